Background: an optimization exercise with open tools, aiming at small area. Do not read the settings as production practice. Where RTL was checked, it was by simulation tests only, not by an equivalence proof against the original. Runs are listed by start time; runs that overlapped did not see each other's results, and the first one shown may already differ from the original design. Some runs may be left out. An edit can pass the tests and still lose a function that they never use. For runs 1 and 3 to 6, only the layout was checked, not whether the RTL still works. In runs 7 to 15 the design's own scripts or RTL, not TritonCTS, make the clock network. The flow treats the clock pin as an ideal source. Dropping or thinning the clock tree relies on that and would not hold on a real chip. Power figures rest on the tool's default switching activity, not on a simulated workload.

### design.v
module Square_wave
(
 output wire [13:0]DA_Data,
 output wire DA_Clock,
 input wire Sys_Clock,
 input wire nReset
);
reg ja, jb, jc;
always @(posedge Sys_Clock or negedge nReset)
  if (!nReset) begin
    ja <= 1'b0; jb <= 1'b0; jc <= 1'b1;
  end else begin
    ja <= jc; jb <= ja; jc <= ~jb;
  end
assign DA_Clock = jc;
reg [5:0]  p;
reg [10:0] u;
reg        ce;       
reg        cd;       
reg [6:0]  lv;       
reg rise, fall;
always @* begin
  case (u[8:0])
    9'd0: rise = 1'b1;
    9'd2: rise = 1'b1;
    9'd6: rise = 1'b1;
    9'd12: rise = 1'b1;
    9'd20: rise = 1'b1;
    9'd30: rise = 1'b1;
    9'd42: rise = 1'b1;
    9'd56: rise = 1'b1;
    9'd72: rise = 1'b1;
    9'd90: rise = 1'b1;
    9'd110: rise = 1'b1;
    9'd132: rise = 1'b1;
    9'd156: rise = 1'b1;
    9'd182: rise = 1'b1;
    9'd210: rise = 1'b1;
    9'd240: rise = 1'b1;
    9'd272: rise = 1'b1;
    9'd306: rise = 1'b1;
    9'd342: rise = 1'b1;
    default: rise = 1'b0;
  endcase
end
always @* begin
  case (u[8:0])
    9'd1: fall = 1'b1;
    9'd4: fall = 1'b1;
    9'd9: fall = 1'b1;
    9'd16: fall = 1'b1;
    9'd25: fall = 1'b1;
    9'd36: fall = 1'b1;
    9'd49: fall = 1'b1;
    9'd64: fall = 1'b1;
    9'd81: fall = 1'b1;
    9'd100: fall = 1'b1;
    9'd121: fall = 1'b1;
    9'd144: fall = 1'b1;
    9'd169: fall = 1'b1;
    9'd196: fall = 1'b1;
    9'd225: fall = 1'b1;
    9'd256: fall = 1'b1;
    9'd289: fall = 1'b1;
    9'd324: fall = 1'b1;
    9'd361: fall = 1'b1;
    default: fall = 1'b0;
  endcase
end
wire [16:0] cnt = {u, p};
wire [17:0] inc = {1'b0, cnt} + 18'd1;
wire carry6 = &p;
wire ovf = inc[17];
wire unit0 = ~p[5] & ~p[4] & ~p[2] & ~p[0];              
wire ev = ce & unit0;
wire bend = ce & u[8] & u[6] & u[5] & u[4] & u[1] & p[4] & p[3] & p[2] & p[1] & p[0];   
always @(posedge Sys_Clock or negedge nReset)
  if (!nReset) begin
    p <= 6'd10; u <= 11'd0; ce <= 1'b1; cd <= 1'b1; lv <= 7'd0;
  end else begin
    if (bend) begin
      p <= 6'd2; u <= 11'd0;
    end else begin
      u <= inc[16:6];
      p <= inc[5:0] | ((ce | ovf) & carry6 ? 6'd10 : 6'd0);
    end
    if (bend) ce <= 1'b0;
    else if (ovf) ce <= 1'b1;
    if (bend) cd <= 1'b0;
    else if (ev & rise) cd <= 1'b1;
    else if (ev & fall) cd <= 1'b0;
    if (ev & rise & (u[8:0] != 9'd0)) lv <= lv + 7'd1;
  end
assign DA_Data = {6'd0, cd ? lv : 7'd0, 1'b0};
endmodule
### run.sh
#!/bin/bash
# synth_recipe.tcl (not shown) runs the flow's synth.tcl, then flattens the netlist and writes it again
# the make line also repeats each setting of config.mk as NAME=value (left out here)
make -C /OpenROAD-flow-scripts/flow DESIGN_CONFIG=/design/flow/config.mk WORK_HOME=/design/flow/orfs CLKGATE_MAP_FILE= SYNTH_SCRIPT=/design/flow/synth_recipe.tcl finish
### config.mk
export PLATFORM = sky130hd
export DESIGN_NAME = Square_wave
export DESIGN_NICKNAME = Square_wave
export VERILOG_FILES = /design/flow/design.v
export SDC_FILE = /design/flow/constraint.sdc
export NUM_CORES = 4
export LEC_CHECK = 0
export CAP_MARGIN = 20
export CORE_MARGIN = 2
export CORE_UTILIZATION = 40
export SLEW_MARGIN = 20
### constraint.sdc
create_clock -name core_clock -period 9.25 [get_ports {Sys_Clock}]
set_input_delay 1.8500 -clock core_clock [delete_from_list [all_inputs] [get_ports {Sys_Clock}]]
set_output_delay 1.8500 -clock core_clock [all_outputs]
set_load 0.01 [all_outputs]
==> flow_metrics.py, run 1 <==
metrics = {
    "drt": {
        "drcViolationCount": 0,
        "dr.pass1.iters": 4,
        "vias": 1626,
        "ant_nets": 0,
        "drt_iter0_drc": 126,
        "routed_via_density": 5.35,
        "wl_per_cell_um": 14.0,
        "wl_mm": 4.25,
    },
    "synthesis": {
        "yosysTopAreaCellShare": 0.293,
        "synth_top_area_cell": "dfrtp_1",
        "synth.avg_cell_area_um2": 8.75,
        "netlist_top_cells_area": "dfrtp_1 (29%), xor2_1 (6.8%), dfstp_2 (6.4%), nor2_1 (4.2%), xnor2_1 (3.4%)",
        "synth.distinct_cells": 56,
        "synth-seq-area-share": 0.358,
        "synth_flop_cell": "dfrtp_1",
        "synthArstFlopShare": 1.00,
        "yosysWarnings": 1,
        "synth-seq-cells": 29,
        "synthCells": 234,
        "synth-edff-count": 0,
        "mappedNetlistArea_um2": 2050,
    },
    "worst_setup_path": {
        "worstSetupPathType": "flip-flop to primary output",
        "worstPathRequired_ps": 7400,
        "crit_slowest_cell": "dfstp_2",
        "cp.arrival_ps": 1530,
        "max_stage_delay_ps": 580,
        "endpoint_kind": "primary output",
        "path_max_fanout": 8,
        "crit_family": "flip-flops",
        "critPathLaunchType": "flip-flop",
        "worstPathBufferInverterCount": 1,
        "crit_chain": "and2_1 > clkdlybuf4s50_1",
    },
    "worst_hold_path": {
        "hp-class": "flip-flop to flip-flop",
    },
    "placement": {
        "port_buffers": 9,
        "gp_congestion": 0.824,
        "hpwl_mm": 2.74,
    },
    "sta": {
        "setup_violations": 0,
        "fmax_mhz": 296,
        "slew_headroom": 0.493,
        "tightestPinTransition_ps": 760,
        "fin_crit_ps": 3380,
        "drv_slew": 0,
        "tns_ps": 0,
        "skew_ps": 5.18,
        "hold_viol": 0,
        "period_share": 0.365,
        "rsz0062_at_grt": "false",
    },
    "layout": {
        "syn_to_final_growth_pct": 8.44,
        "final_common_cell": "dfrtp_1",
        "antennaDiodeCount": 0,
        "nets": 237,
        "layout-drive-gt1-share": 0.0897,
        "utilization": 0.443,
        "final_cell_mix": "dfrtp_1 (24), nor2_1 (23), xor2_1 (16)",
    },
    "floorplan": {
        "fp.dieW_um": 75.5,
        "die_y_um": 75.5,
        "num_rows": 26,
        "dieArea_um2": 5710,
        "core_area_um2": 5010,
        "io-pin-count": 17,
        "start_util": 0.409,
    },
    "global_routing": {
        "grt-busiest-layer": "met2",
        "grt_max_degree": 30,
        "antenna_found_initial": 0,
        "globalRoute.totalOverflow": 0,
        "grt_util_met3": 0.0384,
        "grt_pass1_wl_mm": 7.14,
        "grt_pass1_vias": 1460,
        "use_met2": 0.248,
        "grt_use_total": 0.165,
        "use_met1": 0.230,
    },
    "clocking": {
        "cts_root_buf": "clkbuf_8",
        "htreeDepth": 2,
        "clk_path_buf_depth": 2,
        "cts_setup_buffers": 0,
        "numCtsBuffers": 5,
        "tritoncts": "built",
        "cts.sinks": 29,
        "cts.clk_slew.worst_paths_ps": 60,
        "cts-resized-gates": 0,
        "hold_buffers": 0,
        "clock_latency_ps": 280,
    },
    "outcome": {
        "status": "timing/DRC/antenna clean",
    },
    "run": {
        "cap_violations": 0,
    },
}
stage by stage:
stage	setup slack, ps	hold WS [ps]	instance area [um2]	cells
after global routing	5800	357	2220	304
after CTS	5840	351	2220	304
after detailed placement	6140	336	2130	296
after global placement	6160	335	2130	296
after floorplan	6700	331	2070	240
final	5870	349	2220	304
flip-flops by register name (all words and copies together) (netlist names):
| register | cells |
|---|---|
| cd | 1 |
| p | 6 |
| ja | 1 |
| lv | 7 |
| jb | 1 |
| jc | 1 |
| u | 11 |
| ce | 1 |
synthesized netlist by cell type, types with 2 or more instances:
master	n
a21oi_1	5
a31oi_1	2
a41oi_1	2
and2_1	8
and3_1	10
and3b_1	2
buf_1	3
buf_2	7
buf_4	7
clkbuf_1	7
dfrtp_1	24
dfstp_2	5
ha_1	2
inv_1	8
nand2_1	12
nand2b_1	2
nand3_1	11
nand4_1	6
nor2_1	23
nor2b_1	8
nor3_1	7
nor3b_1	2
nor4_1	2
nor4b_1	2
o211ai_1	3
o21ai_0	5
o32ai_1	5
or3_1	4
xnor2_1	8
xor2_1	16
layer usage:
metal	up-vias	part of all wire
met4	0	0.0092
met2	33	0.45
li1	819	-
met3	5	0.038
met1	769	0.50
met5	-	0
cell families after synthesis:
logic type,after synthesis,share of synthesized area
compound gates,38,0.155
xor+xnor,24,0.103
fa+ha+maj,2,0.0122
buf+inv,33,0.0776
flops,29,0.358
mux,1,0.00550
other cells,1,0.00183
simple gates,106,0.288
path summary, 6_finish.rpt:
kind,from,to,slack [ps],cells past startpoint
max,cd,DA_Data[6],5870,2
min,ja,jb,350,0
max reg2reg,u[7],lv[1],6530,6
min reg2reg,ja,jb,350,0
max in group asynchronous,nReset,p[3],6980,2
min in group asynchronous,nReset,ja,1950,2
worst reg2reg max path, cell delays in order, from the launching register on:
cell and delay, ps:
dfrtp_1 730, nor2b_1 380, a32oi_1 150, nor4b_1 500, a21oi_2 220, o32ai_4 290
mux2_1 350
cell type report:
class	count	area, um2
Multi-Input combinational cell	178	1180
Inverter	9	33.8
Tap cell	70	87.6
Sequential cell	29	732
Clock buffer	8	90.1
Fill cell	504	2790
Timing Repair Buffer	10	97.6
Power of run 1 is not shown: the default activity estimate is doubtful for this run.
==> run 2: changes to the inputs <==
==> design.v (replaced) <==
module Square_wave
(
 output wire [13:0]DA_Data,
 output wire DA_Clock,
 input wire Sys_Clock,
 input wire nReset
);
reg ja, jb, jc;
always @(posedge Sys_Clock or negedge nReset)
  if (!nReset) begin
    ja <= 1'b0; jb <= 1'b0; jc <= 1'b1;
  end else begin
    ja <= jc; jb <= ja; jc <= ~jb;
  end
assign DA_Clock = jc;
reg [5:0] n;
reg [4:0] h;
reg [5:0] p;
reg       ce;       
reg [6:0] lv;       
wire c6  = &p;                    
wire c11 = c6 & (&h);              
wire ovf = c11 & (&n);             
wire tog = ce & c6 & (h == n[5:1]);
wire cn  = tog | c11;
wire bend = ce & n[5] & n[2] & n[0] & h[3] & h[0] & p[4] & p[3] & p[2] & p[1];
always @(posedge Sys_Clock or negedge nReset)
  if (!nReset) begin
    n <= 6'd0; h <= 5'd0; p <= 6'd9; ce <= 1'b1; lv <= 7'd0;
  end else begin
    if (bend) begin
      n <= 6'd0; h <= 5'd0; p <= 6'd1;
    end else begin
      p <= (c6 & (ce | ovf)) ? 6'd10 : p + 6'd1;
      h <= tog ? 5'd0 : h + {4'd0, c6};
      n <= n + {5'd0, cn};
    end
    if (bend) ce <= 1'b0;
    else if (ovf) ce <= 1'b1;
    if (tog & n[0]) lv <= lv + 7'd1;
  end
assign DA_Data = {6'd0, (ce & ~n[0]) ? lv : 7'd0, 1'b0};
endmodule
==> flow_metrics.py, run 2 <==
metrics = {
    "outcome": {
        "status": "timing/DRC/antenna clean",
    },
    "floorplan": {
        "core_area_um2": 3720,
        "io-pin-count": 17,
        "die_y_um": 66.6,
        "start_util": 0.421,
        "num_rows": 22,
        "dieArea_um2": 4430,
        "fp.dieW_um": 66.6,
    },
    "power": {
        "p_leak_nw": 0.816,
        "p_per_area_nw_per_um2": 126,
        "peakVddDrop_mv": 0.0581,
        "power_mw": 0.223,
    },
    "sta": {
        "period_share": 0.403,
        "rsz0062_at_grt": "false",
        "skew_ps": 8.99,
        "hold_slack_ps": 357,
        "fmax_mhz": 268,
        "setup_violations": 0,
        "tns_ps": 0,
        "worst_slack_ps": 5520,
        "tightestPinTransition_ps": 518,
        "drv_slew": 0,
        "slew_headroom": 0.653,
        "fin_crit_ps": 3730,
        "hold_viol": 0,
    },
    "clocking": {
        "tritoncts": "built",
        "htreeDepth": 1,
        "cts.sinks": 28,
        "cts.clk_slew.worst_paths_ps": 100,
        "clock_latency_ps": 280,
        "clk_path_buf_depth": 2,
        "cts_root_buf": "clkbuf_8",
        "cts-resized-gates": 0,
        "cts_setup_buffers": 0,
        "numCtsBuffers": 3,
        "hold_buffers": 0,
    },
    "drt": {
        "wl_mm": 2.52,
        "vias": 967,
        "wl_per_cell_um": 12.3,
        "routed_via_density": 4.74,
        "drcViolationCount": 0,
        "dr.pass1.iters": 3,
        "drt_iter0_drc": 56,
        "ant_nets": 0,
    },
    "placement": {
        "dpl_worst_slack_ps": 5790,
        "port_buffers": 9,
        "gp_congestion": 0.803,
        "dpl_cell_area_um2": 1690,
        "hpwl_mm": 1.92,
        "dp.cells": 200,
    },
    "synthesis": {
        "yosys.area_share.adder": 0.0480,
        "synthArstFlopShare": 1.00,
        "synth_top_area_cell": "dfrtp_1",
        "synth.top_cells.by_count": "dfrtp_1 (24), nor2_1 (14), nand2_1 (11), xor2_1 (11), and2_1 (10)",
        "yosysMostFrequentCell": "dfrtp_1",
        "yosysTopAreaCellShare": 0.384,
        "synth_flop_cell": "dfrtp_1",
        "synthCells": 143,
        "synthMuxAreaShare": 0.00719,
        "netlist_top_cells_area": "dfrtp_1 (38%), dfstp_2 (6.7%), xor2_1 (6.2%), ha_1 (4.8%), xnor2_2 (4.2%)",
        "synth-seq-area-share": 0.451,
        "yosysWarnings": 1,
        "synth_top_family_by_area": "simple AND/OR/NAND/NOR gates",
        "synth-edff-count": 0,
        "synth.distinct_cells": 33,
        "synth.avg_cell_area_um2": 10.9,
        "synth_compound_area_frac": 0.0512,
        "yosys.area_share.simple": 0.258,
        "synth-seq-cells": 28,
        "synth_xor_area_frac": 0.137,
        "mappedNetlistArea_um2": 1570,
    },
    "worst_setup_path": {
        "cp.arrival_ps": 1880,
        "endpoint_kind": "primary output",
        "path_max_fanout": 7,
        "worstPathRequired_ps": 7400,
        "crit_slowest_cell": "dfstp_2",
        "max_stage_delay_ps": 580,
        "critPathLaunchType": "flip-flop",
        "worstPathBufferInverterCount": 1,
        "crit_family": "flip-flops",
        "worstSetupPathType": "flip-flop to primary output",
        "crit_chain": "nor2b_1 > and2_1 > clkdlybuf4s50_1",
    },
    "layout": {
        "fin_area_um2": 1760,
        "n_fill_cell": 338,
        "largest_reg_flops": 7,
        "antennaDiodeCount": 0,
        "final_common_cell": "dfrtp_1",
        "utilization": 0.475,
        "syn_to_final_growth_pct": 12.7,
        "fin_cells": 204,
        "final_cell_mix": "dfrtp_1 (24), nor2_1 (14), nand2_1 (11), xor2_1 (11), and2_1 (10)",
        "top_regs": "lv (7), n (6), p (6)",
        "top_register": "lv",
        "nets": 165,
        "layout-drive-gt1-share": 0.173,
    },
    "global_routing": {
        "grt_pass1_vias": 982,
        "antenna_found_initial": 0,
        "grt_use_total": 0.134,
        "grt_max_degree": 29,
        "globalRoute.totalOverflow": 0,
        "grt_pass1_wl_mm": 4.51,
    },
    "worst_hold_path": {
        "hp-class": "flip-flop to flip-flop",
    },
    "run": {
        "cap_violations": 0,
    },
}
run 2: cell families after synthesis:
| logic type | count (synthesis) |
|---|---|
| compound gates | 10 |
| flops | 28 |
| other cells | 1 |
| mux | 1 |
| buf+inv | 12 |
| xor+xnor | 21 |
| fa+ha+maj | 6 |
| simple gates | 64 |
run 2: worst register-to-register path, stage by stage (launching register included):
cell,delay (ps)
dfrtp_1,420
xnor2_1,350
nand2_1,170
or3_1,330
a21oi_1,140
ha_1,200
ha_1,190
nand3_1,100
xor2_1,160
nor2_1,60
run 2: layer usage:
layer  GRT usage  wire length, um
met1       0.177             1230
met2       0.216             1180
met3      0.0253               68
met4      0.0510               32
met5           0                0
run 2: area by class of cell:
class                           count  area [um2]  share of cell area
Tap cell                           48        60.1              0.0340
Clock inverter                      1        30.0              0.0170
Inverter                            5        18.8              0.0106
Timing Repair Buffer               10        97.6              0.0553
Multi-Input combinational cell    109         811               0.460
Clock buffer                        3        41.3              0.0234
Sequential cell                    28         706               0.400
run 2: final timing paths:
kind	from	endpoint	slack, ps	cells after the start
max	ce	DA_Data[2]	5520	3
max reg2reg	n[5]	n[4]	7000	9
min in group asynchronous	nReset	p[5]	1950	2
max in group asynchronous	nReset	ce	6990	2
min	jb	jc	360	1
min reg2reg	jb	jc	360	1
run 2: where the power goes:
group / switching (mW) / total [mW] / internal, mW / leakage, nW
clock: 0.0383 / 0.0962 / 0.0580 / 0.0357
combinational: 0.00358 / 0.00423 / 0.000648 / 0.413
sequential: 0 / 0.122 / 0.122 / 0.368
total: 0.0418 / 0.223 / 0.181 / 0.816
==> run 3: changes to the inputs <==
--- a/design.v
+++ b/design.v
@@ -20,8 +20,8 @@
 reg [6:0] lv;       
-wire c6  = &p;                    
-wire c11 = c6 & (&h);              
-wire ovf = c11 & (&n);             
-wire tog = ce & c6 & (h == n[5:1]);
-wire cn  = tog | c11;
-wire bend = ce & n[5] & n[2] & n[0] & h[3] & h[0] & p[4] & p[3] & p[2] & p[1];
+wire c6  = &p;                     
+wire b   = c6 & ~(|h);             
+wire ovf = b & (&n);               
+wire [5:0] nn = n + {5'd0, b};
+wire ld  = b & (ce | (&n));        
+wire bend = ce & n[5] & n[2] & n[0] & ~h[2] & ~h[1] & h[3] & h[0] & p[4] & p[3] & p[2] & p[1];
 always @(posedge Sys_Clock or negedge nReset)
@@ -31,7 +31,7 @@
     if (bend) begin
-      n <= 6'd0; h <= 5'd0; p <= 6'd1;
+      n <= 6'd0; h <= 5'd31; p <= 6'd1;
     end else begin
       p <= (c6 & (ce | ovf)) ? 6'd10 : p + 6'd1;
-      h <= tog ? 5'd0 : h + {4'd0, c6};
-      n <= n + {5'd0, cn};
+      h <= ld ? nn[5:1] : h - {4'd0, c6};
+      n <= nn;
     end
@@ -39,3 +39,3 @@
     else if (ovf) ce <= 1'b1;
-    if (tog & n[0]) lv <= lv + 7'd1;
+    if (ce & b & n[0]) lv <= lv + 7'd1;
   end
--- a/config.mk
+++ b/config.mk
@@ -10,2 +10,3 @@
 export CORE_UTILIZATION = 40
+export CTS_BUF_LIST = sky130_fd_sc_hd__clkbuf_8
 export SLEW_MARGIN = 20
==> flow_metrics.py, run 3 <==
metrics = {
    "outcome": {
        "status": "timing/DRC/antenna clean",
    },
    "floorplan": {
        "start_util": 0.425,
        "dieArea_um2": 4130,
        "num_rows": 21,
        "core_area_um2": 3420,
        "fp.dieW_um": 64.2,
        "die_y_um": 64.2,
        "io-pin-count": 17,
    },
    "synthesis": {
        "synth_flop_cell": "dfrtp_1",
        "netlist_top_cells_area": "dfrtp_1 (41%), dfstp_2 (7.2%), xor2_1 (5.4%), and2_1 (5.2%), ha_1 (5.2%)",
        "yosysMostFrequentCell": "dfrtp_1",
        "yosysWarnings": 1,
        "synth.avg_cell_area_um2": 10.5,
        "synthCells": 138,
        "synth.distinct_cells": 31,
        "synth_top_area_cell": "dfrtp_1",
        "synth-edff-count": 0,
        "synth.top_cells.by_count": "dfrtp_1 (24), and2_1 (12), nor2_1 (9), xor2_1 (9), xnor2_1 (8)",
        "synthArstFlopShare": 1.00,
        "yosysTopAreaCellShare": 0.414,
        "synth-seq-area-share": 0.486,
        "mappedNetlistArea_um2": 1450,
        "synth-seq-cells": 28,
    },
    "layout": {
        "final_cell_mix": "dfrtp_1 (24), and2_1 (12), nor2_1 (9), xor2_1 (9), clkdlybuf4s50_1 (9)",
        "n_fill_cell": 331,
        "syn_to_final_growth_pct": 10.7,
        "multi_input_comb_area_um2": 669,
        "final_common_cell": "dfrtp_1",
        "layout-drive-gt1-share": 0.0940,
        "antennaDiodeCount": 0,
        "top_register": "lv",
        "ff_latch_area_um2": 706,
        "nets": 159,
        "largest_reg_flops": 7,
        "fin_cells": 195,
        "top_regs": "lv (7), n (6), p (6)",
    },
    "global_routing": {
        "globalRoute.totalOverflow": 0,
        "grt_max_degree": 29,
        "grt_use_total": 0.136,
        "grt_pass1_vias": 996,
        "antenna_found_initial": 0,
        "grt_pass1_wl_mm": 4.45,
    },
    "clocking": {
        "cts_setup_buffers": 0,
        "cts_root_buf": "clkbuf_8",
        "htreeDepth": 1,
        "cts.clk_slew.worst_paths_ps": 80,
        "cts.sinks": 28,
        "cts-resized-gates": 0,
        "numCtsBuffers": 3,
        "clock_latency_ps": 260,
        "clk_path_buf_depth": 2,
        "hold_buffers": 0,
        "tritoncts": "built",
    },
    "sta": {
        "fin_crit_ps": 3730,
        "tns_ps": 0,
        "skew_ps": 2.52,
        "hold_slack_ps": 356,
        "tightestPinTransition_ps": 525,
        "period_share": 0.403,
        "setup_violations": 0,
        "rsz0062_at_grt": "false",
        "hold_viol": 0,
        "slew_headroom": 0.647,
        "drv_slew": 0,
        "fmax_mhz": 268,
    },
    "worst_setup_path": {
        "cp.arrival_ps": 1880,
        "crit_slowest_cell": "dfstp_2",
        "endpoint_kind": "primary output",
        "r2r_slack_ps": 6540,
        "worstPathBufferInverterCount": 1,
        "worstPathRequired_ps": 7400,
        "crit_chain": "nor2b_1 > and2_1 > clkdlybuf4s50_1",
        "critPathLaunchType": "flip-flop",
        "worstSetupPathType": "flip-flop to primary output",
        "max_stage_delay_ps": 580,
        "path_max_fanout": 7,
        "crit_family": "flip-flops",
    },
    "drt": {
        "ant_nets": 0,
        "wl_per_cell_um": 12.5,
        "routed_via_density": 4.98,
        "drt_iter0_drc": 57,
        "dr.pass1.iters": 4,
        "drcViolationCount": 0,
        "vias": 971,
        "wl_mm": 2.44,
    },
    "power": {
        "peakVddDrop_mv": 0.0975,
        "p_leak_nw": 0.773,
        "p_per_area_nw_per_um2": 118,
    },
    "placement": {
        "dp.cells": 192,
        "gp_congestion": 0.777,
        "port_buffers": 9,
        "hpwl_mm": 1.80,
    },
    "run": {
        "cap_violations": 0,
    },
    "worst_hold_path": {
        "hp-class": "flip-flop to flip-flop",
    },
}
==> run 3: changes by cell type after synthesis, moves of 3 or more <==
cell | before | now
xnor2_2 | 4 | 0
nand2_1 | 11 | 4
nor3_1 | 0 | 5
nor3_2 | 3 | 0
nand4_1 | 2 | 6
nor2_1 | 14 | 9
==> run 3: cell type report <==
cell class,instances,share of cell area
repair buffers,11,0.0654
multi-input cells,101,0.417
inverters,6,0.0171
flip-flops and latches,28,0.439
well taps,46,0.0358
clock buffers,3,0.0257
==> run 3: per-layer routing <==
layer,global-route usage,part of all wire,vias up
li1,-,-,481
met1,0.177,0.49,468
met2,0.227,0.47,20
met3,0.0387,0.039,2
met4,0.0239,0.0070,0
met5,0,0,-
==> run 3: path summary, 6_finish.rpt <==
check,from,to,cells after the start
max in group asynchronous,nReset,p[3],2
min in group asynchronous,nReset,lv[0],2
worst min register to register,ja,jb,0
worst max register to register,p[0],h[3],10
worst min-delay path,ja,jb,0
worst max-delay path,ce,DA_Data[1],3
==> run 3: where the power goes <==
part           switching (mW)  internal (mW)  total [mW]
sequential                  0          0.122       0.122
clock                  0.0337         0.0291      0.0628
combinational         0.00360       0.000647     0.00425
total                  0.0373          0.152       0.189
==> run 3: per-stage QoR <==
stage	power, mW	instance area, um2	worst slack, ps	utilization
3_3_place_gp	0.129	1570	5870	0.458
2_1_floorplan	0.128	1470	6420	-
3_5_place_dp	0.129	1570	5810	0.458
4_1_cts	0.193	1610	5500	0.470
6_report	0.189	1610	5520	0.470
5_1_grt	0.199	1610	5380	0.470
==> run 3: cell families (layout without fill, tap and decap cells) <==
| logic type | Yosys count | count (layout) | share of synthesized area |
|---|---|---|---|
| other | 1 | 7 | 0.00258 |
| flip-flops | 28 | 28 | 0.486 |
| AND/OR/NAND/NOR | 54 | 54 | 0.208 |
| buffers and inverters | 15 | 20 | 0.0681 |
| XOR/XNOR | 17 | 17 | 0.103 |
| adder cells (fa/ha/maj) | 6 | 6 | 0.0517 |
| AO/OA/AOI/OAI | 16 | 16 | 0.0733 |
| multiplexers | 1 | 1 | 0.00776 |
==> run 4: changes to the inputs <==
==> flow/run.sh (new file) <==
#!/bin/bash
# Standard ORFS layout, with two changes to how it is made:
#  - synthesis maps the logic with an area-oriented ABC script (flow/abc_area.script)
#    in place of ORFS's delay-oriented one; the flip-flops are mapped as before;
#  - the port buffers are sky130_fd_sc_hd__buf_1.
set -euo pipefail
W=$(pwd)
rm -rf "$W/scripts"
cp -r "$FLOW_HOME/scripts" "$W/scripts"
cp "$W/flow/abc_area.script" "$W/scripts/abc_speed.script"
cp "$W/flow/abc_area.script" "$W/scripts/abc_area.script"
export SCRIPTS_DIR="$W/scripts"
export BUFFER_PORTS_ARGS="-buffer_cell sky130_fd_sc_hd__buf_1"
bash standard.sh > "$W/standard.log" 2>&1
==> flow/abc_area.script (new file) <==
strash
balance -l
resub -K 6 -l
rewrite -l
resub -K 6 -N 2 -l
refactor -l
resub -K 8 -l
balance -l
resub -K 8 -N 2 -l
rewrite -l
resub -K 10 -l
rewrite -z -l
resub -K 10 -N 2 -l
balance -l
resub -K 12 -l
refactor -z -l
resub -K 12 -N 2 -l
rewrite -z -l
balance -l
balance -l
resub -K 6 -l
rewrite -l
resub -K 6 -N 2 -l
refactor -l
resub -K 8 -l
balance -l
resub -K 8 -N 2 -l
rewrite -l
resub -K 10 -l
rewrite -z -l
resub -K 10 -N 2 -l
balance -l
resub -K 12 -l
refactor -z -l
resub -K 12 -N 2 -l
rewrite -z -l
balance -l
dch -f
amap
==> standard.sh (new file) <==
#!/bin/bash
# synth_recipe.tcl (not shown) runs the flow's synth.tcl, then flattens the netlist and writes it again
# the make line also repeats each setting of config.mk as NAME=value (left out here)
make -C /OpenROAD-flow-scripts/flow DESIGN_CONFIG=/design/flow/config.mk WORK_HOME=/design/flow/orfs CLKGATE_MAP_FILE= SYNTH_SCRIPT=/design/flow/synth_recipe.tcl "${@:-finish}"
removed: run.sh
==> flow_metrics.py, run 4 <==
metrics = {
    "worst_setup_path": {
        "critPathLaunch": "ce",
        "r2r-start": "p[0]",
        "worstSetupPathType": "flip-flop to primary output",
        "endpoint_kind": "primary output",
        "crit_slowest_cell": "dfstp_2",
        "cp.arrival_ps": 1310,
        "worstPathRequired_ps": 7400,
        "crit_end": "DA_Data[1]",
        "crit_chain": "nand2b_1 > nor2b_1 > buf_1",
        "critPathLaunchType": "flip-flop",
        "r2r_end": "lv[5]",
        "r2r_cells": 12,
        "r2r_slack_ps": 6790,
        "path_max_fanout": 7,
        "max_stage_delay_ps": 550,
    },
    "sta": {
        "hold_viol": 0,
        "skew_ps": 5.63,
        "drv_slew": 0,
        "tns_ps": 0,
        "fmax_mhz": 317,
        "tightestPinTransition_ps": 736,
        "rsz0062_at_grt": "false",
        "slew_headroom": 0.505,
        "setup_violations": 0,
        "fin_crit_ps": 3160,
        "period_share": 0.341,
        "hold_slack_ps": 356,
    },
    "floorplan": {
        "start_util": 0.409,
        "io-pin-count": 17,
        "num_rows": 21,
        "fp.dieW_um": 61.9,
        "die_y_um": 61.9,
        "core_area_um2": 3280,
        "dieArea_um2": 3840,
    },
    "drt": {
        "routed_via_density": 4.63,
        "drt_iter0_drc": 58,
        "detailroute.wirelength.met3_um": 66,
        "dr.pass1.iters": 4,
        "m1WireLength_mm": 1.06,
        "ant_nets": 0,
        "vias": 963,
        "wl_mm": 2.21,
        "wl_met2_mm": 1.08,
        "drcViolationCount": 0,
        "wl_per_cell_um": 10.6,
        "routed.top_layer": "met4",
    },
    "power": {
        "internal_power_mw": 0.181,
        "combPwrFrac": 0.018,
        "p_per_area_nw_per_um2": 148,
        "switching_share": 0.180,
        "p_seq_frac": 0.556,
        "p_leak_nw": 0.648,
        "clkPwrFrac": 0.426,
        "peakVddDrop_mv": 0.134,
        "p_switching_mw": 0.0395,
    },
    "synthesis": {
        "synth.top_cells.by_count": "nor2_1 (29), dfrtp_1 (24), clkinv_1 (19)",
        "synth.distinct_cells": 26,
        "mappedNetlistArea_um2": 1340,
        "synth-edff-count": 0,
        "yosysWarnings": 1,
        "synthArstFlopShare": 1.00,
        "yosysTopAreaCellShare": 0.447,
        "synth_top_area_cell": "dfrtp_1",
        "synth_flop_cell": "dfrtp_1",
        "synth-seq-cells": 28,
        "netlist_top_cells_area": "dfrtp_1 (45%), nor2_1 (8.1%), dfstp_2 (7.8%), ha_1 (5.6%), clkinv_1 (5.3%)",
        "synth-seq-area-share": 0.526,
        "yosysMostFrequentCell": "nor2_1",
        "synth.avg_cell_area_um2": 9.07,
        "synthCells": 148,
    },
    "global_routing": {
        "grt_use_total": 0.135,
        "grt_pass1_wl_mm": 3.75,
        "globalRoute.totalOverflow": 0,
        "antenna_found_initial": 0,
        "grt_max_degree": 29,
        "grt_pass1_vias": 876,
    },
    "placement": {
        "hpwl_mm": 1.76,
        "gp_congestion": 0.767,
        "dpl_cell_area_um2": 1420,
        "port_buffers": 9,
    },
    "clocking": {
        "clock_latency_ps": 270,
        "cts-resized-gates": 0,
        "numCtsBuffers": 3,
        "cts.clk_slew.worst_paths_ps": 90,
        "cts_root_buf": "clkbuf_8",
        "hold_buffers": 0,
        "clk_path_buf_depth": 2,
        "cts.sinks": 28,
        "htreeDepth": 1,
        "tritoncts": "built",
        "cts_setup_buffers": 0,
    },
    "layout": {
        "top_register": "lv",
        "final_common_cell": "nor2_1",
        "nets": 171,
        "layout-drive-gt1-share": 0.0617,
        "largest_reg_flops": 7,
        "syn_to_final_growth_pct": 11.0,
        "antennaDiodeCount": 0,
        "final_cell_mix": "nor2_1 (29), dfrtp_1 (24), clkinv_1 (19)",
        "fin_area_um2": 1490,
        "n_fill_cell": 329,
        "top_regs": "lv (7), n (6), p (6)",
    },
    "run": {
        "cap_violations": 0,
    },
    "worst_hold_path": {
        "hp-class": "flip-flop to flip-flop",
        "whs_path_depth": 0,
    },
    "outcome": {
        "status": "timing/DRC/antenna clean",
    },
}
run 4: cell count changes after synthesis, sizes merged, moves of 3 or more:
cell    previous run  this run
nand3              6         3
clkinv             1        19
nor2               9        29
nand2              4        16
and2              12         0
nand4              6         1
inv                5         0
xor2               9         1
o221ai             0         5
xnor2              8         0
and3               3         0
run 4: worst min path at each step:
stage	startpoint	end	slack, ps
after global placement	ja	jb	340
final	ja	jb	360
after CTS	ja	jb	360
after floorplan	ja	jb	330
after global routing	ja	jb	370
after detailed placement	ja	jb	340
run 4: critical path: cells and delay by family, from the launching register on:
family	cells	cell delay, ps
buffers and inverters	1	160
DFF	1	550
and+or+nand+nor	2	330
run 4: cell families (layout without fill, tap and decap cells):
group | after synthesis | after routing | share of synthesized area
and+or+nand+nor | 63 | 63 | 0.204
DFF | 28 | 28 | 0.526
buffers and inverters | 26 | 34 | 0.0923
AOI/OAI and AO/OA | 23 | 23 | 0.113
adders and majority gates | 6 | 6 | 0.0559
other | 1 | 7 | 0.00279
xor gates and xnor gates | 1 | 1 | 0.00652
run 4: final cells by class:
| type | instances | area, um2 | area share |
|---|---|---|---|
| timing repair buffer | 11 | 48.8 | 0.0327 |
| inverter | 19 | 71.3 | 0.0479 |
| sequential | 28 | 706 | 0.474 |
| clock buffer | 3 | 41.3 | 0.0277 |
| clock inverter | 1 | 30.0 | 0.0202 |
| multi-input combinational | 100 | 536 | 0.359 |
| tap | 46 | 57.6 | 0.0386 |
run 4: per-layer routing:
metal  up-vias  GRT usage
met1       437      0.182
met4         0     0.0274
met3         2     0.0435
met2        14      0.215
li1        510          -
met5         -          0
run 4: through the flow:
stage / power [mW] / setup WS, ps / std cells / util
6_report: 0.220 / 6090 / 208 / 0.454
4_1_cts: 0.224 / 6060 / 208 / 0.454
2_1_floorplan: 0.128 / 6540 / 154 / -
5_1_grt: 0.229 / 5990 / 208 / 0.454
3_5_place_dp: 0.129 / 6370 / 204 / 0.432
3_3_place_gp: 0.129 / 6430 / 204 / 0.432
run 4: power by group through the flow:
| stage | logic (mW) | registers, mW | clock network [mW] |
|---|---|---|---|
| CTS | 0.00414 | 0.122 | 0.0979 |
| floorplan | 0.00343 | 0.125 | 0 |
| detailed placement | 0.00412 | 0.125 | 0 |
| global route | 0.00482 | 0.122 | 0.101 |
| finish | 0.00392 | 0.122 | 0.0939 |
| global placement | 0.00406 | 0.125 | 0 |
==> run 5: changes to the inputs <==
==> flow/run.sh (replaced) <==
#!/bin/bash
# ORFS's standard layout (standard.sh), with these changes to how it is made:
#  - synthesis maps the logic with an area-oriented ABC script (flow/abc_area.script)
#    and without Yosys's full-adder extraction; flip-flops are mapped as before;
#  - port buffers: sky130_fd_sc_hd__buf_1 on the outputs, buf_4 on the input;
#  - clock tree: clkbuf_8 only, one sink cluster, no dummy loads;
#  - one tie cell for all the constant outputs.
set -euo pipefail
W=$(pwd)
rm -rf "$W/scripts"
cp -r "$FLOW_HOME/scripts" "$W/scripts"
cp "$W/flow/abc_area.script" "$W/scripts/abc_speed.script"
cp "$W/flow/abc_area.script" "$W/scripts/abc_area.script"
python3 - "$W/scripts/global_place.tcl" <<'PY'
import sys
f = sys.argv[1]
s = open(f).read()
old = "buffer_ports {*}[env_var_or_empty BUFFER_PORTS_ARGS]"
assert old in s
s = s.replace(old, "buffer_ports -inputs -buffer_cell sky130_fd_sc_hd__buf_4\n    buffer_ports -outputs -buffer_cell sky130_fd_sc_hd__buf_1")
open(f, "w").write(s)
PY
export SCRIPTS_DIR="$W/scripts"
export ADDER_MAP_FILE=
export SKIP_REPAIR_TIE_FANOUT=1
export CTS_ARGS="-sink_clustering_enable -repair_clock_nets -dont_use_dummy_load -buf_list sky130_fd_sc_hd__clkbuf_8 -root_buf sky130_fd_sc_hd__clkbuf_8 -sink_clustering_size 40 -sink_clustering_max_diameter 300"
bash standard.sh > "$W/standard.log" 2>&1
--- a/flow/abc_area.script
+++ b/flow/abc_area.script
@@ -37,3 +37,10 @@
 balance -l
-dch -f
-amap
+&get -n
+&dch -f
+&nf -R 1000
+&put
+strash
+&get -n
+&dch -f
+&nf -R 1000
+&put
--- a/config.mk
+++ b/config.mk
@@ -10,3 +10,2 @@
 export CORE_UTILIZATION = 40
-export CTS_BUF_LIST = sky130_fd_sc_hd__clkbuf_8
 export SLEW_MARGIN = 20
==> flow_metrics.py, run 5 <==
metrics = {
    "outcome": {
        "status": "timing/DRC/antenna clean",
    },
    "layout": {
        "n_fill_cell": 298,
        "utilization": 0.440,
        "antennaDiodeCount": 0,
        "largest_reg_flops": 7,
        "multi_input_comb_area_um2": 482,
        "syn_to_final_growth_pct": 6.02,
        "final_cell_mix": "dfrtp_1 (24), nor2_1 (15), and2_0 (8), buf_1 (8)",
        "nets": 129,
        "ff_latch_area_um2": 706,
        "final_common_cell": "dfrtp_1",
        "layout-drive-gt1-share": 0.0720,
        "top_register": "lv",
        "top_regs": "lv (7), n (6), p (6)",
    },
    "drt": {
        "routed_via_density": 5.08,
        "drcViolationCount": 0,
        "dr.pass1.iters": 2,
        "vias": 802,
        "ant_nets": 0,
        "wl_per_cell_um": 12.6,
        "drt_iter0_drc": 24,
        "wl_mm": 1.99,
    },
    "worst_setup_path": {
        "r2r_slack_ps": 5440,
        "endpoint_kind": "flip-flop",
        "r2r_cells": 12,
        "worstSetupPathType": "flip-flop to flip-flop",
        "path_max_fanout": 7,
        "r2r_end": "h[2]",
        "cp.arrival_ps": 3960,
        "critPathLaunchType": "flip-flop",
        "worstPathBufferInverterCount": 0,
        "crit_chain": "and3_1 > and3_1 > nand2_1 > or3_1 > or2_0 > nor3_1 > and2_0 > and3_1 > a41oi_1 > nor2b_1 > a22oi_1 > or2_0",
        "max_stage_delay_ps": 560,
        "worstPathRequired_ps": 9400,
        "cpMostUsedCell": "and3_1",
        "crit_slowest_cell": "dfstp_2",
        "r2r-start": "p[0]",
        "crit_family": "simple AND/OR/NAND/NOR gates",
    },
    "global_routing": {
        "grt_pass1_wl_mm": 3.46,
        "globalRoute.totalOverflow": 0,
        "antenna_found_initial": 0,
        "grt_use_total": 0.133,
        "grt_max_degree": 29,
        "grt_pass1_vias": 767,
    },
    "sta": {
        "tightestPinTransition_ps": 829,
        "skew_ps": 12.6,
        "period_share": 0.411,
        "fmax_mhz": 263,
        "hold_viol": 0,
        "worst_slack_ps": 5440,
        "fin_crit_ps": 3810,
        "slew_headroom": 0.443,
        "hold_slack_ps": 356,
        "rsz0062_at_grt": "false",
        "drv_slew": 0,
        "tns_ps": 0,
        "setup_violations": 0,
    },
    "power": {
        "p_leak_nw": 0.633,
        "p_per_area_nw_per_um2": 144,
        "peakVddDrop_mv": 0.0735,
        "power_mw": 0.190,
    },
    "clocking": {
        "cts.clk_slew.worst_paths_ps": 90,
        "cts-resized-gates": 0,
        "numCtsBuffers": 3,
        "htreeDepth": 1,
        "tritoncts": "built",
        "cts.sinks": 28,
        "cts_root_buf": "clkbuf_8",
        "hold_buffers": 0,
        "clock_latency_ps": 280,
        "clk_path_buf_depth": 2,
        "cts_setup_buffers": 0,
    },
    "floorplan": {
        "die_y_um": 59.8,
        "dieArea_um2": 3580,
        "core_area_um2": 3000,
        "start_util": 0.415,
        "io-pin-count": 17,
        "fp.dieW_um": 59.8,
        "num_rows": 20,
    },
    "synthesis": {
        "synthCells": 119,
        "synth_flop_cell": "dfrtp_1",
        "yosysWarnings": 1,
        "synth_top_area_cell": "dfrtp_1",
        "synth-seq-area-share": 0.566,
        "synth-edff-count": 0,
        "synth.top_cells.by_count": "dfrtp_1 (24), nor2_1 (15), and2_0 (8)",
        "mappedNetlistArea_um2": 1250,
        "yosys.area_share.adder": 0,
        "yosysMostFrequentCell": "dfrtp_1",
        "synth-seq-cells": 28,
        "synth.distinct_cells": 26,
        "synthMuxAreaShare": 0,
        "synthArstFlopShare": 1.00,
        "yosys.area_share.simple": 0.220,
        "yosysTopAreaCellShare": 0.481,
        "synth_compound_area_frac": 0.0722,
        "netlist_top_cells_area": "dfrtp_1 (48%), dfstp_2 (8.4%), xnor2_1 (4.9%), nor2_1 (4.5%), buf_4 (4.2%)",
        "synth_top_family_by_area": "simple AND/OR/NAND/NOR gates",
        "synth.avg_cell_area_um2": 10.5,
        "synth_xor_area_frac": 0.0913,
    },
    "run": {
        "cap_violations": 0,
    },
    "worst_hold_path": {
        "hp-class": "flip-flop to flip-flop",
        "whs_path_depth": 0,
        "hold_end": "jb",
        "worstHoldStart": "ja",
    },
    "placement": {
        "hpwl_mm": 1.39,
        "dpl_worst_slack_ps": 5490,
        "gp_congestion": 0.763,
        "port_buffers": 9,
    },
}
run 5: logic make-up after synthesis:
group | count (synthesis)
buf+inv | 9
xor+xnor | 13
simple gates | 53
compound gates | 15
other cells | 1
flops | 28
run 5: area by class of cell:
| type | instances | area share |
|---|---|---|
| sequential | 28 | 0.534 |
| inverter | 2 | 0.00568 |
| multi-input combinational | 82 | 0.364 |
| timing repair buffer | 10 | 0.0341 |
| tap | 33 | 0.0312 |
| clock buffer | 3 | 0.0312 |
run 5: worst register-to-register path, delay by kind of cell, from the launching register on:
| kind | cells | cell delay (ps) |
|---|---|---|
| AND/OR/NAND/NOR | 10 | 2790 |
| flip-flops | 1 | 560 |
| AO/OA/AOI/OAI | 2 | 350 |
run 5: worst max-delay path by stage:
stage	from	to	slack (ps)	depth (start not counted)
3_5_place_dp	p[0]	h[2]	5490	12
4_1_cts	p[0]	h[2]	5440	12
2_1_floorplan	p[0]	h[2]	5930	12
5_1_grt	p[0]	h[2]	5070	12
3_3_place_gp	p[0]	h[2]	5590	12
6_report	p[0]	h[2]	5440	12
run 5: layer usage:
layer | track usage | vias to the layer above | part of all wire
li1 | - | 402 | -
met1 | 0.176 | 381 | 0.49
met2 | 0.189 | 14 | 0.44
met3 | 0.0455 | 5 | 0.044
met4 | 0.0762 | 0 | 0.023
met5 | 0 | - | 0
run 5: where the power goes:
group / leakage [nW] / internal (mW) / switching, mW
sequential: 0.368 / 0.122 / 0
clock: 0.0216 / 0.0292 / 0.0350
combinational: 0.244 / 0.000287 / 0.00353
total: 0.633 / 0.152 / 0.0385
run 5: metrics by stage:
stage | cells | instance area, um2
2_1_floorplan | 119 | 1250
3_3_place_gp | 155 | 1280
3_5_place_dp | 155 | 1280
4_1_cts | 158 | 1320
5_1_grt | 158 | 1320
6_report | 158 | 1320
==> run 6: changes to the inputs <==
==> flow/run.sh (replaced) <==
#!/bin/bash
# ORFS's standard layout (standard.sh), with these changes to how it is made:
#  - synthesis maps the logic with an area-oriented ABC script (flow/abc_area.script)
#    and without Yosys's full-adder extraction; flip-flops are mapped as before;
#  - port buffers: sky130_fd_sc_hd__buf_1 on the outputs, buf_4 on the input;
#  - clock tree: a single clkbuf_16 drives all the registers (flow/cts_single.tcl);
#  - one tie cell for all the constant outputs.
# Each tool's output is in orfs/logs/ (ORFS's own per-step logs) and standard.log.
set -euo pipefail
W=$(pwd)
rm -rf "$W/scripts"
cp -r "$FLOW_HOME/scripts" "$W/scripts"
cp "$W/flow/abc_area.script" "$W/scripts/abc_speed.script"
cp "$W/flow/abc_area.script" "$W/scripts/abc_area.script"
python3 - "$W/scripts" "$W/flow/cts_single.tcl" <<'PY'
import sys
d, cts = sys.argv[1], sys.argv[2]
def patch(name, old, new):
    f = d + "/" + name
    s = open(f).read()
    assert old in s, (name, old)
    open(f, "w").write(s.replace(old, new))
patch("global_place.tcl", "buffer_ports {*}[env_var_or_empty BUFFER_PORTS_ARGS]",
      "buffer_ports -inputs -buffer_cell sky130_fd_sc_hd__buf_4\n    buffer_ports -outputs -buffer_cell sky130_fd_sc_hd__buf_1")
patch("cts.tcl", "log_cmd clock_tree_synthesis {*}$cts_args", "source " + cts)
PY
export SCRIPTS_DIR="$W/scripts"
export ADDER_MAP_FILE=
export SKIP_REPAIR_TIE_FANOUT=1
export FLOW_CLK_PORT=Sys_Clock
bash standard.sh > "$W/standard.log" 2>&1
==> flow/cts_single.tcl (new file) <==
# Clock tree for a small design: one clkbuf_16 at the centroid of the clock sinks drives
# every register's clock pin, so all registers get the same clock arrival.
set clk_net [get_nets $::env(FLOW_CLK_PORT)]
set xs 0
set ys 0
set k 0
foreach pin [get_pins -of_objects $clk_net] {
  set inst [[sta::sta_to_db_pin $pin] getInst]
  set bb [$inst getBBox]
  set xs [expr {$xs + ([$bb xMin] + [$bb xMax]) / 2}]
  set ys [expr {$ys + ([$bb yMin] + [$bb yMax]) / 2}]
  incr k
}
set dbu [[ord::get_db_block] getDbUnitsPerMicron]
set x [expr {double($xs) / $k / $dbu}]
set y [expr {double($ys) / $k / $dbu}]
puts "clock sinks: $k, root buffer at ($x, $y)"
insert_buffer -buffer_cell sky130_fd_sc_hd__clkbuf_16 -net $::env(FLOW_CLK_PORT) \
  -location [list $x $y] -buffer_name clkbuf_0_root -net_name clknet_0_root
[[ord::get_db_block] findNet $::env(FLOW_CLK_PORT)] setSigType CLOCK
[[ord::get_db_block] findNet clknet_0_root] setSigType CLOCK
set_propagated_clock [all_clocks]
==> flow_metrics.py, run 6 <==
metrics = {
    "synthesis": {
        "synth_flop_cell": "dfrtp_1",
        "synth.avg_cell_area_um2": 10.5,
        "synthCells": 119,
        "yosysMostFrequentCell": "dfrtp_1",
        "netlist_top_cells_area": "dfrtp_1 (48%), dfstp_2 (8.4%), xnor2_1 (4.9%), nor2_1 (4.5%), buf_4 (4.2%)",
        "synthArstFlopShare": 1.00,
        "synth_top_area_cell": "dfrtp_1",
        "synth.distinct_cells": 26,
        "mappedNetlistArea_um2": 1250,
        "synth-seq-area-share": 0.566,
        "yosysTopAreaCellShare": 0.481,
        "synth-seq-cells": 28,
        "yosysWarnings": 1,
        "synth-edff-count": 0,
        "synth.top_cells.by_count": "dfrtp_1 (24), nor2_1 (15), and2_0 (8)",
    },
    "floorplan": {
        "die_y_um": 59.8,
        "start_util": 0.415,
        "io-pin-count": 17,
        "fp.dieW_um": 59.8,
        "num_rows": 20,
    },
    "outcome": {
        "firstError": "Error: cts.tcl, 36 invalid command name \"NULL\"",
        "status": "stopped before the end",
        "lastStage": "clock tree synthesis (4_1_cts)",
    },
    "placement": {
        "hpwl_mm": 1.39,
        "gp_congestion": 0.763,
        "dp.cells": 155,
        "port_buffers": 9,
    },
}
## run 6: cell counts after synthesis
Identical to the previous run, type by type.
## run 6: power groups by stage
stage,registers (mW),logic (mW),clock network (mW)
3_5_place_dp,0.125,0.00406,0
2_1_floorplan,0.125,0.00343,0
3_3_place_gp,0.125,0.00392,0
## run 6: per-stage QoR
stage           util  area, um2  setup WS, ps  hold slack (ps)
2_1_floorplan      -       1250          5930              331
3_3_place_gp   0.427       1280          5590              337
3_5_place_dp   0.427       1280          5490              337
## run 6: cells by family after synthesis
| group | count (synthesis) | share of synthesized area |
|---|---|---|
| compound gates | 15 | 0.0722 |
| simple gates | 53 | 0.220 |
| other cells | 1 | 0.00301 |
| buf+inv | 9 | 0.0481 |
| xor+xnor | 13 | 0.0913 |
| flops | 28 | 0.566 |
## run 6: how the worst min path moves through the flow
stage | from | end | slack [ps] | cells after the start
floorplan | ja | jb | 330 | 0
global placement | ja | jb | 340 | 0
detailed placement | ja | jb | 340 | 0
==> run 7: changes to the inputs <==
--- a/design.v
+++ b/design.v
@@ -19,3 +19,3 @@
 reg       ce;       
-reg [6:0] lv;       
+reg [6:0] lvb;      
 wire c6  = &p;                     
@@ -28,3 +28,3 @@
   if (!nReset) begin
-    n <= 6'd0; h <= 5'd0; p <= 6'd9; ce <= 1'b1; lv <= 7'd0;
+    n <= 6'd0; h <= 5'd0; p <= 6'd9; ce <= 1'b1; lvb <= 7'h7f;
   end else begin
@@ -39,5 +39,6 @@
     else if (ovf) ce <= 1'b1;
-    if (ce & b & n[0]) lv <= lv + 7'd1;
+    if (ce & b & n[0]) lvb <= lvb - 7'd1;
   end
-assign DA_Data = {6'd0, (ce & ~n[0]) ? lv : 7'd0, 1'b0};
+wire off = ~ce | n[0];             
+assign DA_Data = {6'd0, ~(lvb | {7{off}}), 1'b0};
 endmodule
==> flow/cts_single.tcl (replaced) <==
# Clock tree for a small design: one clkbuf_16 at the centroid of the clock sinks drives
# every register's clock pin, so all registers get the same clock arrival.
set block [ord::get_db_block]
set clk_net [get_nets $::env(FLOW_CLK_PORT)]
set xs 0
set ys 0
set k 0
foreach pin [get_pins -of_objects $clk_net] {
  set inst [[sta::sta_to_db_pin $pin] getInst]
  set bb [$inst getBBox]
  set xs [expr {$xs + ([$bb xMin] + [$bb xMax]) / 2}]
  set ys [expr {$ys + ([$bb yMin] + [$bb yMax]) / 2}]
  incr k
}
set dbu [$block getDbUnitsPerMicron]
set x [expr {double($xs) / $k / $dbu}]
set y [expr {double($ys) / $k / $dbu}]
puts "clock sinks: $k, root buffer at ($x, $y)"
set newbuf [insert_buffer -buffer_cell sky130_fd_sc_hd__clkbuf_16 -net $::env(FLOW_CLK_PORT) \
  -location [list $x $y] -buffer_name clkbuf_0_root -net_name clknet_0_root]
puts "inserted $newbuf"
set root [sta::sta_to_db_inst $newbuf]
puts "root buffer [$root getName]"
foreach it [$root getITerms] {
  set net [$it getNet]
  if { $net != "NULL" } {
    puts "clock net [$net getName]"
    $net setSigType CLOCK
  }
}
set_propagated_clock [all_clocks]
==> flow_metrics.py, run 7 <==
metrics = {
    "synthesis": {
        "synth-seq-area-share": 0.578,
        "synthCells": 118,
        "synth_top_area_cell": "dfrtp_1",
        "synth.avg_cell_area_um2": 10.5,
        "synth_flop_cell": "dfrtp_1",
        "synth-edff-count": 0,
        "netlist_top_cells_area": "dfrtp_1 (34%), dfstp_2 (23%), nor2_1 (6.7%), xor2_1 (6.4%), buf_4 (4.3%)",
        "synth.top_cells.by_count": "nor2_1 (22), dfrtp_1 (17), dfstp_2 (11)",
        "yosysMostFrequentCell": "nor2_1",
        "synthArstFlopShare": 1.00,
        "yosysTopAreaCellShare": 0.344,
        "mappedNetlistArea_um2": 1240,
        "yosysWarnings": 1,
        "synth.distinct_cells": 26,
        "synth-seq-cells": 28,
    },
    "power": {
        "power_mw": 0.174,
        "p_per_area_nw_per_um2": 134,
        "p_leak_nw": 0.626,
        "peakVddDrop_mv": 0.0806,
    },
    "sta": {
        "hold_viol": 0,
        "slew_headroom": 0.549,
        "drv_slew": 0,
        "fin_crit_ps": 3400,
        "setup_violations": 0,
        "skew_ps": 4.88,
        "fmax_mhz": 294,
        "worst_slack_ps": 5850,
        "tightestPinTransition_ps": 672,
        "tns_ps": 0,
        "rsz0062_at_grt": "false",
        "period_share": 0.368,
    },
    "layout": {
        "nets": 126,
        "fin_area_um2": 1290,
        "n_fill_cell": 298,
        "largest_reg_flops": 7,
        "antennaDiodeCount": 0,
        "multi_input_comb_area_um2": 465,
        "ff_latch_area_um2": 714,
        "final_cell_mix": "nor2_1 (22), dfrtp_1 (17), dfstp_2 (11)",
        "syn_to_final_growth_pct": 4.76,
        "fin_cells": 155,
        "top_regs": "lvb (7), n (6), p (6)",
        "top_register": "lvb",
        "layout-drive-gt1-share": 0.115,
        "final_common_cell": "nor2_1",
    },
    "floorplan": {
        "fp.dieW_um": 59.6,
        "num_rows": 20,
        "dieArea_um2": 3550,
        "core_area_um2": 3000,
        "start_util": 0.412,
        "io-pin-count": 17,
        "die_y_um": 59.6,
    },
    "worst_setup_path": {
        "critPathLaunchType": "flip-flop",
        "worstPathRequired_ps": 9300,
        "worstSetupPathType": "flip-flop to flip-flop",
        "path_max_fanout": 5,
        "endpoint_kind": "flip-flop",
        "cp.arrival_ps": 3460,
    },
    "global_routing": {
        "grt_pass1_vias": 756,
        "antenna_found_initial": 0,
        "grt_max_degree": 29,
        "grt_use_total": 0.118,
        "grt_pass1_wl_mm": 3.36,
        "globalRoute.totalOverflow": 0,
    },
    "drt": {
        "routed_via_density": 5.08,
        "drcViolationCount": 0,
        "wl_per_cell_um": 12.4,
        "wl_mm": 1.92,
        "wl_met2_um": 899,
        "detailroute.wirelength.met3_um": 68,
        "routed.top_layer": "met3",
        "dr.pass1.iters": 5,
        "drt_iter0_drc": 22,
        "vias": 788,
        "m1WireLength_um": 955,
        "ant_nets": 0,
    },
    "placement": {
        "hpwl_mm": 1.42,
        "dp.cells": 154,
        "gp_congestion": 0.789,
        "dpl_cell_area_um2": 1270,
        "port_buffers": 9,
        "dpl_worst_slack_ps": 5880,
    },
    "clocking": {
        "cts-resized-gates": 0,
        "clock_latency_ps": 160,
        "hold_buffers": 0,
        "cts_setup_buffers": 0,
        "cts.clk_slew.worst_paths_ps": 100,
    },
    "worst_hold_path": {
        "hp-class": "flip-flop to flip-flop",
    },
    "outcome": {
        "status": "timing/DRC/antenna clean",
    },
    "run": {
        "cap_violations": 0,
    },
}
==> run 7: changes by cell type after synthesis, moves of 2 or more <==
cell,previous run,this run
xor2_1,6,9
nor3_1,6,8
nand4b_1,2,0
xnor2_1,7,5
nor2b_1,2,0
dfrtp_1,24,17
nand2_1,6,4
nand2b_1,1,4
o21ai_0,2,4
a21oi_1,7,5
and2_0,8,2
dfstp_2,4,11
nor2_1,15,22
==> run 7: path summary, 6_finish.rpt <==
check | from | slack, ps | endpoint | depth (start not counted)
min in group asynchronous | nReset | 1590 | n[3] | 1
max in group asynchronous | nReset | 7360 | lvb[5] | 1
max reg2reg | p[0] | 5850 | h[2] | 13
max | p[0] | 5850 | h[2] | 13
min | ja | 360 | jb | 0
min reg2reg | ja | 360 | jb | 0
==> run 7: where the power goes <==
group / internal [mW] / leakage, nW / switching [mW]
clock network: 0.0199 / 0.0123 / 0.0277
registers: 0.123 / 0.342 / 0
logic: 0.000288 / 0.272 / 0.00342
total: 0.143 / 0.626 / 0.0311
==> run 7: worst max-delay path: stages (launching register included) <==
cell	delay, ps
dfstp_2	570
and3_1	230
and3_1	240
nand2_1	140
nor2_1	170
nand2_1	150
nor3_1	210
and2_0	300
and3_1	290
and2_0	240
a31oi_1	160
nor2_1	270
a22oi_1	140
or2_0	210
==> run 7: per-layer routing <==
layer	vias to the layer above	global-route usage
met5	-	0
met2	16	0.206
met1	377	0.170
li1	395	-
met3	0	0.0109
met4	0	0.00317
==> run 7: cell families (layout without fill, tap and decap cells) <==
kind of cell / after synthesis / count (layout) / share of synthesized area
simple gates: 52 / 52 / 0.202
buf+inv: 8 / 12 / 0.0455
flops: 28 / 28 / 0.578
other cells: 1 / 1 / 0.00303
xor+xnor: 14 / 14 / 0.0992
compound gates: 15 / 15 / 0.0719
==> run 7: final cells by class, without the clock buffers <==
cell class / count / share of cell area
sequential: 28 / 0.552
tap: 33 / 0.0319
inverter: 1 / 0.00290
multi-input combinational: 82 / 0.359
timing repair buffer: 10 / 0.0348
==> run 7: through the flow <==
step | hold slack, ps | utilization
5_1_grt | 367 | 0.431
2_1_floorplan | 331 | -
4_1_cts | 363 | 0.431
3_3_place_gp | 333 | 0.423
6_report | 359 | 0.431
3_5_place_dp | 343 | 0.423
==> run 8: changes to the inputs <==
--- a/flow/run.sh
+++ b/flow/run.sh
@@ -23,3 +23,3 @@
 patch("global_place.tcl", "buffer_ports {*}[env_var_or_empty BUFFER_PORTS_ARGS]",
-      "buffer_ports -inputs -buffer_cell sky130_fd_sc_hd__buf_4\n    buffer_ports -outputs -buffer_cell sky130_fd_sc_hd__buf_1")
+      "buffer_ports -inputs -buffer_cell sky130_fd_sc_hd__buf_2\n    buffer_ports -outputs -buffer_cell sky130_fd_sc_hd__buf_1")
 patch("cts.tcl", "log_cmd clock_tree_synthesis {*}$cts_args", "source " + cts)
--- a/config.mk
+++ b/config.mk
@@ -7,5 +7,5 @@
 export LEC_CHECK = 0
-export CAP_MARGIN = 20
+export CAP_MARGIN = 0
 export CORE_MARGIN = 2
 export CORE_UTILIZATION = 40
-export SLEW_MARGIN = 20
+export SLEW_MARGIN = 0
==> flow_metrics.py, run 8 <==
metrics = {
    "floorplan": {
        "dieArea_um2": 3550,
        "core_area_um2": 3000,
        "start_util": 0.412,
        "fp.dieW_um": 59.6,
        "io-pin-count": 17,
        "num_rows": 20,
        "die_y_um": 59.6,
    },
    "worst_setup_path": {
        "worstPathBufferInverterCount": 0,
        "r2r_cells": 13,
        "worstSetupPathType": "flip-flop to flip-flop",
        "cpMostUsedCell": "and3_1",
        "crit_family": "simple AND/OR/NAND/NOR gates",
        "endpoint_kind": "flip-flop",
        "cp.arrival_ps": 3420,
        "critPathLaunchType": "flip-flop",
        "crit_slowest_cell": "dfstp_2",
        "r2r_slack_ps": 5880,
        "r2r-start": "p[0]",
        "max_stage_delay_ps": 570,
        "crit_chain": "and3_1 > and3_1 > nand2_1 > nor2_1 > nand2_1 > nor3_1 > and2_0 > and3_1 > and2_0 > a31oi_1 > nor2_1 > a22oi_1 > or2_0",
        "worstPathRequired_ps": 9300,
        "path_max_fanout": 5,
        "r2r_end": "h[4]",
    },
    "drt": {
        "vias": 778,
        "wl_per_cell_um": 12.0,
        "m1WireLength_um": 966,
        "routed_via_density": 5.02,
        "wl_met2_um": 822,
        "drcViolationCount": 0,
        "routed.top_layer": "met3",
        "drt_iter0_drc": 32,
        "detailroute.wirelength.met3_um": 72,
        "dr.pass1.iters": 4,
        "wl_mm": 1.86,
        "ant_nets": 0,
    },
    "synthesis": {
        "yosys.area_share.simple": 0.202,
        "mappedNetlistArea_um2": 1240,
        "synth-seq-area-share": 0.578,
        "synth_top_family_by_area": "simple AND/OR/NAND/NOR gates",
        "synthArstFlopShare": 1.00,
        "synth_flop_cell": "dfrtp_1",
        "synthCells": 118,
        "yosysMostFrequentCell": "nor2_1",
        "yosys.area_share.adder": 0,
        "synthMuxAreaShare": 0,
        "synth.distinct_cells": 26,
        "synth-seq-cells": 28,
        "synth_compound_area_frac": 0.0719,
        "synth_xor_area_frac": 0.0992,
        "synth.avg_cell_area_um2": 10.5,
        "synth.top_cells.by_count": "nor2_1 (22), dfrtp_1 (17), dfstp_2 (11)",
        "yosysWarnings": 1,
        "yosysTopAreaCellShare": 0.344,
        "synth-edff-count": 0,
        "synth_top_area_cell": "dfrtp_1",
        "netlist_top_cells_area": "dfrtp_1 (34%), dfstp_2 (23%), nor2_1 (6.7%), xor2_1 (6.4%), buf_4 (4.3%)",
    },
    "global_routing": {
        "grt_max_degree": 29,
        "globalRoute.totalOverflow": 0,
        "antenna_found_initial": 0,
        "grt_pass1_wl_mm": 3.24,
        "grt_use_total": 0.115,
        "grt_pass1_vias": 741,
    },
    "placement": {
        "hpwl_mm": 1.42,
        "dpl_worst_slack_ps": 5880,
        "port_buffers": 9,
        "gp_congestion": 0.736,
    },
    "layout": {
        "top_register": "lvb",
        "layout-drive-gt1-share": 0.115,
        "largest_reg_flops": 7,
        "final_cell_mix": "nor2_1 (22), dfrtp_1 (17), dfstp_2 (11)",
        "final_common_cell": "nor2_1",
        "antennaDiodeCount": 0,
        "top_regs": "lvb (7), n (6), p (6)",
        "syn_to_final_growth_pct": 4.55,
        "nets": 126,
    },
    "clocking": {
        "cts.clk_slew.worst_paths_ps": 100,
        "cts-resized-gates": 0,
        "hold_buffers": 0,
        "clock_latency_ps": 160,
        "cts_setup_buffers": 0,
    },
    "power": {
        "p_leak_nw": 0.625,
        "p_per_area_nw_per_um2": 135,
        "peakVddDrop_mv": 0.0731,
    },
    "sta": {
        "fin_crit_ps": 3370,
        "drv_slew": 0,
        "slew_headroom": 0.532,
        "tightestPinTransition_ps": 696,
        "hold_slack_ps": 365,
        "worst_slack_ps": 5880,
        "period_share": 0.364,
        "rsz0062_at_grt": "false",
        "fmax_mhz": 297,
        "setup_violations": 0,
        "tns_ps": 0,
        "skew_ps": 1.68,
        "hold_viol": 0,
    },
    "run": {
        "cap_violations": 0,
    },
    "outcome": {
        "status": "timing/DRC/antenna clean",
    },
    "worst_hold_path": {
        "hp-class": "flip-flop to flip-flop",
        "hold_end": "jb",
        "whs_path_depth": 0,
        "worstHoldStart": "ja",
    },
}
-- run 8: kinds of logic (layout without fill, tap and decap cells) --
kind of cell | Yosys count | count (layout)
simple gates | 52 | 52
flops | 28 | 28
compound gates | 15 | 15
xor+xnor | 14 | 14
buf+inv | 8 | 12
other cells | 1 | 1
-- run 8: how the worst max path moves through the flow --
| stage | startpoint | cells after the start | to |
|---|---|---|---|
| floorplan | p[0] | 13 | h[4] |
| global placement | p[0] | 13 | h[2] |
| detailed placement | p[0] | 13 | h[2] |
| CTS | p[0] | 13 | h[4] |
| global route | p[0] | 13 | h[4] |
| finish | p[0] | 13 | h[4] |
-- run 8: stage by stage --
| stage | power (mW) | cell area, um2 | util | cells |
|---|---|---|---|---|
| 2_1_floorplan | 0.128 | 1240 | - | 118 |
| 3_3_place_gp | 0.129 | 1270 | 0.422 | 154 |
| 3_5_place_dp | 0.129 | 1270 | 0.422 | 154 |
| 4_1_cts | 0.178 | 1290 | 0.430 | 155 |
| 5_1_grt | 0.181 | 1290 | 0.430 | 155 |
| 6_report | 0.175 | 1290 | 0.430 | 155 |
-- run 8: final cells by class, without the clock buffers --
cell class,count,area (um2)
fill,296,1710
inverter,1,3.75
multi-input combinational,82,465
sequential,28,714
tap,33,41.3
timing repair buffer,10,42.5
-- run 8: layer usage --
layer  vias up  global-route usage
met5         -                   0
met4         0             0.00317
met3         0              0.0109
met2        11               0.188
met1       368               0.175
li1        399                   -
-- run 8: power breakdown --
group / leakage, nW / internal [mW] / switching (mW)
registers: 0.342 / 0.123 / 0
clock network: 0.0123 / 0.0200 / 0.0286
logic: 0.271 / 0.000151 / 0.00339
==> run 9: changes to the inputs <==
--- a/flow/run.sh
+++ b/flow/run.sh
@@ -23,3 +23,3 @@
 patch("global_place.tcl", "buffer_ports {*}[env_var_or_empty BUFFER_PORTS_ARGS]",
-      "buffer_ports -inputs -buffer_cell sky130_fd_sc_hd__buf_2\n    buffer_ports -outputs -buffer_cell sky130_fd_sc_hd__buf_1")
+      "buffer_ports -inputs -buffer_cell sky130_fd_sc_hd__buf_1\n    buffer_ports -outputs -buffer_cell sky130_fd_sc_hd__buf_1")
 patch("cts.tcl", "log_cmd clock_tree_synthesis {*}$cts_args", "source " + cts)
--- a/config.mk
+++ b/config.mk
@@ -7,5 +7,5 @@
 export LEC_CHECK = 0
-export CAP_MARGIN = 0
+export CAP_MARGIN = 20
 export CORE_MARGIN = 2
 export CORE_UTILIZATION = 40
-export SLEW_MARGIN = 0
+export SLEW_MARGIN = 20
==> flow_metrics.py, run 9 <==
metrics = {
    "sta": {
        "drv_slew": 0,
        "tns_ps": 0,
        "rsz0062_at_grt": "false",
        "tightestPinTransition_ps": 645,
        "fmax_mhz": 298,
        "hold_slack_ps": 361,
        "fin_crit_ps": 3360,
        "slew_headroom": 0.567,
        "period_share": 0.363,
        "skew_ps": 5.36,
        "setup_violations": 0,
        "hold_viol": 0,
    },
    "synthesis": {
        "yosysMostFrequentCell": "nor2_1",
        "synth-seq-area-share": 0.578,
        "synth-edff-count": 0,
        "mappedNetlistArea_um2": 1240,
        "synth.avg_cell_area_um2": 10.5,
        "synth_flop_cell": "dfrtp_1",
        "yosysWarnings": 1,
        "synth_top_area_cell": "dfrtp_1",
        "netlist_top_cells_area": "dfrtp_1 (34%), dfstp_2 (23%), nor2_1 (6.7%), xor2_1 (6.4%), buf_4 (4.3%)",
        "synthArstFlopShare": 1.00,
        "synth.top_cells.by_count": "nor2_1 (22), dfrtp_1 (17), dfstp_2 (11)",
        "synthCells": 118,
        "synth.distinct_cells": 26,
        "synth-seq-cells": 28,
        "yosysTopAreaCellShare": 0.344,
    },
    "clocking": {
        "cts_setup_buffers": 0,
        "hold_buffers": 0,
        "cts-resized-gates": 0,
        "clock_latency_ps": 160,
        "cts.clk_slew.worst_paths_ps": 100,
    },
    "floorplan": {
        "fp.dieW_um": 59.6,
        "dieArea_um2": 3550,
        "die_y_um": 59.6,
        "start_util": 0.412,
        "core_area_um2": 3000,
        "num_rows": 20,
        "io-pin-count": 17,
    },
    "global_routing": {
        "grt_use_total": 0.120,
        "antenna_found_initial": 0,
        "grt_max_degree": 29,
        "grt_pass1_wl_mm": 3.48,
        "globalRoute.totalOverflow": 0,
        "grt_pass1_vias": 775,
    },
    "worst_hold_path": {
        "hp-class": "flip-flop to flip-flop",
    },
    "worst_setup_path": {
        "cp.arrival_ps": 3410,
        "endpoint_kind": "flip-flop",
        "path_max_fanout": 5,
        "worstPathRequired_ps": 9300,
        "worstSetupPathType": "flip-flop to flip-flop",
        "critPathLaunchType": "flip-flop",
    },
    "drt": {
        "drt_iter0_drc": 25,
        "ant_nets": 0,
        "wl_mm": 1.88,
        "dr.pass1.iters": 4,
        "vias": 785,
        "wl_per_cell_um": 12.0,
        "drcViolationCount": 0,
        "routed_via_density": 5.03,
    },
    "placement": {
        "gp_congestion": 0.798,
        "hpwl_mm": 1.41,
        "port_buffers": 9,
    },
    "layout": {
        "top_regs": "lvb (7), n (6), p (6)",
        "layout-drive-gt1-share": 0.114,
        "syn_to_final_growth_pct": 5.06,
        "top_register": "lvb",
        "utilization": 0.433,
        "largest_reg_flops": 7,
        "nets": 127,
        "antennaDiodeCount": 0,
        "final_common_cell": "nor2_1",
        "final_cell_mix": "nor2_1 (22), dfrtp_1 (17), dfstp_2 (11)",
    },
    "outcome": {
        "status": "timing/DRC/antenna clean",
    },
    "power": {
        "peakVddDrop_mv": 0.0815,
        "p_leak_nw": 0.627,
        "p_per_area_nw_per_um2": 134,
    },
    "run": {
        "cap_violations": 0,
    },
}
-- run 9: changes by cell type in the layout (fill, tap and decap cells not counted) --
| cell | delta |
|---|---|
| buf_1 | +1 |
| buf_4 | +1 |
| buf_2 | -1 |
-- run 9: kinds of logic (layout without fill, tap and decap cells) --
logic type	after synthesis	after routing	share of synthesized area
flops	28	28	0.578
xor+xnor	14	14	0.0992
buf+inv	8	13	0.0455
other cells	1	1	0.00303
simple gates	52	52	0.202
compound gates	15	15	0.0719
-- run 9: metrics by stage --
step / cells / worst slack [ps] / power (mW) / instance area [um2]
3_5_place_dp: 155 / 5850 / 0.129 / 1270
3_3_place_gp: 155 / 5990 / 0.129 / 1270
5_1_grt: 156 / 5390 / 0.183 / 1300
2_1_floorplan: 118 / 6280 / 0.128 / 1240
4_1_cts: 156 / 5850 / 0.178 / 1300
6_report: 156 / 5890 / 0.174 / 1300
-- run 9: routing by layer --
layer / up-vias / wire, um / track usage
li1: 401 / - / -
met1: 373 / 913 / 0.171
met2: 11 / 906 / 0.212
met3: 0 / 55 / 0.0109
met4: 0 / 0 / 0.00317
met5: - / 0 / 0
-- run 9: worst paths after layout --
path                       endpoint  slack (ps)  startpoint  cells after the start
max                            h[2]        5890        p[0]                     13
min                              jb         360          ja                      0
max reg2reg                    h[2]        5890        p[0]                     13
min reg2reg                      jb         360          ja                      0
max in group asynchronous    lvb[6]        7280      nReset                      2
min in group asynchronous      n[0]        1670      nReset                      2
-- run 9: final cells by class, without the clock buffers --
type,instances,area (um2)
Sequential cell,28,714
Inverter,1,3.75
Timing Repair Buffer,11,48.8
Fill cell,311,1700
Tap cell,33,41.3
Multi-Input combinational cell,82,465
-- run 9: power by group --
part | internal (mW) | total [mW] | switching (mW)
combinational | 0.000378 | 0.00385 | 0.00347
sequential | 0.123 | 0.123 | 0
clock | 0.0199 | 0.0479 | 0.0279
total | 0.143 | 0.174 | 0.0314
-- run 9: critical path: stages, from the launching register on --
cell and delay [ps]:
dfstp_2 570, and3_1 240, and3_1 240, nand2_1 130
nor2_1 160, nand2_1 140, nor3_1 210, and2_0 320
and3_1 260, and2_0 220, a31oi_1 150, nor2_1 270
a22oi_1 130, or2_0 210
==> run 10: changes to the inputs <==
--- a/design.v
+++ b/design.v
@@ -20,3 +20,5 @@
 reg [6:0] lvb;      
-wire c6  = &p;                     
+wire pz  = ~(p[4] | p[2] | p[1] | p[0]);
+wire fb  = p[5] ^ p[0] ^ (pz & (~p[3] | ce));
+wire c6  = (p == 6'd22);           
 wire b   = c6 & ~(|h);             
@@ -25,11 +27,11 @@
 wire ld  = b & (ce | (&n));        
-wire bend = ce & n[5] & n[2] & n[0] & ~h[2] & ~h[1] & h[3] & h[0] & p[4] & p[3] & p[2] & p[1];
+wire bend = ce & n[5] & n[2] & n[0] & ~h[2] & ~h[1] & h[3] & h[0] & ~p[5] & p[2] & p[1];
 always @(posedge Sys_Clock or negedge nReset)
   if (!nReset) begin
-    n <= 6'd0; h <= 5'd0; p <= 6'd9; ce <= 1'b1; lvb <= 7'h7f;
+    n <= 6'd0; h <= 5'd1; p <= 6'd22; ce <= 1'b1; lvb <= 7'h7f;
   end else begin
     if (bend) begin
-      n <= 6'd0; h <= 5'd31; p <= 6'd1;
+      n <= 6'd0; h <= 5'd31; p <= 6'd25;
     end else begin
-      p <= (c6 & (ce | ovf)) ? 6'd10 : p + 6'd1;
+      p <= {p[4:0], fb};
       h <= ld ? nn[5:1] : h - {4'd0, c6};
--- a/flow/run.sh
+++ b/flow/run.sh
@@ -23,3 +23,3 @@
 patch("global_place.tcl", "buffer_ports {*}[env_var_or_empty BUFFER_PORTS_ARGS]",
-      "buffer_ports -inputs -buffer_cell sky130_fd_sc_hd__buf_1\n    buffer_ports -outputs -buffer_cell sky130_fd_sc_hd__buf_1")
+      "buffer_ports -inputs -buffer_cell sky130_fd_sc_hd__buf_4\n    buffer_ports -outputs -buffer_cell sky130_fd_sc_hd__buf_1")
 patch("cts.tcl", "log_cmd clock_tree_synthesis {*}$cts_args", "source " + cts)
==> flow_metrics.py, run 10 <==
metrics = {
    "synthesis": {
        "synth_flop_cell": "dfrtp_1",
        "synth-seq-cells": 28,
        "yosysWarnings": 1,
        "synthCells": 114,
        "synth-edff-count": 0,
        "synth-seq-area-share": 0.590,
        "synth.avg_cell_area_um2": 10.7,
        "synth.distinct_cells": 27,
        "mappedNetlistArea_um2": 1220,
        "yosysMostFrequentCell": "dfrtp_1",
        "synth_top_area_cell": "dfrtp_1",
        "yosysTopAreaCellShare": 0.309,
        "netlist_top_cells_area": "dfrtp_1 (31%), dfstp_2 (28%), buf_4 (4.3%), xnor2_1 (4.3%), nor2_1 (4.0%)",
        "synthArstFlopShare": 1.00,
        "synth.top_cells.by_count": "dfrtp_1 (15), dfstp_2 (13), nor2_1 (13)",
    },
    "clocking": {
        "clock_latency_ps": 160,
        "cts-resized-gates": 0,
        "cts.clk_slew.worst_paths_ps": 100,
        "cts_setup_buffers": 0,
        "hold_buffers": 0,
    },
    "drt": {
        "wl_per_cell_um": 13.0,
        "ant_nets": 0,
        "drcViolationCount": 0,
        "dr.pass1.iters": 4,
        "drt_iter0_drc": 24,
        "vias": 762,
        "wl_mm": 1.93,
        "routed_via_density": 5.11,
    },
    "floorplan": {
        "dieArea_um2": 3500,
        "fp.dieW_um": 59.1,
        "core_area_um2": 2980,
        "num_rows": 20,
        "die_y_um": 59.1,
        "io-pin-count": 17,
        "start_util": 0.408,
    },
    "worst_setup_path": {
        "r2r_cells": 11,
        "r2r_end": "lvb[6]",
        "path_max_fanout": 5,
        "cp.arrival_ps": 3740,
        "r2r_slack_ps": 5600,
        "r2r-start": "p[1]",
        "critPathLaunchType": "flip-flop",
        "worstPathRequired_ps": 9340,
        "worstSetupPathType": "flip-flop to flip-flop",
        "endpoint_kind": "flip-flop",
    },
    "power": {
        "peakVddDrop_mv": 0.0690,
        "p_switching_mw": 0.0322,
        "switching_share": 0.184,
        "power_mw": 0.175,
        "p_seq_frac": 0.701,
        "p_per_area_nw_per_um2": 139,
        "combPwrFrac": 0.021,
        "clkPwrFrac": 0.279,
        "p_leak_nw": 0.544,
        "internal_power_mw": 0.143,
    },
    "global_routing": {
        "grt_max_degree": 29,
        "grt_use_total": 0.115,
        "grt_pass1_wl_mm": 3.24,
        "grt_pass1_vias": 723,
        "antenna_found_initial": 0,
        "globalRoute.totalOverflow": 0,
    },
    "layout": {
        "top_regs": "lvb (7), n (6), p (6)",
        "final_common_cell": "dfrtp_1",
        "nets": 120,
        "final_cell_mix": "dfrtp_1 (15), nor2_1 (13), dfstp_2 (13)",
        "syn_to_final_growth_pct": 3.91,
        "multi_input_comb_area_um2": 439,
        "layout-drive-gt1-share": 0.129,
        "antennaDiodeCount": 0,
        "largest_reg_flops": 7,
        "fin_area_um2": 1260,
        "top_register": "lvb",
        "n_fill_cell": 291,
        "ff_latch_area_um2": 717,
    },
    "run": {
        "cap_violations": 0,
    },
    "sta": {
        "hold_viol": 0,
        "drv_slew": 0,
        "skew_ps": 3.06,
        "tns_ps": 0,
        "setup_violations": 0,
        "fmax_mhz": 274,
        "rsz0062_at_grt": "false",
        "period_share": 0.394,
        "fin_crit_ps": 3650,
    },
    "placement": {
        "gp_congestion": 0.815,
        "dpl_cell_area_um2": 1240,
        "hpwl_mm": 1.44,
        "port_buffers": 9,
    },
    "worst_hold_path": {
        "hp-class": "flip-flop to flip-flop",
        "worstHoldStart": "ja",
        "hold_end": "jb",
        "whs_path_depth": 0,
    },
    "outcome": {
        "status": "timing/DRC/antenna clean",
    },
}
run 10: worst max path at each step:
stage,slack [ps],to,from
5_1_grt,5320,lvb[6],p[1]
2_1_floorplan,5980,lvb[6],p[1]
3_3_place_gp,5720,lvb[6],p[1]
3_5_place_dp,5620,lvb[6],p[1]
6_report,5600,lvb[6],p[1]
4_1_cts,5590,lvb[6],p[1]
run 10: cell type report, without the clock buffers:
type,instances,area share
repair buffers,9,0.0297
multi-input cells,77,0.348
flip-flops and latches,28,0.567
inverters,1,0.00297
well taps,33,0.0327
run 10: kinds of logic after synthesis:
group | Yosys count | synth area share
AND/OR/NAND/NOR | 51 | 0.213
flip-flops | 28 | 0.590
AO/OA/AOI/OAI | 15 | 0.0730
XOR/XNOR | 10 | 0.0720
buffers and inverters | 9 | 0.0494
other | 1 | 0.00308
run 10: critical path: stages (launching register included):
cell      delay, ps
dfstp_2         580
nand4b_1         90
or3_1           340
or2_0           280
or3_1           400
nor3_1          340
and2_0          320
nand2_1         100
or2_0           280
or4_1           480
nor3_1          200
xor2_1          170
run 10: through the flow:
stage / setup slack (ps) / util / cells / hold WS [ps]
final: 5600 / 0.424 / 149 / 367
after global routing: 5320 / 0.424 / 149 / 373
after CTS: 5590 / 0.424 / 149 / 374
after detailed placement: 5620 / 0.416 / 148 / 350
after global placement: 5720 / 0.416 / 148 / 337
after floorplan: 5980 / - / 114 / 331
run 10: power by group through the flow:
| stage | clock, mW | combinational, mW | sequential [mW] |
|---|---|---|---|
| after detailed placement | 0 | 0.00388 | 0.125 |
| after floorplan | 0 | 0.00343 | 0.125 |
| final | 0.0488 | 0.00366 | 0.123 |
| after CTS | 0.0510 | 0.00386 | 0.123 |
| after global routing | 0.0549 | 0.00436 | 0.123 |
| after global placement | 0 | 0.00385 | 0.125 |
run 10: metal layers:
| layer | track usage | routed length (um) |
|---|---|---|
| met1 | 0.169 | 943 |
| met2 | 0.192 | 912 |
| met3 | 0.00873 | 60 |
| met4 | 0.00974 | 16 |
| met5 | 0 | 0 |
==> run 11: changes to the inputs <==
--- a/flow/run.sh
+++ b/flow/run.sh
@@ -23,3 +23,3 @@
 patch("global_place.tcl", "buffer_ports {*}[env_var_or_empty BUFFER_PORTS_ARGS]",
-      "buffer_ports -inputs -buffer_cell sky130_fd_sc_hd__buf_4\n    buffer_ports -outputs -buffer_cell sky130_fd_sc_hd__buf_1")
+      "buffer_ports -inputs -buffer_cell sky130_fd_sc_hd__buf_2\n    buffer_ports -outputs -buffer_cell sky130_fd_sc_hd__buf_1")
 patch("cts.tcl", "log_cmd clock_tree_synthesis {*}$cts_args", "source " + cts)
--- a/config.mk
+++ b/config.mk
@@ -7,5 +7,5 @@
 export LEC_CHECK = 0
-export CAP_MARGIN = 20
+export CAP_MARGIN = 0
 export CORE_MARGIN = 2
 export CORE_UTILIZATION = 40
-export SLEW_MARGIN = 20
+export SLEW_MARGIN = 0
==> flow_metrics.py, run 11 <==
metrics = {
    "clocking": {
        "clock_latency_ps": 160,
        "cts_setup_buffers": 0,
        "cts.clk_slew.worst_paths_ps": 100,
        "cts-resized-gates": 0,
        "hold_buffers": 0,
    },
    "sta": {
        "worst_slack_ps": 5570,
        "tns_ps": 0,
        "drv_slew": 0,
        "tightestPinTransition_ps": 606,
        "hold_viol": 0,
        "skew_ps": 2.38,
        "fmax_mhz": 272,
        "period_share": 0.397,
        "rsz0062_at_grt": "false",
        "fin_crit_ps": 3680,
        "slew_headroom": 0.596,
        "setup_violations": 0,
    },
    "drt": {
        "vias": 769,
        "drt_iter0_drc": 31,
        "routed_via_density": 5.16,
        "wl_per_cell_um": 13.7,
        "wl_mm": 2.04,
        "dr.pass1.iters": 4,
        "ant_nets": 0,
        "drcViolationCount": 0,
    },
    "synthesis": {
        "mappedNetlistArea_um2": 1220,
        "synthArstFlopShare": 1.00,
        "yosysMostFrequentCell": "dfrtp_1",
        "synthCells": 114,
        "synth.top_cells.by_count": "dfrtp_1 (15), dfstp_2 (13), nor2_1 (13)",
        "synth.distinct_cells": 27,
        "synth_xor_area_frac": 0.0720,
        "yosysWarnings": 1,
        "synth_compound_area_frac": 0.0730,
        "synth.avg_cell_area_um2": 10.7,
        "yosys.area_share.adder": 0,
        "synthMuxAreaShare": 0,
        "synth_top_family_by_area": "simple AND/OR/NAND/NOR gates",
        "netlist_top_cells_area": "dfrtp_1 (31%), dfstp_2 (28%), buf_4 (4.3%), xnor2_1 (4.3%), nor2_1 (4.0%)",
        "synth_flop_cell": "dfrtp_1",
        "yosysTopAreaCellShare": 0.309,
        "yosys.area_share.simple": 0.213,
        "synth_top_area_cell": "dfrtp_1",
        "synth-edff-count": 0,
        "synth-seq-cells": 28,
        "synth-seq-area-share": 0.590,
    },
    "global_routing": {
        "globalRoute.totalOverflow": 0,
        "grt_pass1_vias": 776,
        "grt_max_degree": 29,
        "antenna_found_initial": 0,
        "grt_use_total": 0.125,
        "grt_pass1_wl_mm": 3.51,
    },
    "layout": {
        "top_regs": "lvb (7), n (6), p (6)",
        "antennaDiodeCount": 0,
        "fin_cells": 149,
        "final_common_cell": "dfrtp_1",
        "syn_to_final_growth_pct": 3.70,
        "final_cell_mix": "dfrtp_1 (15), nor2_1 (13), dfstp_2 (13)",
        "nets": 120,
        "largest_reg_flops": 7,
        "top_register": "lvb",
        "fin_area_um2": 1260,
        "layout-drive-gt1-share": 0.129,
    },
    "power": {
        "p_per_area_nw_per_um2": 138,
        "p_leak_nw": 0.543,
        "power_mw": 0.174,
        "peakVddDrop_mv": 0.0825,
    },
    "placement": {
        "hpwl_mm": 1.46,
        "dpl_worst_slack_ps": 5640,
        "gp_congestion": 0.819,
        "dpl_cell_area_um2": 1240,
        "dp.cells": 148,
        "port_buffers": 9,
    },
    "floorplan": {
        "io-pin-count": 17,
        "dieArea_um2": 3500,
        "fp.dieW_um": 59.1,
        "start_util": 0.408,
        "die_y_um": 59.1,
        "num_rows": 20,
        "core_area_um2": 2980,
    },
    "run": {
        "cap_violations": 0,
    },
    "worst_setup_path": {
        "critPathLaunchType": "flip-flop",
        "path_max_fanout": 5,
        "endpoint_kind": "flip-flop",
        "cp.arrival_ps": 3770,
        "worstSetupPathType": "flip-flop to flip-flop",
        "worstPathRequired_ps": 9340,
    },
    "worst_hold_path": {
        "hp-class": "flip-flop to flip-flop",
    },
    "outcome": {
        "status": "timing/DRC/antenna clean",
    },
}
-- run 11: routing by layer --
metal,GRT usage,part of all wire,vias to the layer above
met1,0.185,0.51,376
met3,0.00873,0.028,2
met2,0.213,0.45,9
met5,0,0,-
met4,0.00649,0.0049,0
li1,-,-,382
-- run 11: final timing paths --
| path | slack [ps] | cells after the start | startpoint | to |
|---|---|---|---|---|
| worst min register to register | 360 | 0 | ja | jb |
| worst max-delay path | 5570 | 11 | p[2] | lvb[6] |
| max in group asynchronous | 7170 | 1 | nReset | ja |
| worst max register to register | 5570 | 11 | p[2] | lvb[6] |
| min in group asynchronous | 1690 | 1 | nReset | n[3] |
| worst min-delay path | 360 | 0 | ja | jb |
-- run 11: logic make-up (layout without fill, tap and decap cells) --
family / after synthesis / after routing
and+or+nand+nor: 51 / 51
DFF: 28 / 28
AOI/OAI and AO/OA: 15 / 15
xor gates and xnor gates: 10 / 10
buffers and inverters: 9 / 11
other: 1 / 1
-- run 11: critical path, stage by stage (launching register included) --
cell	delay, ps
dfstp_2	570
nand4b_1	100
or3_1	330
or2_0	280
or3_1	400
nor3_1	350
and2_0	340
nand2_1	100
or2_0	280
or4_1	490
nor3_1	200
xor2_1	170
-- run 11: final cells by class, without the clock buffers --
| cell class | count | area (um2) |
|---|---|---|
| sequential | 28 | 717 |
| fill | 298 | 1720 |
| multi-input combinational | 77 | 439 |
| inverter | 1 | 3.75 |
| tap | 33 | 41.3 |
| timing repair buffer | 9 | 35.0 |
-- run 11: per-stage QoR --
stage          utilization  hold slack [ps]
6_report             0.424              363
5_1_grt              0.424              372
4_1_cts              0.424              368
3_5_place_dp         0.415              343
3_3_place_gp         0.415              339
2_1_floorplan            -              331
-- run 11: power breakdown --
part	switching, mW	internal [mW]
combinational	0.00347	0.000151
clock	0.0280	0.0199
sequential	0	0.123
total	0.0315	0.143
==> run 12: changes to the inputs <==
--- a/design.v
+++ b/design.v
@@ -18,5 +18,6 @@
 reg [5:0] p;
-reg       ce;       
+reg       pf;       
 reg [6:0] lvb;      
 wire pz  = ~(p[4] | p[2] | p[1] | p[0]);
+wire ce  = ~pf;                    
 wire fb  = p[5] ^ p[0] ^ (pz & (~p[3] | ce));
@@ -30,13 +31,9 @@
   if (!nReset) begin
-    n <= 6'd0; h <= 5'd1; p <= 6'd22; ce <= 1'b1; lvb <= 7'h7f;
+    n <= 6'd0; h <= 5'd1; p <= 6'd22; pf <= 1'b0; lvb <= 7'h7f;
   end else begin
-    if (bend) begin
-      n <= 6'd0; h <= 5'd31; p <= 6'd25;
-    end else begin
-      p <= {p[4:0], fb};
-      h <= ld ? nn[5:1] : h - {4'd0, c6};
-      n <= nn;
-    end
-    if (bend) ce <= 1'b0;
-    else if (ovf) ce <= 1'b1;
+    p <= {p[4:0], fb} & ~{3'd0, bend, 2'd0} | {5'd0, bend};
+    h <= (ld ? nn[5:1] : h - {4'd0, c6}) | {bend, 1'b0, bend, bend, 1'b0};
+    n <= nn & ~{bend, 2'd0, bend, 1'b0, bend};
+    if (bend) pf <= 1'b1;
+    else if (ovf) pf <= 1'b0;
     if (ce & b & n[0]) lvb <= lvb - 7'd1;
==> flow/run.sh (replaced) <==
#!/bin/bash
# ORFS's standard layout (standard.sh), with these changes to how it is made:
#  - synthesis maps the logic with area-oriented ABC scripts (flow/abc_*.script) in place of
#    ORFS's delay-oriented one, and without Yosys's full-adder extraction; each script is
#    tried in a side folder (try_*/, log try_*.log) and the one with the smallest cell area
#    (port buffers left out) is used for the layout; flip-flops are mapped as in ORFS;
#  - port buffers: sky130_fd_sc_hd__buf_1 on the outputs, buf_2 on the input;
#  - clock tree: a single clkbuf_16 drives all the registers (flow/cts_single.tcl);
#  - one tie cell for all the constant outputs.
# Each tool's output is in orfs/logs/ (ORFS's own per-step logs) and standard.log.
set -euo pipefail
W=$(pwd)
export ADDER_MAP_FILE=
export SKIP_REPAIR_TIE_FANOUT=1
export FLOW_CLK_PORT=Sys_Clock

make_scripts() {  # make_scripts DIR ABC_SCRIPT
  rm -rf "$1"
  cp -r "$FLOW_HOME/scripts" "$1"
  cp "$2" "$1/abc_speed.script"
  cp "$2" "$1/abc_area.script"
  python3 - "$1" "$W/flow/cts_single.tcl" <<'PY'
import sys
d, cts = sys.argv[1], sys.argv[2]
def patch(name, old, new):
    f = d + "/" + name
    s = open(f).read()
    assert old in s, (name, old)
    open(f, "w").write(s.replace(old, new))
patch("global_place.tcl", "buffer_ports {*}[env_var_or_empty BUFFER_PORTS_ARGS]",
      "buffer_ports -inputs -buffer_cell sky130_fd_sc_hd__buf_2\n    buffer_ports -outputs -buffer_cell sky130_fd_sc_hd__buf_1")
patch("cts.tcl", "log_cmd clock_tree_synthesis {*}$cts_args", "source " + cts)
PY
}

# try each ABC script on synthesis alone
best=""
best_area=""
for s in "$W"/flow/abc_*.script; do
  name=$(basename "$s" .script)
  make_scripts "$W/scripts_$name" "$s"
  sed -e "s|WORK_HOME=$W/orfs |WORK_HOME=$W/try_$name |" standard.sh > "$W/try_$name.sh"
  grep -q "WORK_HOME=$W/try_$name " "$W/try_$name.sh"
  if SCRIPTS_DIR="$W/scripts_$name" bash "$W/try_$name.sh" synth > "$W/try_$name.log" 2>&1; then
    stat="$W/try_$name/reports/$FLOW_PLATFORM/Square_wave/base/synth_stat.txt"
    area=$(awk '/sky130_fd_sc_hd__/ { if ($3 !~ /__buf_/) s += $2 } END { printf "%.4f\n", s }' "$stat")
    echo "$name $area" | tee -a "$W/abc_choice.log"
    if [[ -z "$best" ]] || awk -v a="$area" -v b="$best_area" 'BEGIN { exit !(a < b) }'; then
      best=$name
      best_area=$area
    fi
  fi
done
echo "chosen: $best" | tee -a "$W/abc_choice.log"
export SCRIPTS_DIR="$W/scripts_$best"
bash standard.sh > "$W/standard.log" 2>&1
==> flow/abc_a7.script (new file) <==
strash
balance -l
resub -K 6 -l
rewrite -l
resub -K 6 -N 2 -l
refactor -l
resub -K 8 -l
balance -l
resub -K 8 -N 2 -l
rewrite -l
resub -K 10 -l
rewrite -z -l
resub -K 10 -N 2 -l
balance -l
resub -K 12 -l
refactor -z -l
resub -K 12 -N 2 -l
rewrite -z -l
balance -l
balance -l
resub -K 6 -l
rewrite -l
resub -K 6 -N 2 -l
refactor -l
resub -K 8 -l
balance -l
resub -K 8 -N 2 -l
rewrite -l
resub -K 10 -l
rewrite -z -l
resub -K 10 -N 2 -l
balance -l
resub -K 12 -l
refactor -z -l
resub -K 12 -N 2 -l
rewrite -z -l
balance -l
dch -f
amap
==> flow/abc_b3.script (new file) <==
strash
balance -l
resub -K 6 -l
rewrite -l
resub -K 6 -N 2 -l
refactor -l
resub -K 8 -l
balance -l
resub -K 8 -N 2 -l
rewrite -l
resub -K 10 -l
rewrite -z -l
resub -K 10 -N 2 -l
balance -l
resub -K 12 -l
refactor -z -l
resub -K 12 -N 2 -l
rewrite -z -l
balance -l
balance -l
resub -K 6 -l
rewrite -l
resub -K 6 -N 2 -l
refactor -l
resub -K 8 -l
balance -l
resub -K 8 -N 2 -l
rewrite -l
resub -K 10 -l
rewrite -z -l
resub -K 10 -N 2 -l
balance -l
resub -K 12 -l
refactor -z -l
resub -K 12 -N 2 -l
rewrite -z -l
balance -l
&get -n
&dch -f
&nf -R 1000
&put
==> flow/abc_b8.script (new file) <==
strash
balance -l
resub -K 6 -l
rewrite -l
resub -K 6 -N 2 -l
refactor -l
resub -K 8 -l
balance -l
resub -K 8 -N 2 -l
rewrite -l
resub -K 10 -l
rewrite -z -l
resub -K 10 -N 2 -l
balance -l
resub -K 12 -l
refactor -z -l
resub -K 12 -N 2 -l
rewrite -z -l
balance -l
balance -l
resub -K 6 -l
rewrite -l
resub -K 6 -N 2 -l
refactor -l
resub -K 8 -l
balance -l
resub -K 8 -N 2 -l
rewrite -l
resub -K 10 -l
rewrite -z -l
resub -K 10 -N 2 -l
balance -l
resub -K 12 -l
refactor -z -l
resub -K 12 -N 2 -l
rewrite -z -l
balance -l
&get -n
&dch -f
&nf -R 1000
&put
strash
&get -n
&dch -f
&nf -R 1000
&put
==> flow/abc_c4.script (new file) <==
strash
balance -l
resub -K 6 -l
rewrite -l
resub -K 6 -N 2 -l
refactor -l
resub -K 8 -l
balance -l
resub -K 8 -N 2 -l
rewrite -l
resub -K 10 -l
rewrite -z -l
resub -K 10 -N 2 -l
balance -l
resub -K 12 -l
refactor -z -l
resub -K 12 -N 2 -l
rewrite -z -l
balance -l
balance -l
resub -K 6 -l
rewrite -l
resub -K 6 -N 2 -l
refactor -l
resub -K 8 -l
balance -l
resub -K 8 -N 2 -l
rewrite -l
resub -K 10 -l
rewrite -z -l
resub -K 10 -N 2 -l
balance -l
resub -K 12 -l
refactor -z -l
resub -K 12 -N 2 -l
rewrite -z -l
balance -l
&get -n
&dch -f
&nf -R 1000
&put
strash
&get -n
&dch -f
&nf -R 1000
&put
strash
&get -n
&dch -f
&nf -R 1000
&put
--- a/flow/cts_single.tcl
+++ b/flow/cts_single.tcl
@@ -18,3 +18,3 @@
 puts "clock sinks: $k, root buffer at ($x, $y)"
-set newbuf [insert_buffer -buffer_cell sky130_fd_sc_hd__clkbuf_16 -net $::env(FLOW_CLK_PORT) \
+set newbuf [insert_buffer -buffer_cell sky130_fd_sc_hd__buf_12 -net $::env(FLOW_CLK_PORT) \
   -location [list $x $y] -buffer_name clkbuf_0_root -net_name clknet_0_root]
removed: flow/abc_area.script
==> flow_metrics.py, run 12 <==
metrics = {
    "sta": {
        "setup_violations": 0,
        "tns_ps": 0,
        "slew_headroom": 0.597,
        "skew_ps": 5.54,
        "rsz0062_at_grt": "false",
        "period_share": 0.394,
        "fin_crit_ps": 3640,
        "hold_viol": 0,
        "worst_slack_ps": 5610,
        "drv_slew": 0,
        "fmax_mhz": 275,
        "tightestPinTransition_ps": 604,
    },
    "layout": {
        "ff_latch_area_um2": 716,
        "n_fill_cell": 264,
        "syn_to_final_growth_pct": 3.50,
        "layout-drive-gt1-share": 0.123,
        "top_regs": "lvb (7), n (6), p (6)",
        "largest_reg_flops": 7,
        "nets": 118,
        "final_cell_mix": "nor2_1 (16), nand2_1 (16), dfrtp_1 (16)",
        "utilization": 0.439,
        "multi_input_comb_area_um2": 407,
        "top_register": "lvb",
        "antennaDiodeCount": 0,
    },
    "power": {
        "p_seq_frac": 0.707,
        "peakVddDrop_mv": 0.119,
        "switching_share": 0.190,
        "power_mw": 0.173,
        "p_per_area_nw_per_um2": 142,
        "clkPwrFrac": 0.272,
        "internal_power_mw": 0.140,
        "p_switching_mw": 0.0330,
        "combPwrFrac": 0.021,
        "p_leak_nw": 0.580,
    },
    "floorplan": {
        "core_area_um2": 2780,
        "die_y_um": 58.3,
        "io-pin-count": 17,
        "dieArea_um2": 3400,
        "num_rows": 19,
        "fp.dieW_um": 58.3,
        "start_util": 0.424,
    },
    "global_routing": {
        "antenna_found_initial": 0,
        "globalRoute.totalOverflow": 0,
        "grt_pass1_vias": 736,
        "grt_max_degree": 29,
        "use_met1": 0.168,
        "grt-busiest-layer": "met2",
        "use_met2": 0.209,
        "grt_pass1_wl_mm": 3.27,
        "grt_util_met3": 0.0112,
        "grt_use_total": 0.119,
    },
    "synthesis": {
        "yosys.area_share.adder": 0,
        "synth_top_family_by_area": "simple AND/OR/NAND/NOR gates",
        "synth-seq-area-share": 0.607,
        "synthArstFlopShare": 1.00,
        "netlist_top_cells_area": "dfrtp_1 (34%), dfstp_2 (27%), nand2_1 (5.1%), nor2_1 (5.1%), buf_4 (4.5%)",
        "yosys.area_share.simple": 0.210,
        "synth-edff-count": 0,
        "yosysWarnings": 1,
        "synth_xor_area_frac": 0.0594,
        "synthCells": 111,
        "mappedNetlistArea_um2": 1180,
        "synth.distinct_cells": 25,
        "synth_compound_area_frac": 0.0722,
        "synth_top_area_cell": "dfrtp_1",
        "yosysTopAreaCellShare": 0.340,
        "synth.top_cells.by_count": "dfrtp_1 (16), nand2_1 (16), nor2_1 (16)",
        "synth_flop_cell": "dfrtp_1",
        "synth-seq-cells": 28,
        "synth.avg_cell_area_um2": 10.6,
        "synthMuxAreaShare": 0,
    },
    "worst_hold_path": {
        "worstHoldStart": "ja",
        "hold_end": "jb",
        "whs_path_depth": 0,
        "hp-class": "flip-flop to flip-flop",
    },
    "worst_setup_path": {
        "crit_slowest_cell": "dfstp_2",
        "r2r_cells": 11,
        "r2r_end": "lvb[6]",
        "crit_family": "simple AND/OR/NAND/NOR gates",
        "endpoint_kind": "flip-flop",
        "worstPathRequired_ps": 9330,
        "worstPathBufferInverterCount": 0,
        "critPathLaunchType": "flip-flop",
        "cpMostUsedCell": "or3_1",
        "r2r_slack_ps": 5610,
        "crit_chain": "nand4b_1 > or3_1 > or3_1 > or3_1 > nor2_1 > nand2_1 > or3_1 > or2_0 > or3_1 > nor3_1 > xor2_1",
        "cp.arrival_ps": 3720,
        "worstSetupPathType": "flip-flop to flip-flop",
        "r2r-start": "p[1]",
        "max_stage_delay_ps": 570,
        "path_max_fanout": 5,
    },
    "clocking": {
        "cts_setup_buffers": 0,
        "hold_buffers": 0,
        "cts.clk_slew.worst_paths_ps": 110,
        "clock_latency_ps": 140,
        "cts-resized-gates": 0,
    },
    "drt": {
        "routed_via_density": 5.17,
        "dr.pass1.iters": 6,
        "wl_mm": 1.88,
        "drcViolationCount": 0,
        "wl_per_cell_um": 13.0,
        "ant_nets": 0,
        "vias": 750,
        "drt_iter0_drc": 20,
    },
    "placement": {
        "hpwl_mm": 1.41,
        "dpl_worst_slack_ps": 5640,
        "port_buffers": 9,
        "gp_congestion": 0.773,
    },
    "outcome": {
        "status": "timing/DRC/antenna clean",
    },
    "run": {
        "cap_violations": 0,
    },
}
## run 12: power by group through the flow
| stage | sequential [mW] | combinational [mW] | clock [mW] |
|---|---|---|---|
| after floorplan | 0.125 | 0.00343 | 0 |
| after global placement | 0.125 | 0.00372 | 0 |
| after detailed placement | 0.125 | 0.00375 | 0 |
| after CTS | 0.123 | 0.00378 | 0.0492 |
| after global routing | 0.123 | 0.00438 | 0.0517 |
| final | 0.123 | 0.00361 | 0.0472 |
## run 12: final cells by class, without the clock buffers
type                       instances  share of cell area
multi-input combinational         75               0.333
sequential                        28               0.587
timing repair buffer               9              0.0287
inverter                           1             0.00308
tap                               31              0.0318
## run 12: cells by family (layout without fill, tap and decap cells)
kind of cell           count (synthesis)  in the layout
AND/OR/NAND/NOR                       52             52
flip-flops                            28             28
AO/OA/AOI/OAI                         14             14
XOR/XNOR                               8              8
buffers and inverters                  8             11
other                                  1              1
## run 12: how the worst max path moves through the flow
stage	startpoint	end	slack, ps	depth (start not counted)
floorplan	p[1]	lvb[6]	5860	11
global placement	p[1]	lvb[6]	5730	11
detailed placement	p[1]	lvb[6]	5640	11
CTS	p[1]	lvb[6]	5610	11
global route	p[1]	lvb[6]	5300	11
finish	p[1]	lvb[6]	5610	11
## run 12: layer usage
| layer | share of wire | up-vias | wire length [um] |
|---|---|---|---|
| li1 | - | 370 | - |
| met1 | 0.48 | 369 | 895 |
| met2 | 0.48 | 9 | 901 |
| met3 | 0.031 | 2 | 59 |
| met4 | 0.011 | 0 | 21 |
| met5 | 0 | - | 0 |
## run 12: stage by stage
step           area [um2]  hold slack (ps)  cells
5_1_grt              1220              379    145
3_5_place_dp         1200              346    144
6_report             1220              373    145
2_1_floorplan        1180              331    111
3_3_place_gp         1200              335    144
4_1_cts              1220              378    145
==> run 13: changes to the inputs <==
--- a/flow/cts_single.tcl
+++ b/flow/cts_single.tcl
@@ -1,2 +1,2 @@
-# Clock tree for a small design: one clkbuf_16 at the centroid of the clock sinks drives
+# Clock tree for a small design: one buf_12 at the centroid of the clock sinks drives
 # every register's clock pin, so all registers get the same clock arrival.
--- a/config.mk
+++ b/config.mk
@@ -8,4 +8,4 @@
 export CAP_MARGIN = 0
-export CORE_MARGIN = 2
-export CORE_UTILIZATION = 40
+export CORE_AREA = 2.3 2.72 58.2 57.8
+export DIE_AREA = 0 0 60.5 60.5
 export SLEW_MARGIN = 0
==> flow_metrics.py, run 13 <==
metrics = {
    "outcome": {
        "status": "timing/DRC/antenna clean",
    },
    "drt": {
        "ant_nets": 0,
        "wl_per_cell_um": 11.8,
        "drt_iter0_drc": 14,
        "routed_via_density": 4.70,
        "dr.pass1.iters": 4,
        "drcViolationCount": 0,
        "vias": 743,
        "wl_mm": 1.86,
    },
    "worst_setup_path": {
        "worstPathRequired_ps": 9320,
        "endpoint_kind": "flip-flop",
        "worstPathBufferInverterCount": 0,
        "crit_family": "simple AND/OR/NAND/NOR gates",
        "max_stage_delay_ps": 570,
        "path_max_fanout": 5,
        "cpMostUsedCell": "or3_1",
        "worstSetupPathType": "flip-flop to flip-flop",
        "crit_slowest_cell": "dfstp_2",
        "crit_chain": "nand4b_1 > or3_1 > or3_1 > or3_1 > nor2_1 > nand2_1 > or3_1 > or2_0 > or3_1 > nor3_1 > xor2_1",
        "critPathLaunchType": "flip-flop",
        "cp.arrival_ps": 3710,
        "r2r_slack_ps": 5620,
    },
    "layout": {
        "top_regs": "lvb (7), n (6), p (6)",
        "layout-drive-gt1-share": 0.123,
        "nets": 118,
        "n_fill_cell": 301,
        "largest_reg_flops": 7,
        "antennaDiodeCount": 0,
        "final_cell_mix": "nor2_1 (16), nand2_1 (16), dfrtp_1 (16)",
        "top_register": "lvb",
        "syn_to_final_growth_pct": 4.88,
    },
    "sta": {
        "period_share": 0.393,
        "slew_headroom": 0.611,
        "drv_slew": 0,
        "fin_crit_ps": 3630,
        "hold_viol": 0,
        "tns_ps": 0,
        "skew_ps": 4.59,
        "rsz0062_at_grt": "false",
        "tightestPinTransition_ps": 584,
        "setup_violations": 0,
        "fmax_mhz": 275,
        "worst_slack_ps": 5620,
    },
    "clocking": {
        "cts.clk_slew.worst_paths_ps": 100,
        "clock_latency_ps": 140,
        "cts_setup_buffers": 0,
        "cts-resized-gates": 0,
        "hold_buffers": 0,
    },
    "power": {
        "clkPwrFrac": 0.271,
        "power_mw": 0.173,
        "switching_share": 0.189,
        "p_leak_nw": 0.580,
        "combPwrFrac": 0.020,
        "p_seq_frac": 0.708,
        "p_per_area_nw_per_um2": 140,
        "internal_power_mw": 0.140,
        "peakVddDrop_mv": 0.0847,
        "p_switching_mw": 0.0327,
    },
    "synthesis": {
        "synth.distinct_cells": 25,
        "synth.avg_cell_area_um2": 10.6,
        "synth.top_cells.by_count": "dfrtp_1 (16), nand2_1 (16), nor2_1 (16)",
        "synthCells": 111,
        "synthArstFlopShare": 1.00,
        "yosysTopAreaCellShare": 0.340,
        "netlist_top_cells_area": "dfrtp_1 (34%), dfstp_2 (27%), nand2_1 (5.1%), nor2_1 (5.1%), buf_4 (4.5%)",
        "synth-seq-cells": 28,
        "yosysWarnings": 1,
        "synth_flop_cell": "dfrtp_1",
        "synth-edff-count": 0,
        "synth_top_area_cell": "dfrtp_1",
        "synth-seq-area-share": 0.607,
        "mappedNetlistArea_um2": 1180,
    },
    "placement": {
        "dpl_worst_slack_ps": 5590,
        "gp_congestion": 0.780,
        "hpwl_mm": 1.37,
        "port_buffers": 9,
    },
    "global_routing": {
        "grt_use_total": 0.107,
        "grt_max_degree": 29,
        "grt_pass1_wl_mm": 3.11,
        "grt_pass1_vias": 656,
        "globalRoute.totalOverflow": 0,
        "antenna_found_initial": 0,
    },
    "floorplan": {
        "dieArea_um2": 3660,
        "io-pin-count": 17,
        "start_util": 0.389,
        "core_area_um2": 3030,
        "num_rows": 20,
        "fp.dieW_um": 60.5,
        "die_y_um": 60.5,
    },
    "run": {
        "cap_violations": 0,
    },
    "worst_hold_path": {
        "hp-class": "flip-flop to flip-flop",
    },
}
[run 13: metrics by stage]
step,utilization,instance area [um2],instances,hold WS [ps]
after floorplan,-,1180,111,331
after global placement,0.402,1220,157,339
after detailed placement,0.402,1220,157,344
after CTS,0.408,1240,158,370
after global routing,0.408,1240,158,373
final,0.408,1240,158,365
[run 13: cell families (layout without fill, tap and decap cells)]
family,Yosys count,count (layout),synth area share
flops,28,28,0.607
xor+xnor,8,8,0.0595
buf+inv,8,11,0.0478
other cells,1,1,0.00318
compound gates,14,14,0.0722
simple gates,52,52,0.210
[run 13: worst paths after layout]
kind / startpoint / end / depth (start not counted)
setup reg to reg: p[1] / lvb[6] / 11
hold / removal: ja / jb / 0
setup / recovery: p[1] / lvb[6] / 11
hold reg to reg: ja / jb / 0
max in group asynchronous: nReset / lvb[5] / 1
min in group asynchronous: nReset / h[1] / 1
[run 13: cell type report, without the clock buffers]
class,count,area (um2),area share
multi-input combinational,75,407,0.329
tap,44,55.1,0.0445
timing repair buffer,9,35.0,0.0283
inverter,1,3.75,0.00304
sequential,28,716,0.579
[run 13: power by group through the flow]
| stage | combinational (mW) | sequential (mW) | clock [mW] |
|---|---|---|---|
| final | 0.00354 | 0.123 | 0.0470 |
| after global routing | 0.00424 | 0.123 | 0.0521 |
| after CTS | 0.00376 | 0.123 | 0.0490 |
| after detailed placement | 0.00376 | 0.125 | 0 |
| after global placement | 0.00373 | 0.125 | 0 |
| after floorplan | 0.00343 | 0.125 | 0 |
[run 13: worst register-to-register path, stage by stage (launching register included)]
cell and delay, ps:
dfstp_2 570, nand4b_1 90, or3_1 360, or3_1 380, or3_1 370, nor2_1 250, nand2_1 160, or3_1 360
or2_0 270, or3_1 400, nor3_1 190, xor2_1 170
[run 13: routing by layer]
layer	vias up	routed length [um]	global-route usage
li1	368	-	-
met3	0	54	0.00640
met2	6	859	0.171
met4	0	0	0.00621
met1	369	945	0.169
met5	-	0	0
==> run 14: changes to the inputs <==
--- a/flow/run.sh
+++ b/flow/run.sh
@@ -7,5 +7,4 @@
 #  - port buffers: sky130_fd_sc_hd__buf_1 on the outputs, buf_2 on the input;
-#  - clock tree: a single clkbuf_16 drives all the registers (flow/cts_single.tcl);
-#  - one tie cell for all the constant outputs.
-# Each tool's output is in orfs/logs/ (ORFS's own per-step logs) and standard.log.
+#  - clock tree: a single buf_12 drives all the registers (flow/cts_single.tcl);
+#  - one tie cell for all the constant outputs;
 set -euo pipefail
==> flow_metrics.py, run 14 <==
metrics = {
    "sta": {
        "rsz0062_at_grt": "false",
        "drv_slew": 0,
        "fmax_mhz": 275,
        "fin_crit_ps": 3630,
        "setup_violations": 0,
        "tightestPinTransition_ps": 584,
        "period_share": 0.393,
        "slew_headroom": 0.611,
        "skew_ps": 4.59,
        "tns_ps": 0,
        "hold_viol": 0,
    },
    "worst_setup_path": {
        "crit_family": "simple AND/OR/NAND/NOR gates",
        "worstPathRequired_ps": 9320,
        "crit_end": "lvb[6]",
        "worstSetupPathDepth": 11,
        "r2r_end": "lvb[6]",
        "max_stage_delay_ps": 570,
        "cpMostUsedCell": "or3_1",
        "r2r-start": "p[1]",
        "r2r_slack_ps": 5620,
        "critPathLaunch": "p[1]",
        "crit_chain": "nand4b_1 > or3_1 > or3_1 > or3_1 > nor2_1 > nand2_1 > or3_1 > or2_0 > or3_1 > nor3_1 > xor2_1",
        "critPathLaunchType": "flip-flop",
        "cp.arrival_ps": 3710,
        "crit_slowest_cell": "dfstp_2",
        "path_max_fanout": 5,
        "r2r_cells": 11,
        "worstSetupPathType": "flip-flop to flip-flop",
        "worstPathBufferInverterCount": 0,
        "endpoint_kind": "flip-flop",
    },
    "clocking": {
        "hold_buffers": 0,
        "clock_latency_ps": 140,
        "cts-resized-gates": 0,
        "cts.clk_slew.worst_paths_ps": 100,
        "cts_setup_buffers": 0,
    },
    "synthesis": {
        "synth.top_cells.by_count": "dfrtp_1 (16), nand2_1 (16), nor2_1 (16)",
        "synthCells": 111,
        "synth_top_area_cell": "dfrtp_1",
        "synthArstFlopShare": 1.00,
        "yosysWarnings": 1,
        "netlist_top_cells_area": "dfrtp_1 (34%), dfstp_2 (27%), nand2_1 (5.1%), nor2_1 (5.1%), buf_4 (4.5%)",
        "synth-seq-cells": 28,
        "synth-seq-area-share": 0.607,
        "synth-edff-count": 0,
        "synth_flop_cell": "dfrtp_1",
        "synth.avg_cell_area_um2": 10.6,
        "yosysTopAreaCellShare": 0.340,
        "mappedNetlistArea_um2": 1180,
        "synth.distinct_cells": 25,
    },
    "layout": {
        "top_regs": "lvb (7), n (6), p (6)",
        "nets": 118,
        "n_fill_cell": 301,
        "fin_area_um2": 1240,
        "syn_to_final_growth_pct": 4.88,
        "layout-drive-gt1-share": 0.123,
        "top_register": "lvb",
        "fin_cells": 158,
        "largest_reg_flops": 7,
        "final_cell_mix": "nor2_1 (16), nand2_1 (16), dfrtp_1 (16)",
        "antennaDiodeCount": 0,
    },
    "run": {
        "cap_violations": 0,
    },
    "drt": {
        "ant_nets": 0,
        "dr.pass1.iters": 4,
        "vias": 743,
        "drcViolationCount": 0,
        "wl_mm": 1.86,
        "drt_iter0_drc": 14,
        "wl_per_cell_um": 11.8,
        "routed_via_density": 4.70,
    },
    "floorplan": {
        "io-pin-count": 17,
        "die_y_um": 60.5,
        "core_area_um2": 3030,
        "dieArea_um2": 3660,
        "start_util": 0.389,
        "fp.dieW_um": 60.5,
        "num_rows": 20,
    },
    "global_routing": {
        "grt_use_total": 0.107,
        "grt_pass1_wl_mm": 3.11,
        "globalRoute.totalOverflow": 0,
        "grt_max_degree": 29,
        "antenna_found_initial": 0,
        "grt_pass1_vias": 656,
    },
    "outcome": {
        "status": "timing/DRC/antenna clean",
    },
    "placement": {
        "hpwl_mm": 1.37,
        "gp_congestion": 0.780,
        "dpl_cell_area_um2": 1220,
        "dp.cells": 157,
        "port_buffers": 9,
    },
    "power": {
        "peakVddDrop_mv": 0.0847,
        "p_leak_nw": 0.580,
        "power_mw": 0.173,
        "p_per_area_nw_per_um2": 140,
    },
    "worst_hold_path": {
        "hp-class": "flip-flop to flip-flop",
    },
}
-- run 14: cell counts after synthesis --
Identical to the previous run, type by type.
-- run 14: worst min-delay path by stage --
stage / startpoint / to / slack, ps / cells past startpoint
final: ja / jb / 370 / 0
after global routing: ja / jb / 370 / 0
after CTS: ja / jb / 370 / 0
after detailed placement: ja / jb / 340 / 0
after global placement: ja / jb / 340 / 0
after floorplan: ja / jb / 330 / 0
-- run 14: cell families after synthesis --
group	Yosys count	share of synthesized area
XOR/XNOR	8	0.0595
other	1	0.00318
flip-flops	28	0.607
buffers and inverters	8	0.0478
AO/OA/AOI/OAI	14	0.0722
AND/OR/NAND/NOR	52	0.210
-- run 14: final cells by class, without the clock buffers --
cell class | count | area [um2] | share of cell area
multi-input combinational | 75 | 407 | 0.329
timing repair buffer | 9 | 35.0 | 0.0283
sequential | 28 | 716 | 0.579
tap | 44 | 55.1 | 0.0445
inverter | 1 | 3.75 | 0.00304
-- run 14: through the flow --
stage | utilization | worst slack (ps) | hold slack [ps]
floorplan | - | 5860 | 331
global placement | 0.402 | 5660 | 339
detailed placement | 0.402 | 5590 | 344
CTS | 0.408 | 5570 | 370
global route | 0.408 | 5310 | 373
finish | 0.408 | 5620 | 365
-- run 14: layer usage --
metal  GRT usage  vias to the layer above  share of wire
met5           0                        -              0
met4     0.00621                        0              0
met3     0.00640                        0          0.029
met2       0.171                        6           0.46
met1       0.169                      369           0.51
li1            -                      368              -
-- run 14: where the power goes --
group	leakage, nW	internal, mW	switching (mW)	total, mW
logic	0.231	0.000151	0.00339	0.00354
clock network	0.00940	0.0177	0.0293	0.0470
registers	0.340	0.123	0	0.123
total	0.580	0.140	0.0327	0.173
==> run 15: changes to the inputs <==
--- a/flow/run.sh
+++ b/flow/run.sh
@@ -6,3 +6,3 @@
 #    (port buffers left out) is used for the layout; flip-flops are mapped as in ORFS;
-#  - port buffers: sky130_fd_sc_hd__buf_1 on the outputs, buf_2 on the input;
+#  - port buffers: sky130_fd_sc_hd__buf_1 on the outputs, buf_1 on the input;
 #  - clock tree: a single buf_12 drives all the registers (flow/cts_single.tcl);
@@ -29,3 +29,3 @@
 patch("global_place.tcl", "buffer_ports {*}[env_var_or_empty BUFFER_PORTS_ARGS]",
-      "buffer_ports -inputs -buffer_cell sky130_fd_sc_hd__buf_2\n    buffer_ports -outputs -buffer_cell sky130_fd_sc_hd__buf_1")
+      "buffer_ports -inputs -buffer_cell sky130_fd_sc_hd__buf_1\n    buffer_ports -outputs -buffer_cell sky130_fd_sc_hd__buf_1")
 patch("cts.tcl", "log_cmd clock_tree_synthesis {*}$cts_args", "source " + cts)
==> flow_metrics.py, run 15 <==
metrics = {
    "outcome": {
        "status": "timing/DRC/antenna clean",
    },
    "run": {
        "cap_violations": 0,
    },
    "global_routing": {
        "grt_pass1_wl_mm": 3.19,
        "grt_use_total": 0.111,
        "grt_pass1_vias": 695,
        "globalRoute.totalOverflow": 0,
        "grt_max_degree": 29,
        "antenna_found_initial": 0,
    },
    "power": {
        "clkPwrFrac": 0.272,
        "combPwrFrac": 0.022,
        "p_seq_frac": 0.705,
        "internal_power_mw": 0.141,
        "p_switching_mw": 0.0332,
        "p_leak_nw": 0.582,
        "switching_share": 0.191,
        "peakVddDrop_mv": 0.0794,
        "p_per_area_nw_per_um2": 140,
    },
    "layout": {
        "ff_latch_area_um2": 716,
        "final_cell_mix": "nor2_1 (16), nand2_1 (16), dfrtp_1 (16)",
        "layout-drive-gt1-share": 0.122,
        "nets": 119,
        "multi_input_comb_area_um2": 407,
        "top_register": "lvb",
        "utilization": 0.410,
        "syn_to_final_growth_pct": 5.41,
        "n_fill_cell": 319,
        "top_regs": "lvb (7), n (6), p (6)",
        "antennaDiodeCount": 0,
        "fin_area_um2": 1240,
        "fin_cells": 159,
        "largest_reg_flops": 7,
    },
    "placement": {
        "gp_congestion": 0.816,
        "dp.cells": 158,
        "port_buffers": 9,
        "hpwl_mm": 1.39,
        "dpl_cell_area_um2": 1220,
    },
    "synthesis": {
        "synthCells": 111,
        "synth-seq-area-share": 0.607,
        "synthArstFlopShare": 1.00,
        "yosysTopAreaCellShare": 0.340,
        "synth.avg_cell_area_um2": 10.6,
        "synth-seq-cells": 28,
        "synth_flop_cell": "dfrtp_1",
        "synth.top_cells.by_count": "dfrtp_1 (16), nand2_1 (16), nor2_1 (16)",
        "netlist_top_cells_area": "dfrtp_1 (34%), dfstp_2 (27%), nand2_1 (5.1%), nor2_1 (5.1%), buf_4 (4.5%)",
        "mappedNetlistArea_um2": 1180,
        "synth_top_area_cell": "dfrtp_1",
        "synth-edff-count": 0,
        "synth.distinct_cells": 25,
        "yosysWarnings": 1,
    },
    "sta": {
        "fin_crit_ps": 3690,
        "drv_slew": 0,
        "rsz0062_at_grt": "false",
        "setup_violations": 0,
        "period_share": 0.399,
        "skew_ps": 2.14,
        "hold_viol": 0,
        "tns_ps": 0,
        "fmax_mhz": 271,
    },
    "drt": {
        "vias": 726,
        "routed_via_density": 4.57,
        "wl_mm": 1.89,
        "ant_nets": 0,
        "dr.pass1.iters": 4,
        "wl_per_cell_um": 11.9,
        "drt_iter0_drc": 35,
        "drcViolationCount": 0,
    },
    "clocking": {
        "cts_setup_buffers": 0,
        "hold_buffers": 0,
        "cts-resized-gates": 0,
        "cts.clk_slew.worst_paths_ps": 110,
        "clock_latency_ps": 140,
    },
    "worst_setup_path": {
        "r2r_slack_ps": 5560,
        "critPathLaunch": "p[1]",
        "worstSetupPathType": "flip-flop to flip-flop",
        "r2r_end": "lvb[6]",
        "crit_chain": "nand4b_1 > or3_1 > or3_1 > or3_1 > nor2_1 > nand2_1 > or3_1 > or2_0 > or3_1 > nor3_1 > xor2_1",
        "max_stage_delay_ps": 570,
        "worstPathRequired_ps": 9330,
        "crit_end": "lvb[6]",
        "path_max_fanout": 5,
        "cpMostUsedCell": "or3_1",
        "critPathLaunchType": "flip-flop",
        "r2r-start": "p[1]",
        "crit_slowest_cell": "dfstp_2",
        "cp.arrival_ps": 3760,
        "r2r_cells": 11,
        "endpoint_kind": "flip-flop",
    },
    "floorplan": {
        "start_util": 0.389,
        "core_area_um2": 3030,
        "io-pin-count": 17,
        "dieArea_um2": 3660,
        "num_rows": 20,
        "fp.dieW_um": 60.5,
        "die_y_um": 60.5,
    },
    "worst_hold_path": {
        "hp-class": "flip-flop to flip-flop",
    },
}
[run 15: how the worst min path moves through the flow]
stage               from  endpoint  slack, ps  cells past startpoint
floorplan             ja        jb        330                      0
global placement      ja        jb        340                      0
detailed placement    ja        jb        350                      0
CTS                   ja        jb        370                      0
global route          ja        jb        380                      0
finish                ja        jb        370                      0
[run 15: critical path: cells and delay by family, from the launching register on]
family,cells,cell delay (ps)
xor gates and xnor gates,1,160
and+or+nand+nor,10,2880
DFF,1,570
[run 15: metal layers]
layer  GRT usage  vias to the layer above  share of wire
met4     0.00932                        0         0.0042
met1       0.165                      347           0.48
met2       0.186                        6           0.48
li1            -                      371              -
met3     0.00853                        2          0.031
met5           0                        -              0
[run 15: cells by family after synthesis]
group                  after synthesis  synth area share
other                                1           0.00318
buffers and inverters                8            0.0478
flip-flops                          28             0.607
AO/OA/AOI/OAI                       14            0.0722
AND/OR/NAND/NOR                     52             0.210
XOR/XNOR                             8            0.0595
[run 15: final cells by class, without the clock buffers]
cell class,instances,area share
tap,44,0.0443
multi-input combinational,75,0.327
sequential,28,0.576
timing repair buffer,10,0.0332
inverter,1,0.00302
[run 15: power by group through the flow]
| stage | sequential (mW) | combinational (mW) | clock [mW] |
|---|---|---|---|
| after floorplan | 0.125 | 0.00343 | 0 |
| after global placement | 0.125 | 0.00401 | 0 |
| after detailed placement | 0.125 | 0.00408 | 0 |
| after CTS | 0.123 | 0.00406 | 0.0481 |
| after global routing | 0.123 | 0.00459 | 0.0523 |
| final | 0.123 | 0.00385 | 0.0473 |
[run 15: per-stage QoR]
step | power [mW] | worst slack [ps] | hold slack (ps)
6_report | 0.174 | 5560 | 368
2_1_floorplan | 0.128 | 5860 | 331
3_5_place_dp | 0.129 | 5590 | 348
4_1_cts | 0.175 | 5550 | 373
5_1_grt | 0.180 | 5210 | 382
3_3_place_gp | 0.129 | 5690 | 339

-- separate check: timing with driven ports --
In the flow no input, the clock included, has a driving cell. The finished layouts below were timed again as built, in two steps. Step 1 assumes that a clkbuf_16 drives the clock port and a buf_2 every other input. Step 2 moves the port delays by t, midway between the first and last clock arrival at a register: inputs arrive t later, outputs are due t later. That takes back most of the time a late clock gives input paths. Three values: no drivers, after step 1, after step 2; two values: the first two.
run	t (ns)	setup WS [ns]	hold slack, ns
run 1	0.301	5.869 / 5.843 / 6.144	0.349 / 0.349 / 0.349
run 2	0.298	5.525 / 5.500 / 5.799	0.357 / 0.357 / 0.357
run 3	0.287	5.520 / 5.496 / 5.783	0.356 / 0.356 / 0.356
run 4	0.291	6.093 / 6.070 / 6.361	0.356 / 0.356 / 0.356
run 5	0.296	5.445 / 5.445 / 5.445	0.356 / 0.356 / 0.356
run 7	0.184	5.845 / 5.845 / 5.845	0.359 / 0.359 / 0.359
run 8	0.187	5.885 / 5.885 / 5.885	0.365 / 0.365 / 0.365
run 9	0.185	5.889 / 5.889 / 5.889	0.361 / 0.361 / 0.361
run 10	0.189	5.605 / 5.605 / 5.605	0.367 / 0.367 / 0.367
run 11	0.185	5.574 / 5.574 / 5.574	0.363 / 0.363 / 0.363
run 12	0.167	5.607 / 5.607 / 5.607	0.373 / 0.373 / 0.373
run 13	0.164	5.616 / 5.616 / 5.616	0.365 / 0.365 / 0.365
run 14	0.164	5.616 / 5.616 / 5.616	0.365 / 0.365 / 0.365
run 15	0.167	5.562 / 5.561 / 5.561	0.368 / 0.368 / 0.368
After both steps every run listed still meets setup and hold. For run 15, which loses most, drivers alone change the setup slack by -0.001 ns; drivers and shift together by -0.001 ns.
